What follows belongs to an exercise in optimizing a design on an open flow for small area and a short achievable clock period; a production flow would make more cautious choices. Where RTL was checked, it was by simulation tests only, not by an equivalence proof against the original. Runs are listed by start time; runs that overlapped did not see each other's results, and the first one shown may already differ from the original design. Not every run is shown, and edits may drop behaviour that the tests do not exercise. The RTL of runs 2 to 4 was laid out without a check of its function. Power and IR drop assume default switching activity.

==> design/flow/design.v <==
`timescale 1ns/1ps
module regfile(input             clk, 
               input             we, 
               input      [4:0]  ra1, ra2, wa, 
               input      [31:0] wd, 
               output reg [31:0] rd1, rd2);
	reg [31:0] R1;
	reg [31:0] R2;
	reg [31:0] R3;
	reg [31:0] R4;
	reg [31:0] R5;
	reg [31:0] R6;
	reg [31:0] R7;
	reg [31:0] R8;
	reg [31:0] R9;
	reg [31:0] R10;
	reg [31:0] R11;
	reg [31:0] R12;
	reg [31:0] R13;
	reg [31:0] R14;
	reg [31:0] R15;
	reg [31:0] R16;
	reg [31:0] R17;
	reg [31:0] R18;
	reg [31:0] R19;
	reg [31:0] R20;
	reg [31:0] R21;
	reg [31:0] R22;
	reg [31:0] R23;
	reg [31:0] R24;
	reg [31:0] R25;
	reg [31:0] R26;
	reg [31:0] R27;
	reg [31:0] R28;
	reg [31:0] R29;
	reg [31:0] R30;
	reg [31:0] R31;
	always @(posedge clk)
	begin
  	 if (we) 
	 begin
   		case (wa[4:0])
   		5'd0:   ;
   		5'd1:   R1  <= wd;
   		5'd2:   R2  <= wd;
   		5'd3:   R3  <= wd;
   		5'd4:   R4  <= wd;
   		5'd5:   R5  <= wd;
   		5'd6:   R6  <= wd;
   		5'd7:   R7  <= wd;
   		5'd8:   R8  <= wd;
   		5'd9:   R9  <= wd;
   		5'd10:  R10 <= wd;
   		5'd11:  R11 <= wd;
   		5'd12:  R12 <= wd;
   		5'd13:  R13 <= wd;
   		5'd14:  R14 <= wd;
   		5'd15:  R15 <= wd;
   		5'd16:  R16 <= wd;
   		5'd17:  R17 <= wd;
   		5'd18:  R18 <= wd;
   		5'd19:  R19 <= wd;
   		5'd20:  R20 <= wd;
   		5'd21:  R21 <= wd;
   		5'd22:  R22 <= wd;
   		5'd23:  R23 <= wd;
   		5'd24:  R24 <= wd;
   		5'd25:  R25 <= wd;
   		5'd26:  R26 <= wd;
   		5'd27:  R27 <= wd;
   		5'd28:  R28 <= wd;
   		5'd29:  R29 <= wd;
   		5'd30:  R30 <= wd;
   		5'd31:  R31 <= wd;
   		endcase
     end
	end
	always @(*)
	begin
		case (ra2[4:0])
		5'd0:   rd2 = 32'b0;
		5'd1:   rd2 = R1;
		5'd2:   rd2 = R2;
		5'd3:   rd2 = R3;
		5'd4:   rd2 = R4;
		5'd5:   rd2 = R5;
		5'd6:   rd2 = R6;
		5'd7:   rd2 = R7;
		5'd8:   rd2 = R8;
		5'd9:   rd2 = R9;
		5'd10:  rd2 = R10;
		5'd11:  rd2 = R11;
		5'd12:  rd2 = R12;
		5'd13:  rd2 = R13;
		5'd14:  rd2 = R14;
		5'd15:  rd2 = R15;
		5'd16:  rd2 = R16;
		5'd17:  rd2 = R17;
		5'd18:  rd2 = R18;
		5'd19:  rd2 = R19;
		5'd20:  rd2 = R20;
		5'd21:  rd2 = R21;
		5'd22:  rd2 = R22;
		5'd23:  rd2 = R23;
		5'd24:  rd2 = R24;
		5'd25:  rd2 = R25;
		5'd26:  rd2 = R26;
		5'd27:  rd2 = R27;
		5'd28:  rd2 = R28;
		5'd29:  rd2 = R29;
		5'd30:  rd2 = R30;
		5'd31:  rd2 = R31;
		endcase
	end
	always @(*)
	begin
		case (ra1[4:0])
		5'd0:   rd1 = 32'b0;
		5'd1:   rd1 = R1;
		5'd2:   rd1 = R2;
		5'd3:   rd1 = R3;
		5'd4:   rd1 = R4;
		5'd5:   rd1 = R5;
		5'd6:   rd1 = R6;
		5'd7:   rd1 = R7;
		5'd8:   rd1 = R8;
		5'd9:   rd1 = R9;
		5'd10:  rd1 = R10;
		5'd11:  rd1 = R11;
		5'd12:  rd1 = R12;
		5'd13:  rd1 = R13;
		5'd14:  rd1 = R14;
		5'd15:  rd1 = R15;
		5'd16:  rd1 = R16;
		5'd17:  rd1 = R17;
		5'd18:  rd1 = R18;
		5'd19:  rd1 = R19;
		5'd20:  rd1 = R20;
		5'd21:  rd1 = R21;
		5'd22:  rd1 = R22;
		5'd23:  rd1 = R23;
		5'd24:  rd1 = R24;
		5'd25:  rd1 = R25;
		5'd26:  rd1 = R26;
		5'd27:  rd1 = R27;
		5'd28:  rd1 = R28;
		5'd29:  rd1 = R29;
		5'd30:  rd1 = R30;
		5'd31:  rd1 = R31;
		endcase
	end
endmodule
module alu(input      [31:0] a, b, 
           input      [2:0]  alucont, 
           output reg [31:0] result,
           output            zero);
  wire [31:0] b2, sum, slt;
  assign b2 = alucont[2] ? ~b:b; 
  assign sum = a + b2 + alucont[2];
  assign slt = sum[31];
  always@(*)
    case(alucont[1:0])
      2'b00: result <= a & b;
      2'b01: result <= a | b;
      2'b10: result <= sum;
      2'b11: result <= slt;
    endcase
  assign zero = (result == 32'b0);
endmodule
module adder(input [31:0] a, b,
             output [31:0] y);
  assign y = a + b;
endmodule
module sl2(input  [31:0] a,
           output [31:0] y);
  assign y = {a[29:0], 2'b00};
endmodule
module sign_zero_ext(input      [15:0] a,
                     input             signext,
                     output reg [31:0] y);
   always @(*)
	begin
	   if (signext)  y <= {{16{a[15]}}, a[15:0]};
	   else          y <= {16'b0, a[15:0]};
	end
endmodule
module shift_left_16(input      [31:0] a,
		               input         shiftl16,
                     output reg [31:0] y);
   always @(*)
	begin
	   if (shiftl16) y = {a[15:0],16'b0};
	   else          y = a[31:0];
	end
endmodule
module flopr #(parameter WIDTH = 8)
              (input                  clk, reset,
               input      [WIDTH-1:0] d, 
               output reg [WIDTH-1:0] q);
  always @(posedge clk, posedge reset)
    if (reset) q <= 0;
    else       q <= d;
endmodule
module flopenr #(parameter WIDTH = 8)
                (input                  clk, reset,
                 input                  en,
                 input      [WIDTH-1:0] d, 
                 output reg [WIDTH-1:0] q);
  always @(posedge clk, posedge reset)
    if      (reset) q <= 0;
    else if (en)    q <= d;
endmodule
module mux2 #(parameter WIDTH = 8)
             (input  [WIDTH-1:0] d0, d1, 
              input              s, 
              output [WIDTH-1:0] y);
  assign y = s ? d1 : d0; 
endmodule
module mux4to1 #(parameter WIDTH = 8)
             (input  [WIDTH-1:0] d0, d1, d2, d3, 
              input        s0,
				  input  		s1,  
              output [WIDTH-1:0] y);
  assign y = s1 ? (s0 ? d3 : d2) : (s0 ? d1 : d0); 
endmodule
`timescale 1ns/1ps
module mips(input         clk, reset,
            output [31:0] pc,
            input  [31:0] instr,
            output        memwrite,
            output [31:0] memaddr,
            output [31:0] memwritedata,
            input  [31:0] memreaddata);
  wire        signext, shiftl16, memtoreg, branch;
  wire        pcsrc, zero;
  wire        alusrc, regdst, regwrite, jump;
  wire [2:0]  alucontrol;
  wire 		  stall;
  wire ID_EX_memtoreg;
  wire [4:0] ID_EX_rs, ID_EX_rt, IF_ID_rs, IF_ID_rt;
  wire EX_MEM_regwrite;   
  wire [1:0] ForwardC, ForwardD;
  wire ForwardA, ForwardB;
  wire [4:0] EX_MEM_writereg, MEM_WB_writereg;
  wire [31:0] IF_ID_instr;
  wire flush;
  controller c(
    .stall     (stall),
	 .flush     (flush),		 
    .clk       (clk),
	 .reset     (reset),		 
    .op         (IF_ID_instr[31:26]), 
		.funct      (IF_ID_instr[5:0]), 
		.zero       (zero),
		.signext    (signext),
		.shiftl16   (shiftl16),
		.MEM_WB_memtoreg   (memtoreg),
		.EX_MEM_memwrite   (memwrite),
		.pcsrc      (pcsrc),
		.ID_EX_alusrc     (alusrc),
		.ID_EX_regdst     (regdst),
		.MEM_WB_regwrite   (regwrite),
		.EX_MEM_regwrite   (EX_MEM_regwrite),
		.ID_EX_jump       (jump),
		.alucontrol (alucontrol),
		.ID_EX_memtoreg  (ID_EX_memtoreg)
		);
  datapath dp(
    .flush      (flush),    
    .stall      (stall),    
    .clk        (clk),
    .reset      (reset),
    .signext    (signext),
    .shiftl16   (shiftl16),
    .memtoreg   (memtoreg),
    .pcsrc      (pcsrc),
    .alusrc     (alusrc),
    .regdst     (regdst),
    .regwrite   (regwrite),
    .jump       (jump),
    .alucontrol (alucontrol),
    .EX_MEM_zero       (zero),   
    .pc         (pc),
    .instr      (instr),
    .EX_MEM_aluout     (memaddr), 
    .EX_MEM_writedata  (memwritedata),
    .readdata   (memreaddata),
	 .IF_ID_instr (IF_ID_instr),
	 .IF_ID_rs   (IF_ID_rs), 
	 .IF_ID_rt   (IF_ID_rt), 
	 .ID_EX_rt   (ID_EX_rt),
	 .ID_EX_rs   (ID_EX_rs),
	 .ForwardA   (ForwardA),
	 .ForwardB   (ForwardB),
	 .ForwardC   (ForwardC),
	 .ForwardD   (ForwardD),
	 .EX_MEM_writereg (EX_MEM_writereg), 
	 .MEM_WB_writereg (MEM_WB_writereg));
	hazard_detection hz (
	.reset      (reset),
	.stall      (stall),
	.ID_EX_memtoreg  (ID_EX_memtoreg),
	.IF_ID_rs   (IF_ID_rs), 
	.IF_ID_rt   (IF_ID_rt), 
	.ID_EX_rt   (ID_EX_rt),
	.flush      (flush),
	.jump       (jump),
	.pcsrc      (pcsrc));
	forwarding_unit fwd (
	.EX_MEM_regwrite  (EX_MEM_regwrite),
	.MEM_WB_regwrite  (regwrite),
	.IF_ID_rs         (IF_ID_rs),
	.IF_ID_rt         (IF_ID_rt),
	.ID_EX_rs         (ID_EX_rs),
	.ID_EX_rt         (ID_EX_rt),
	.EX_MEM_writereg  (EX_MEM_writereg),
	.MEM_WB_writereg  (MEM_WB_writereg),
	.ForwardA         (ForwardA),
	.ForwardB         (ForwardB),
	.ForwardC         (ForwardC),
	.ForwardD         (ForwardD));
endmodule
module forwarding_unit (
						input            EX_MEM_regwrite, MEM_WB_regwrite,
                  input      [4:0] IF_ID_rs, IF_ID_rt, ID_EX_rs, ID_EX_rt, EX_MEM_writereg, MEM_WB_writereg,
                  output reg [1:0] ForwardC, ForwardD,
						output reg ForwardA, ForwardB);
  always @(*) 
  begin
    if (MEM_WB_regwrite & MEM_WB_writereg == IF_ID_rs) 
		ForwardA = 1'b1;
    else 
		ForwardA = 1'b0;
    if (MEM_WB_regwrite & MEM_WB_writereg == IF_ID_rt) 
		ForwardB = 1'b1;
    else 
		ForwardB = 1'b0;
    if (EX_MEM_regwrite & EX_MEM_writereg == ID_EX_rs) 
		ForwardC[1:0] = 2'b01;
    else if (MEM_WB_regwrite & MEM_WB_writereg == ID_EX_rs) 
		ForwardC[1:0] = 2'b10;
    else 
		ForwardC[1:0] = 2'b00;
    if (EX_MEM_regwrite & EX_MEM_writereg == ID_EX_rt) 
		ForwardD[1:0] = 2'b01;
    else if (MEM_WB_regwrite & MEM_WB_writereg == ID_EX_rt) 
		ForwardD[1:0] = 2'b10;
    else 
		ForwardD[1:0] = 2'b00;
  end
endmodule
module hazard_detection (
								input reset,
								input ID_EX_memtoreg,   
								input [4:0] ID_EX_rt,  IF_ID_rs, IF_ID_rt,
								input pcsrc, jump,
								output reg stall, 
								output reg flush
								);
  always @(*) begin
  if (reset == 1)
   stall = 1'b0;
  else if ((ID_EX_memtoreg==1) & (IF_ID_rs == ID_EX_rt))
	stall = 1'b1;
  else if ((ID_EX_memtoreg==1) & (IF_ID_rt == ID_EX_rt))
	stall = 1'b1;
  else 
	stall = 1'b0;
  end
  always @(*) begin
  if (reset == 1)
   flush = 1'b0;
  if (pcsrc | jump)
   flush = 1'b1;
  else
	flush = 1'b0;
  end
endmodule
module controller(  
						input clk, reset, stall, flush,     
						input  [5:0] op, funct,
                  input        zero,
                  output       signext,
                  output       shiftl16,
                  output       MEM_WB_memtoreg, EX_MEM_memwrite,
                  output       pcsrc, ID_EX_alusrc,
                  output       ID_EX_regdst, MEM_WB_regwrite,
                  output       ID_EX_jump,
                  output [2:0] alucontrol,
						output ID_EX_memtoreg,
						output EX_MEM_regwrite
						);
  wire [1:0] aluop;
  wire       branch;
  wire [1:0] hz_aluop;
  wire hz_memtoreg, hz_memwrite, hz_branch, hz_alusrc, hz_regdst, hz_regwrite, hz_jump;
  wire ID_EX_memwrite, ID_EX_branch, ID_EX_regwrite;   
  wire [5:0] ID_EX_funct;
  wire [1:0] ID_EX_aluop;
  wire EX_MEM_memtoreg, EX_MEM_branch;  
  mux2 #(9) hazard (
    .d0 ({memtoreg, memwrite, branch, alusrc, regdst, regwrite, aluop, jump}),
    .d1 (9'b0),
    .s  (stall | flush),
    .y  ({hz_memtoreg, hz_memwrite, hz_branch, hz_alusrc, hz_regdst, hz_regwrite, hz_aluop, hz_jump}));
  flopr #(15) ID_EX (
    .clk (clk),
    .reset (reset),
    .d  ({hz_memtoreg, hz_memwrite, hz_branch, hz_alusrc, hz_regdst, hz_regwrite, hz_aluop, funct, hz_jump}),
    .q  ({ID_EX_memtoreg, ID_EX_memwrite, ID_EX_branch, ID_EX_alusrc, ID_EX_regdst, ID_EX_regwrite, ID_EX_aluop, ID_EX_funct, ID_EX_jump}));
  flopr #(4) EX_MEM (
    .clk (clk),
	 .reset (reset),
	 .d  ({ID_EX_memtoreg, ID_EX_memwrite, ID_EX_branch, ID_EX_regwrite}),
	 .q  ({EX_MEM_memtoreg, EX_MEM_memwrite, EX_MEM_branch, EX_MEM_regwrite}));
  flopr #(2) MEM_WB (
    .clk (clk),
	 .reset (reset),
	 .d  ({EX_MEM_regwrite, EX_MEM_memtoreg}),
	 .q  ({MEM_WB_regwrite, MEM_WB_memtoreg}));
  maindec md(
    .op       (op),
	 .funct	  (funct),    
    .signext  (signext),
    .shiftl16 (shiftl16),
    .memtoreg (memtoreg),
    .memwrite (memwrite),
    .branch   (branch),
    .alusrc   (alusrc),
    .regdst   (regdst),
    .regwrite (regwrite),
    .jump     (jump),
    .aluop    (aluop));
  aludec ad( 
    .op         (op),
    .funct      (ID_EX_funct),
    .aluop      (ID_EX_aluop), 
    .alucontrol (alucontrol));
  assign pcsrc = op[0] ? (EX_MEM_branch & ~zero) : (EX_MEM_branch & zero);  
endmodule
module maindec(input  [5:0] op, funct,   
               output       signext,
               output       shiftl16,
               output       memtoreg, memwrite,
               output       branch, alusrc,
               output       regdst, regwrite,
               output       jump,
               output [1:0] aluop);
  reg [10:0] controls;
  assign {signext, shiftl16, regwrite, regdst, alusrc, branch, memwrite,
          memtoreg, jump, aluop} = controls;
  always @(*)
    case(op)
      6'b000000:
		if (funct == 6'b001000)
			controls <= 11'b00000000100; 
      else if(funct == 6'b000000)
			controls <= 11'b00000000000;  
		else
			controls <= 11'b00110000011;  
      6'b100011: controls <= 11'b10101001000;  
      6'b101011: controls <= 11'b10001010000;  
      6'b000100: controls <= 11'b10000100001;  
		6'b000101: controls <= 11'b10000100001;  
      6'b001000, 
      6'b001001: controls <= 11'b10101000000;  
      6'b001101: controls <= 11'b00101000010;  
      6'b001111: controls <= 11'b01101000000;  
      6'b000010: controls <= 11'b00000000100;  
		6'b000011: controls <= 11'b00100000100;  
		6'b001010: controls <= 11'b10101000011;  
      default:   controls <= 11'b00000000000;  
    endcase
endmodule
module aludec(input      [5:0] funct,
              input      [1:0] aluop,
              output reg [2:0] alucontrol,
				  input      [5:0] op);
  always @(*)
    case(aluop)
      2'b00: alucontrol <= 3'b010;   
      2'b01: alucontrol <= 3'b110;   
      2'b10: alucontrol <= 3'b001;   
		default: case(op)
			 6'b001010: alucontrol <= 3'b111;  
      default: case(funct)           
          6'b100000,
          6'b100001: alucontrol <= 3'b010;  
          6'b100010,
          6'b100011: alucontrol <= 3'b110;  
          6'b100100: alucontrol <= 3'b000;  
          6'b100101: alucontrol <= 3'b001;  
			 6'b101010: alucontrol <= 3'b111;  
          6'b101011: alucontrol <= 3'b111;  
          default:   alucontrol <= 3'b010;  
        endcase
    endcase
    endcase
endmodule
module datapath(input         clk, reset,
                input         signext,
                input         shiftl16,
                input         memtoreg, pcsrc,
                input         alusrc, regdst,
                input         regwrite, jump,
                input  [2:0]  alucontrol,
                output        EX_MEM_zero,
                output [31:0] pc,
                input  [31:0] instr,
                output [31:0] EX_MEM_aluout, EX_MEM_writedata,
                input  [31:0] readdata,
					 output [4:0] IF_ID_rs, IF_ID_rt, ID_EX_rs, ID_EX_rt,
					 input stall, flush,
					 input ForwardA, ForwardB,
					 input [1:0] ForwardC, ForwardD,
					 output [4:0] EX_MEM_writereg, MEM_WB_writereg,
					 output [31:0] IF_ID_instr);
  wire [4:0]  writereg, wa_mux_result;
  wire [31:0] pcnext, pcnextbr, pcplus4, pcbranch;
  wire [31:0] signimm, signimmsh, shiftedimm;
  wire [31:0] srca, srcb;
  wire [31:0] result, jr_pc_result, wd_mux_result;
  wire        shift;
  wire [4:0] ra1_mux_result;
  wire [31:0] MEM_WB_readdata ,MEM_WB_aluout;  
  wire [31:0] aluout;  
  wire [31:0] ID_EX_pcplus4_out;
  wire [31:0] ID_EX_srca, ID_EX_writedata, ID_EX_shiftedimm;
  wire [31:0] IF_ID_pcplus4_out;
  wire [31:0] fwd_srca, fwd_writedata;
  wire [31:0] fwd_srca2, fwd_writedata2;
  wire [4:0]  IF_ID_rd, ID_EX_rd;
  wire [31:0] writedata;
  wire [31:0] pcnext_flush;
  assign IF_ID_rs = IF_ID_instr[25:21];
  assign IF_ID_rt = IF_ID_instr[20:16];
  assign IF_ID_rd = IF_ID_instr[15:11];
  flopenr #(32) pcreg(
    .clk   (clk),
    .reset (reset),
	 .en    (~stall),
    .d     (pcnext_flush),
    .q     (pc));
  adder pcadd1(
    .a (pc),
    .b (32'b100),
    .y (pcplus4));
  sl2 immsh(
    .a (signimm),
    .y (signimmsh));
  adder pcadd2(
    .a (ID_EX_pcplus4_out),
    .b (signimmsh),
    .y (pcbranch));
  mux2 #(32) pcbrmux(
    .d0  (pcplus4),
    .d1  (pcbranch),
    .s   (pcsrc),
    .y   (pcnextbr));
  mux2 #(32) pcmux(
    .d0   (pcnextbr),
    .d1   (jr_pc_result),   
    .s    (~IF_ID_instr[31] & ~IF_ID_instr[30] & ~IF_ID_instr[29] & ~IF_ID_instr[28] & ~IF_ID_instr[27] & ~IF_ID_instr[26] & ~IF_ID_instr[0] & ~IF_ID_instr[1] & ~IF_ID_instr[2] & IF_ID_instr[3] & ~IF_ID_instr[4] & ~IF_ID_instr[5]),
    .y    (pcnext));
   mux2 #(32) pcmux_flush(   
    .d0   (pcplus4),
    .d1   (pcnext),
    .s    (flush),
    .y    (pcnext_flush));
  regfile rf(
    .clk     (clk),
    .we      (regwrite),
    .ra1     (IF_ID_instr[25:21]),
    .ra2     (ra1_mux_result),
    .wa      (wa_mux_result),
    .wd      (wd_mux_result),
    .rd1     (srca),
    .rd2     (writedata));
  mux2 #(5) wrmux(
    .d0  (ID_EX_rt),
    .d1  (ID_EX_rd),
    .s   (regdst),
    .y   (writereg));
  mux2 #(32) resmux(
    .d0 (MEM_WB_aluout),
    .d1 (MEM_WB_readdata),
    .s  (memtoreg),
    .y  (result));
  sign_zero_ext sze(
    .a       (IF_ID_instr[15:0]),
    .signext (signext),
    .y       (signimm[31:0]));
  shift_left_16 sl16(
    .a         (signimm[31:0]),
    .shiftl16  (shiftl16),
    .y         (shiftedimm[31:0]));
  mux2 #(32) srcbmux(
    .d0 (fwd_writedata2),
    .d1 (ID_EX_shiftedimm[31:0]),
    .s  (alusrc),
    .y  (srcb));
  alu alu(
    .a       (fwd_srca2),
    .b       (srcb),
    .alucont (alucontrol),
    .result  (aluout),
    .zero    (zero));
	 mux2 #(32) wd_mux(
    .d0 (result),
    .d1 (IF_ID_pcplus4_out),
    .s  (jump),
    .y  (wd_mux_result));  
	 mux2 #(5) wa_mux(
    .d0 (MEM_WB_writereg),
    .d1 (5'b11111),
    .s  (jump),
    .y  (wa_mux_result));   
	 mux2 #(5) ra1_mux(
    .d0 (IF_ID_instr[20:16]),
    .d1 (5'b11111),
    .s  (~IF_ID_instr[31] & ~IF_ID_instr[30] & ~IF_ID_instr[29] & ~IF_ID_instr[28] & ~IF_ID_instr[27] & ~IF_ID_instr[26] & ~IF_ID_instr[0] & ~IF_ID_instr[1] & ~IF_ID_instr[2] & IF_ID_instr[3] & ~IF_ID_instr[4] & ~IF_ID_instr[5]),  
    .y  (ra1_mux_result));   
	 mux2 #(32) jr_pc_mux(
    .d0 ({pcplus4[31:28], IF_ID_instr[25:0], 2'b00}),
    .d1 (writedata),
    .s  (~IF_ID_instr[31] & ~IF_ID_instr[30] & ~IF_ID_instr[29] & ~IF_ID_instr[28] & ~IF_ID_instr[27] & ~IF_ID_instr[26] & ~IF_ID_instr[0] & ~IF_ID_instr[1] & ~IF_ID_instr[2] & IF_ID_instr[3] & ~IF_ID_instr[4] & ~IF_ID_instr[5]),
    .y  (jr_pc_result));   
	 flopenr #(32) IF_ID(
    .clk   (clk),
    .reset (reset),
    .en    (~stall),
    .d     (flush ? 32'b0 : {instr}),
    .q     ({IF_ID_instr}));
	 flopenr #(32) IF_ID_pcplus4 (   
	 .clk   (clk), 
	 .reset (reset),
	 .en    (~stall),
	 .d     (pcplus4),
	 .q     (IF_ID_pcplus4_out));
	 flopr #(111) ID_EX(    
    .clk   (clk),
    .reset (reset),
    .d     ({fwd_srca, fwd_writedata, shiftedimm, IF_ID_rs, IF_ID_rt, IF_ID_rd}),
    .q     ({ID_EX_srca, ID_EX_writedata, ID_EX_shiftedimm, ID_EX_rs, ID_EX_rt, ID_EX_rd}));
	 flopr #(32) ID_EX_pcplus4 (
	 .clk   (clk), 
	 .reset (reset),
	 .d     (IF_ID_pcplus4_out),
	 .q     (ID_EX_pcplus4_out));
	 flopr #(70) EX_MEM(    
    .clk   (clk),
    .reset (reset),
    .d     ({aluout, fwd_writedata2, writereg, zero}),   
    .q     ({EX_MEM_aluout, EX_MEM_writedata, EX_MEM_writereg, EX_MEM_zero}));
	 flopr #(69) MEM_WB(
    .clk   (clk),
    .reset (reset),
    .d     ({readdata, EX_MEM_aluout, EX_MEM_writereg}),
    .q     ({MEM_WB_readdata, MEM_WB_aluout, MEM_WB_writereg}));
	 mux2 #(32) fwd_before_srca(
    .d0 (srca),
    .d1 (result),
    .s  (ForwardA),
    .y  (fwd_srca));
	 mux2 #(32) fwd_before_writedata(
    .d0 (writedata),
    .d1 (result),
    .s  (ForwardB),
    .y  (fwd_writedata));
	 mux4to1 #(32) fwd_after_srca(
    .d0 (ID_EX_srca),
    .d1 (EX_MEM_aluout),
    .d2 (result),
    .d3 (32'b0),
    .s0 (ForwardC[0]),
	 .s1 (ForwardC[1]),
    .y  (fwd_srca2));
	 mux4to1 #(32) fwd_after_writedata(
    .d0 (ID_EX_writedata),
    .d1 (EX_MEM_aluout),
    .d2 (result),
    .d3 (32'b0),
    .s0 (ForwardD[0]),
	 .s1 (ForwardD[1]),
    .y  (fwd_writedata2));
endmodule
==> design/flow/run.sh <==
#!/bin/bash
# synth_recipe.tcl (not shown) runs the flow's synth.tcl, then flattens the netlist and writes it again
# the make line also repeats each setting of config.mk as NAME=value (left out here)
make -C /OpenROAD-flow-scripts/flow DESIGN_CONFIG=/design/flow/config.mk WORK_HOME=/design/flow/orfs CLKGATE_MAP_FILE= SYNTH_SCRIPT=/design/flow/synth_recipe.tcl finish
==> design/flow/config.mk <==
export PLATFORM = sky130hd
export DESIGN_NAME = mips
export DESIGN_NICKNAME = mips
export VERILOG_FILES = /design/flow/design.v
export SDC_FILE = /design/flow/constraint.sdc
export NUM_CORES = 4
export LEC_CHECK = 0
export CAP_MARGIN = 20
export CORE_MARGIN = 2
export CORE_UTILIZATION = 40
export PLACE_DENSITY = 0.6
export SLEW_MARGIN = 20
==> design/flow/constraint.sdc <==
create_clock -name core_clock -period 7.0 [get_ports {clk}]
set_input_delay 1.4000 -clock core_clock [delete_from_list [all_inputs] [get_ports {clk}]]
set_output_delay 1.4000 -clock core_clock [all_outputs]
set_load 0.01 [all_outputs]
==> impl_metrics.env, run 1 <==
export IMPL_fin_util=0.4712
export IMPL_via_per_inst=7.186
export IMPL_synth_cell_type_count=89
export IMPL_maxCapViolCount=0
export IMPL_syn_area_um2=62070
export IMPL_dp_hpwl_um=179300
export IMPL_syn_inst=4819
export IMPL_drtIter0Drc=10004
export IMPL_p_leak_uw=0.02534
export IMPL_antenna_left=0
export IMPL_cts_root_buf="clkbuf_16"
export IMPL_skew_ns=0.05708
export IMPL_drc=0
export IMPL_cp_max_fo=16
export IMPL_globalplace_congestion=0.9919
export IMPL_status="finished clean"
export IMPL_via_count=51638
export IMPL_arrival_ns=7.13
export IMPL_numCtsBuffers=150
export IMPL_rows=144
export IMPL_path_cells="nand4bb_1 > o311ai_2 > nand2_2 > buf_4 > xor2_1 > ha_1 > a21o_1 > a21o_1 > a21o_1 > a221o_1 > a21oi_1 > o211ai_1 > a21o_1 > a21oi_1 > mux2i_1 > o32a_1 > or4_1 > nor3_1 > o211a_1"
export IMPL_port_buffers=162
export IMPL_antenna_found_initial=10
export IMPL_fillers=13603
export IMPL_yosys_top_cells_count="edfxtp_1, a22oi_1, dfrtp_1"
export IMPL_max_stage_delay_ns=0.73
export IMPL_slew_violations=0
export IMPL_synth_area_leaders="edfxtp_1, dfrtp_1, a22oi_1, a221oi_1, a22o_1"
export IMPL_reg2reg_setup_slack_ns=0.57
export IMPL_fin_nets=5137
export IMPL_synth_seq_area_share=0.6407
export IMPL_worstRegToRegCells=19
export IMPL_syn_to_final_growth_pct=16.94
export IMPL_yosys_area_top_type="edfxtp_1"
export IMPL_syn_nets=4949
export IMPL_crit_slowest_cell="o311ai_2"
export IMPL_ir_worst_vdd_mv=0.2537
export IMPL_ctsResizeCount=0
export IMPL_fin_crit_sh=0.9183
export IMPL_holdPathEnd="c.EX_MEM.q[1]"
export IMPL_p_per_area_nw_per_um2=321.3
export IMPL_cts_tree="built"
export IMPL_ioPinCount=163
export IMPL_die_area_um2=158300
export IMPL_clkTransAtPathRegs_ns=0.06
export IMPL_yosysMostFrequentCell="edfxtp_1"
export IMPL_reg2reg_to="dp.EX_MEM.q[0]"
export IMPL_power_total_uw=23320
export IMPL_clockBufferDepth=3
export IMPL_critPathKind="reg2reg"
export IMPL_post_cts_repair_setup_buffers=0
export IMPL_endpoint_kind="register"
export IMPL_slew_headroom=0.1062
export IMPL_hold_viol_final=0
export IMPL_hold_buffers=0
export IMPL_required_ns=7.71
export IMPL_htree_levels=4
export IMPL_first_global_vias=48660
export IMPL_grt_pass1_wl_um=403100
export IMPL_ys_seq_elements=1391
export IMPL_multiInputGateArea_um2=21650
export IMPL_reg_top3="dp.ID_EX.q x111, dp.EX_MEM.q x70, dp.MEM_WB.q x69"
export IMPL_startpoint_type="register"
export IMPL_synth_top_area_frac=0.4799
export IMPL_largest_register_ffs=111
export IMPL_synth_flop_cell="edfxtp_1"
export IMPL_cts_sinks=1391
export IMPL_die_h_um=397.9
export IMPL_hold_class="reg2reg"
export IMPL_grt_ovfl_total=0
export IMPL_synth_edff_count=992
export IMPL_dr_pass1_iters=10
export IMPL_crit_reg2reg_launch="dp.IF_ID.q[26]"
export IMPL_synth_warning_count=23
export IMPL_hold_start="c.ID_EX.q[12]"
export IMPL_layout_min_cycle_time_ns=6.428
export IMPL_async_flop_share=0.2868
export IMPL_core_area_um2=154000
export IMPL_initial_core_util=0.4029
export IMPL_cp_common_cell="a21o_1"
export IMPL_setup_viol=0
export IMPL_crit_path_start="dp.IF_ID.q[26]"
export IMPL_min_path_cells=0
export IMPL_rsz0062_at_grt="no"
export IMPL_drt_wl_total_um=300500
export IMPL_register_area_um2=39780
export IMPL_max_flop_register="dp.ID_EX.q"
export IMPL_worst_pin_slew_ns=1.333
export IMPL_drive_gt1_frac=0.1297
export IMPL_finalSetupTns_ns=0
export IMPL_routedWlPerCell_um=41.81
export IMPL_fp_dieW_um=397.9
export IMPL_clk_latency_ns=0.82
export IMPL_track_usage=0.3708
export IMPL_fmax_mhz=155.6
export IMPL_grt_max_degree=156
export IMPL_syn_area_per_cell_um2=12.88
layout make-up:
type                            count  share of cell area
Tap cell                         2044             0.03523
Clock inverter                     89             0.01310
Antenna cell                        8           0.0002758
Clock buffer                      190             0.05488
Multi-Input combinational cell   3016              0.2982
Sequential cell                  1391              0.5480
Timing Repair Buffer              382             0.04685
Inverter                           66            0.003465
power by group:
part / switching (µW) / internal [µW] / total [µW]
combinational: 3140 / 1430 / 4570
sequential: 587 / 10200 / 10800
clock: 3580 / 4410 / 7990
per-stage QoR:
step	std cells	hold slack (ns)	setup WS (ns)	cell area [µm²]
after floorplan	4819	0.3312	-1.931	62270
after global placement	6895	0.3341	0.7668	67510
after detailed placement	6898	0.3371	0.7026	67590
after CTS	7177	0.3477	0.6076	72530
after global routing	7181	0.3571	0.2079	72570
final	7186	0.3465	0.5721	72590
worst max-delay path, delay by kind of cell, from the launching register on:
family / cells / cell delay [ns]
AO/OA/AOI/OAI: 11 / 3.10
multiplexers: 1 / 0.10
XOR/XNOR: 1 / 0.17
buffers and inverters: 1 / 0.33
flip-flops: 1 / 0.55
AND/OR/NAND/NOR: 4 / 1.62
adder cells (fa/ha/maj): 1 / 0.42
layout by cell type, fill, tap and decap left out, types with 14 or more instances in the layout:
cell type        netlist  final
edfxtp_1             992    992
a22oi_1              496    496
dfrtp_1              399    397
nand2_1              267    265
buf_4                  6    211
a221oi_1             211    208
a22o_1               206    206
nand3_1              181    179
clkdlybuf4s50_1        0    162
nor2_1               243    160
a21oi_1              161    154
clkbuf_16              0    150
o21ai_0              154    144
nand4_1              136    136
mux2i_1              114     96
nor2_4                 0     81
xor2_1                71     71
nor3_1                95     71
xnor2_1               67     67
inv_1                 66     65
a222oi_1              64     64
ha_1                  62     62
o22ai_1               49     49
a21o_1                39     39
mux2_2                34     34
clkbuf_1             273     32
and3_1                32     30
clkinv_2               0     30
nor2b_1               26     26
a31oi_1               25     25
nor3_2                 1     25
clkinv_1               0     23
a211oi_1              22     22
o21a_1                20     20
nor4_1                22     18
o21ai_1                9     17
mux2i_2                0     16
and2_1                15     14
nand2b_1              14     14
worst max-delay path by stage:
stage	endpoint	slack, ns	cells past startpoint
floorplan	dp.pcreg.q[22]	-1.93	6
global placement	dp.EX_MEM.q[0]	0.77	19
detailed placement	dp.EX_MEM.q[0]	0.70	19
CTS	dp.EX_MEM.q[0]	0.61	19
global route	dp.EX_MEM.q[0]	0.21	21
finish	dp.EX_MEM.q[0]	0.57	19
layer usage:
| layer | vias to the layer above | global-route usage | part of all wire |
|---|---|---|---|
| li1 | 19729 | - | - |
| met1 | 25440 | 0.4565 | 0.34 |
| met2 | 5020 | 0.5222 | 0.40 |
| met3 | 1437 | 0.1620 | 0.16 |
| met4 | 12 | 0.2533 | 0.090 |
| met5 | - | 0.006659 | 0.00072 |
kinds of logic (layout without fill, tap and decap cells):
| family | count (synthesis) | in the layout | synth area share |
|---|---|---|---|
| AND/OR/NAND/NOR | 1088 | 1088 | 0.08504 |
| flip-flops | 1391 | 1391 | 0.6407 |
| multiplexers | 149 | 149 | 0.02479 |
| adder cells (fa/ha/maj) | 73 | 73 | 0.01461 |
| other | 0 | 8 | 0 |
| buffers and inverters | 412 | 727 | 0.02626 |
| AO/OA/AOI/OAI | 1564 | 1564 | 0.1880 |
| XOR/XNOR | 142 | 142 | 0.02052 |
==> run 2: changes to the inputs <==
==> design/flow/design.v (replaced) <==
`timescale 1ns/1ps
module regfile(input             clk,
               input             we,
               input      [4:0]  ra1, ra2, wa,
               input      [31:0] wd,
               output     [31:0] rd1, rd2,
               output     [31:0] r31);
  wire [31:0] q   [0:31];
  wire [31:0] t1  [0:31];
  wire [31:0] t2  [0:31];
  assign q[0]  = 32'b0;
  assign t1[0] = 32'b0;
  assign t2[0] = 32'b0;
  genvar i;
  generate
    for (i = 1; i < 32; i = i + 1) begin : r
      reg  [31:0] R;
      wire        wen = we & (wa == i);
      always @(posedge clk)
        if (wen) R <= wd;
      assign q[i]  = R;
      assign t1[i] = t1[i-1] | (R & {32{ra1 == i}});
      assign t2[i] = t2[i-1] | (R & {32{ra2 == i}});
    end
  endgenerate
  assign rd1 = t1[31];
  assign rd2 = t2[31];
  assign r31 = q[31];
endmodule
module alu(input      [31:0] a, b,
           input      [2:0]  alucont,
           output reg [31:0] result);
  wire [31:0] b2, sum;
  assign b2  = alucont[2] ? ~b : b;
  assign sum = a + b2 + alucont[2];
  always @(*)
    case (alucont[1:0])
      2'b00: result = a & b;
      2'b01: result = a | b;
      2'b10: result = sum;
      2'b11: result = {31'b0, sum[31]};
    endcase
endmodule
`timescale 1ns/1ps
module mips(input         clk, reset,
            output [31:0] pc,
            input  [31:0] instr,
            output        memwrite,
            output [31:0] memaddr,
            output [31:0] memwritedata,
            input  [31:0] memreaddata);
  reg  [31:0] pcF;           
  reg  [31:0] pcprev;        
  reg  [11:0] ctlD;          
  reg  [19:0] fldD;          
  reg         sltiD;         
  reg  [31:0] srcaE, wdE, immE;
  reg  [4:0]  wregE;
  reg         fa1E, fa2E, fb1E, fb2E;   
  reg  [2:0]  aluctlE;
  reg         rtypeE, alusrcE;
  reg         memtoregE, memwriteE, branchE, regwriteE, jumpE;
  reg  [31:0] aluoutM, wdM;
  reg  [4:0]  wregM;
  reg         eqM;
  reg         memtoregM, memwriteM, branchM, regwriteM;
  reg  [31:0] resultW;
  reg  [4:0]  wregW;
  reg         regwriteW;
  wire [31:0] instrD = {ctlD[11:6], fldD, ctlD[5:0]};
  wire [5:0]  opD    = instrD[31:26];
  wire [5:0]  functD = instrD[5:0];
  wire [4:0]  rsD    = instrD[25:21];
  wire [4:0]  rtD    = instrD[20:16];
  wire [4:0]  rdD    = instrD[15:11];
  wire [15:0] immD   = instrD[15:0];
  reg signext, shiftl16, regwrite, regdst, alusrc, branch, memwrite_d,
      memtoreg, jump;
  reg [1:0] aluop;
  always @(*) begin
    {signext, shiftl16, regwrite, regdst, alusrc, branch, memwrite_d,
     memtoreg, jump, aluop} = 11'b0;
    case (opD)
      6'b000000:
        if (functD == 6'b001000)      {jump} = 1'b1;                       
        else if (functD != 6'b000000) {regwrite, regdst, aluop} = 4'b1111;  
      6'b100011: {signext, regwrite, alusrc, memtoreg} = 4'b1111;           
      6'b101011: {signext, alusrc, memwrite_d} = 3'b111;                    
      6'b000100,
      6'b000101: {signext, branch, aluop} = 4'b1101;                        
      6'b001000,
      6'b001001: {signext, regwrite, alusrc} = 3'b111;                      
      6'b001101: {regwrite, alusrc, aluop} = 4'b1110;                       
      6'b001111: {shiftl16, regwrite, alusrc} = 3'b111;                     
      6'b000010: {jump} = 1'b1;                                             
      6'b000011: {regwrite, jump} = 2'b11;                                  
      6'b001010: {signext, regwrite, alusrc, aluop} = 5'b11111;             
      default: ;
    endcase
  end
  reg [2:0] aluctlD;
  always @(*)
    case (aluop)
      2'b00: aluctlD = 3'b010;
      2'b01: aluctlD = 3'b110;
      2'b10: aluctlD = 3'b001;
      default:
        case (functD)
          6'b100010, 6'b100011: aluctlD = 3'b110;
          6'b100100:            aluctlD = 3'b000;
          6'b100101:            aluctlD = 3'b001;
          6'b101010, 6'b101011: aluctlD = 3'b111;
          default:              aluctlD = 3'b010;
        endcase
    endcase
  wire isjrD = (opD == 6'b000000) & (functD == 6'b001000);
  wire [31:0] signimmD = {{16{signext & immD[15]}}, immD};
  wire [31:0] shimmD   = shiftl16 ? {immD, 16'b0} : signimmD;
  wire stall = memtoregE & ((rsD == wregE) | (rtD == wregE));
  wire pcsrc = branchM & (opD[0] ^ eqM);
  wire flush = pcsrc | jumpE;
  wire bubble = stall | flush;
  wire [31:0] rd1, rd2, r31;
  wire        jumpW = jumpE;
  regfile rf(
    .clk (clk),
    .we  (regwriteW),
    .ra1 (rsD),
    .ra2 (rtD),
    .wa  (jumpW ? 5'd31 : wregW),
    .wd  (jumpW ? pcF : resultW),
    .rd1 (rd1),
    .rd2 (rd2),
    .r31 (r31));
  wire fwdA = regwriteW & (wregW == rsD);
  wire fwdB = regwriteW & (wregW == rtD);
  wire [31:0] srcaD = fwdA ? resultW : rd1;
  wire [31:0] wdD   = fwdB ? resultW : rd2;
  wire [31:0] pcplus4  = pcF + 32'd4;
  wire [31:0] pcbranch = pcprev + {signimmD[29:0], 2'b00};
  wire [31:0] pcnext   = ~flush ? pcplus4 :
                         isjrD  ? r31 :
                         pcsrc  ? pcbranch : pcplus4;
  always @(posedge clk, posedge reset)
    if (reset)       pcF <= 32'b0;
    else if (~stall) pcF <= pcnext;
  always @(posedge clk)
    pcprev <= pcF;
  always @(posedge clk, posedge reset)
    if (reset)       ctlD <= 12'b0;
    else if (~stall) ctlD <= flush ? 12'b0 : {instr[31:26], instr[5:0]};
  always @(posedge clk)
    if (~stall) begin
      fldD  <= flush ? 20'b0 : instr[25:6];
      sltiD <= ~flush & (instr[31:26] == 6'b001010);
    end
  always @(posedge clk) begin
    srcaE   <= srcaD;
    wdE     <= wdD;
    immE    <= shimmD;
    wregE   <= regdst ? rdD : rtD;
    fa1E    <= regwriteE & (wregE == rsD);
    fa2E    <= regwriteM & (wregM == rsD);
    fb1E    <= regwriteE & (wregE == rtD);
    fb2E    <= regwriteM & (wregM == rtD);
    aluctlE <= aluctlD;
    rtypeE  <= aluop == 2'b11;
    alusrcE <= alusrc;
  end
  always @(posedge clk, posedge reset)
    if (reset) {memtoregE, memwriteE, branchE, regwriteE, jumpE} <= 5'b0;
    else       {memtoregE, memwriteE, branchE, regwriteE, jumpE} <=
                 bubble ? 5'b0 : {memtoreg, memwrite_d, branch, regwrite, jump};
  wire [31:0] srcA = fa1E ? aluoutM : fa2E ? resultW : srcaE;
  wire [31:0] srcB = fb1E ? aluoutM : fb2E ? resultW : wdE;
  wire [31:0] opB  = alusrcE ? immE : srcB;
  wire [2:0]  alucontrol = (rtypeE & sltiD) ? 3'b111 : aluctlE;
  wire [31:0] aluout;
  alu alu(
    .a       (srcA),
    .b       (opB),
    .alucont (alucontrol),
    .result  (aluout));
  always @(posedge clk) begin
    aluoutM <= aluout;
    wdM     <= srcB;
    wregM   <= wregE;
    eqM     <= srcA == opB;
  end
  always @(posedge clk, posedge reset)
    if (reset) {memtoregM, memwriteM, branchM, regwriteM} <= 4'b0;
    else       {memtoregM, memwriteM, branchM, regwriteM} <=
                 {memtoregE, memwriteE, branchE, regwriteE};
  assign pc           = pcF;
  assign memwrite     = memwriteM;
  assign memaddr      = aluoutM;
  assign memwritedata = wdM;
  always @(posedge clk) begin
    resultW <= memtoregM ? memreaddata : aluoutM;
    wregW   <= wregM;
  end
  always @(posedge clk, posedge reset)
    if (reset) regwriteW <= 1'b0;
    else       regwriteW <= regwriteM;
endmodule
--- a/design/flow/config.mk
+++ b/design/flow/config.mk
@@ -5,8 +5,10 @@
 export SDC_FILE = /design/flow/constraint.sdc
 export NUM_CORES = 4
 export LEC_CHECK = 0
+export ABC_CLOCK_PERIOD_IN_PS = 3500
 export CAP_MARGIN = 20
 export CORE_MARGIN = 2
 export CORE_UTILIZATION = 40
 export PLACE_DENSITY = 0.6
+export SETUP_SLACK_MARGIN = 3.5
 export SLEW_MARGIN = 20
==> run 2 against run 1 <==
Net effect: still clean; clock skew down 0.017 ns; wire length down 6.6%; non-clock buffer count up 24; synthesized cell count down 4.8%; sequential power about the same; cell area down 4.4%; setup slack better by 2.5 ns; via count down 3.3%; clock power down 7.8%; critical endpoint is now aluoutM[24]; largest power group unchanged.
==> impl_metrics.env, run 2 <==
export IMPL_cts_sinks=1316
export IMPL_synth_edff_count=1013
export IMPL_hold_start="memwriteE"
export IMPL_synth_flop_cell="edfxtp_1"
export IMPL_via_per_inst=7.272
export IMPL_numCtsBuffers=138
export IMPL_layout_min_cycle_time_ns=3.891
export IMPL_slew_headroom=0.1205
export IMPL_final_common_cell="edfxtp_1"
export IMPL_ioPinCount=163
export IMPL_arrival_ns=4.62
export IMPL_largest_register_ffs=992
export IMPL_syn_area_per_cell_um2=12.75
export IMPL_synth_top_family_by_area="compound AO/OA/AOI/OAI gates"
export IMPL_cp_common_cell="nor2_1"
export IMPL_startpoint_type="register"
export IMPL_track_usage=0.3651
export IMPL_hold_class="reg2reg"
export IMPL_combPwrFrac=0.217
export IMPL_crit_slowest_cell="or4b_1"
export IMPL_slew_violations=0
export IMPL_p_leak_uw=0.02382
export IMPL_antenna_found_initial=17
export IMPL_cp_max_fo=6
export IMPL_die_area_um2=149200
export IMPL_fin_nets=5021
export IMPL_power_switching_share=0.3193
export IMPL_wl_met3_um=46930
export IMPL_dr_pass1_iters=15
export IMPL_reg2reg_to="aluoutM[24]"
export IMPL_first_global_vias=46563
export IMPL_synth_xor_area_share=0.01678
export IMPL_final_cell_mix="edfxtp_1, a22oi_1, a22o_1, a221oi_1, dfxtp_1"
export IMPL_grt_ovfl_total=0
export IMPL_htree_levels=4
export IMPL_wl_met2_um=114800
export IMPL_worst_pin_slew_ns=1.319
export IMPL_syn_inst=4586
export IMPL_setup_viol=0
export IMPL_p_sw_uw=7375
export IMPL_synth_top_area_frac=0.5203
export IMPL_crit_family="compound AO/OA/AOI/OAI gates"
export IMPL_required_ns=7.73
export IMPL_yosys_area_top_type="edfxtp_1"
export IMPL_clk_latency_ns=0.81
export IMPL_core_area_um2=145400
export IMPL_rows=140
export IMPL_antenna_left=0
export IMPL_cp_depth=19
export IMPL_grt_max_degree=65
export IMPL_dp_hpwl_um=162800
export IMPL_synth_fa_ha_area_frac=0.02722
export IMPL_die_h_um=386.3
export IMPL_worstRegToRegCells=19
export IMPL_pwr_share_seq=0.464
export IMPL_synth_cell_type_count=76
export IMPL_grt_pass1_wl_um=375400
export IMPL_cts_root_buf="clkbuf_16"
export IMPL_drive_gt1_frac=0.1634
export IMPL_p_per_area_nw_per_um2=332.7
export IMPL_status="finished clean"
export IMPL_drc=0
export IMPL_path_cells="buf_8 > mux2i_1 > nor2_1 > a21oi_2 > nor2_1 > a21oi_2 > xor2_1 > ha_1 > a21o_1 > a211oi_2 > o2111ai_2 > nand2_2 > o41ai_4 > a41oi_2 > buf_4 > nor2_1 > or4b_1 > a21oi_1 > o311a_1"
export IMPL_synth_seq_area_share=0.6286
export IMPL_via_count=49943
export IMPL_ys_seq_elements=1316
export IMPL_wl_met1_um=91430
export IMPL_max_flop_register="rf.r.R"
export IMPL_synth_mux_area_frac=0.02865
export IMPL_synth_simple_area_share=0.07890
export IMPL_async_flop_share=0.04103
export IMPL_globalplace_congestion=0.9724
export IMPL_endpoint_kind="register"
export IMPL_yosys_top_cells_count="edfxtp_1, a22oi_1, nor2_1"
export IMPL_critPathKind="reg2reg"
export IMPL_p_int_uw=15720
export IMPL_drt_wl_total_um=280600
export IMPL_syn_to_final_growth_pct=18.74
export IMPL_crit_path_start="fb2E"
export IMPL_yosysMostFrequentCell="edfxtp_1"
export IMPL_ir_worst_vdd_mv=0.1831
export IMPL_syn_area_um2=58470
export IMPL_hold_buffers=0
export IMPL_crit_buf_inv=2
export IMPL_routedWlPerCell_um=40.86
export IMPL_synth_area_leaders="edfxtp_1, dfxtp_1, a22oi_1, a221oi_1, a22o_1"
export IMPL_max_stage_delay_ns=0.46
export IMPL_port_buffers=162
export IMPL_initial_core_util=0.4021
export IMPL_power_share_clock=0.319
export IMPL_fin_cells=6868
export IMPL_fin_crit_sh=0.5559
export IMPL_drtIter0Drc=10905
export IMPL_fp_dieW_um=386.3
export IMPL_dp_cells=6509
export IMPL_skew_ns=0.03960
export IMPL_rsz0062_at_grt="yes"
export IMPL_reg2reg_setup_slack_ns=3.11
export IMPL_finalSetupTns_ns=0
export IMPL_crit_path_end="aluoutM[24]"
export IMPL_clockBufferDepth=3
export IMPL_top_layer="met5"
export IMPL_synth_warning_count=3
export IMPL_hold_viol_final=0
export IMPL_cts_tree="built"
export IMPL_clkTransAtPathRegs_ns=0.06
export IMPL_syn_nets=4778
export IMPL_power_total_uw=23100
export IMPL_synth_compound_area_frac=0.1920
export IMPL_crit_reg2reg_launch="fb2E"
export IMPL_fmax_mhz=257.0
export IMPL_maxCapViolCount=0
[run 2: changes by cell type in the layout (fill, tap and decap cells not counted), moves of 40 or more]
cell | before | now
a22oi_1 | 496 | 414
nand3_1 | 179 | 101
nand2_1 | 265 | 124
a22o_1 | 206 | 246
dfxtp_1 | 0 | 242
nor2_1 | 160 | 224
ha_1 | 62 | 113
o21ai_0 | 144 | 94
inv_1 | 65 | 125
dfrtp_1 | 397 | 33
a21oi_1 | 154 | 194
[run 2: per-stage QoR]
stage / worst slack, ns / cell area, µm² / util / hold slack, ns
2_1_floorplan: 3.420 / 58680 / - / 0.3312
3_3_place_gp: 2.374 / 63340 / 0.4357 / 0.3369
3_5_place_dp: 2.424 / 63350 / 0.4357 / 0.3418
4_1_cts: 3.140 / 68690 / 0.4725 / 0.3522
5_1_grt: 2.913 / 69400 / 0.4773 / 0.3572
6_report: 3.109 / 69430 / 0.4775 / 0.3491
[run 2: worst reg2reg max path: stages (launching register included)]
cell       delay, ns
dfxtp_4         0.42
buf_8           0.16
mux2i_1         0.19
nor2_1          0.08
a21oi_2         0.15
nor2_1          0.08
a21oi_2         0.20
xor2_1          0.18
ha_1            0.26
a21o_1          0.18
a211oi_2        0.25
o2111ai_2       0.19
nand2_2         0.15
o41ai_4         0.11
a41oi_2         0.24
buf_4           0.16
nor2_1          0.04
or4b_1          0.46
a21oi_1         0.16
o311a_1         0.16
[run 2: timing repair]
action / CTS / global route
setup buffers: 54 / 39
setup endpoints to repair: 91 / 77
pin swaps: 21 / 30
cloned: 2 / 0
resized for setup: 113 / 89
[run 2: logic make-up after synthesis]
group                    Yosys count
buffers and inverters            431
adder cells (fa/ha/maj)          126
AND/OR/NAND/NOR                  948
AO/OA/AOI/OAI                   1495
flip-flops                      1316
multiplexers                     158
XOR/XNOR                         112
[run 2: routing by layer]
metal	vias to the layer above	global-route usage
met4	26	0.2710
met1	24067	0.4274
met2	5311	0.5234
met3	1625	0.1666
met5	-	0.008447
li1	18914	-
[run 2: how the worst min path moves through the flow]
stage | end | depth (start not counted)
after floorplan | branchM | 0
after global placement | memwriteM | 0
after detailed placement | memwriteM | 0
after CTS | branchM | 0
after global routing | memwriteM | 0
final | memwriteM | 0
[run 2: final cells by class]
type / count / area [µm²]
diodes: 11 / 27.53
clock buffers: 170 / 3679
clock inverters: 81 / 772.0
fillers: 12690 / 75960
inverters: 127 / 476.7
multi-input cells: 2840 / 21610
flip-flops and latches: 1316 / 36800
well taps: 1917 / 2399
repair buffers: 406 / 3660
[run 2: power by group through the flow]
stage / combinational, µW / sequential (µW) / clock, µW
6_report: 5020 / 10700 / 7370
5_1_grt: 5260 / 10700 / 7660
4_1_cts: 4600 / 10700 / 7370
3_5_place_dp: 4410 / 10800 / 0
3_3_place_gp: 4370 / 10800 / 0
2_1_floorplan: 2540 / 10400 / 0
==> run 3: changes to the inputs <==
--- a/design/flow/design.v
+++ b/design/flow/design.v
@@ -5,36 +5,50 @@
                input      [31:0] wd,
                output     [31:0] rd1, rd2,
                output     [31:0] r31);
-  wire [31:0] q   [0:31];
-  wire [31:0] t1  [0:31];
-  wire [31:0] t2  [0:31];
-  assign q[0]  = 32'b0;
-  assign t1[0] = 32'b0;
-  assign t2[0] = 32'b0;
-  genvar i;
+  reg  [31:0] R [1:31];
+  wire [31:1] s1, s2;
+  genvar i, b;
   generate
     for (i = 1; i < 32; i = i + 1) begin : r
-      reg  [31:0] R;
-      wire        wen = we & (wa == i);
       always @(posedge clk)
-        if (wen) R <= wd;
-      assign q[i]  = R;
-      assign t1[i] = t1[i-1] | (R & {32{ra1 == i}});
-      assign t2[i] = t2[i-1] | (R & {32{ra2 == i}});
+        if (we & (wa == i)) R[i] <= wd;
+      assign s1[i] = ra1 == i;
+      assign s2[i] = ra2 == i;
+    end
+    for (b = 0; b < 32; b = b + 1) begin : c
+      wire [31:1] col;
+      for (i = 1; i < 32; i = i + 1) begin : g
+        assign col[i] = R[i][b];
+      end
+      rdsel p1(.d(col), .s(s1), .y(rd1[b]));
+      rdsel p2(.d(col), .s(s2), .y(rd2[b]));
     end
   endgenerate
-  assign rd1 = t1[31];
-  assign rd2 = t2[31];
-  assign r31 = q[31];
+  assign r31 = R[31];
+endmodule
+module rdsel(input [31:1] d, input [31:1] s, output y);
+  wire [10:0] n;
+  genvar k;
+  generate
+    for (k = 0; k < 10; k = k + 1) begin : g
+      aoi222 a(.a1(d[3*k+1]), .a2(s[3*k+1]),
+               .b1(d[3*k+2]), .b2(s[3*k+2]),
+               .c1(d[3*k+3]), .c2(s[3*k+3]), .y(n[k]));
+    end
+  endgenerate
+  assign n[10] = ~(d[31] & s[31]);
+  assign y = ~(&n[3:0]) | ~(&n[7:4]) | ~(&n[10:8]);
+endmodule
+module aoi222(input a1, a2, b1, b2, c1, c2, output y);
+  assign y = ~((a1 & a2) | (b1 & b2) | (c1 & c2));
 endmodule
 module alu(input      [31:0] a, b,
-           input      [2:0]  alucont,
+           input             cin,
+           input      [1:0]  sel,
            output reg [31:0] result);
-  wire [31:0] b2, sum;
-  assign b2  = alucont[2] ? ~b : b;
-  assign sum = a + b2 + alucont[2];
+  wire [31:0] sum = a + b + cin;
   always @(*)
-    case (alucont[1:0])
+    case (sel)
       2'b00: result = a & b;
       2'b01: result = a | b;
       2'b10: result = sum;
@@ -56,9 +70,10 @@
   reg         sltiD;         
   reg  [31:0] srcaE, wdE, immE;
   reg  [4:0]  wregE;
-  reg         fa1E, fa2E, fb1E, fb2E;   
-  reg  [2:0]  aluctlE;
-  reg         rtypeE, alusrcE;
+  reg         fa0E, fa1E, fa2E;   
+  reg         fb0E, fb1E, fb2E;   
+  reg  [1:0]  aluselE;
+  reg         subE, alusrcE;
   reg         memtoregE, memwriteE, branchE, regwriteE, jumpE;
   reg  [31:0] aluoutM, wdM;
   reg  [4:0]  wregM;
@@ -132,6 +147,11 @@
     .rd1 (rd1),
     .rd2 (rd2),
     .r31 (r31));
+  wire fa1N = regwriteE & (wregE == rsD);
+  wire fa2N = regwriteM & (wregM == rsD);
+  wire fb1N = regwriteE & (wregE == rtD);
+  wire fb2N = regwriteM & (wregM == rtD);
+  wire subN = aluctlD[2] | (aluop == 2'b11 & sltiN);
   wire fwdA = regwriteW & (wregW == rsD);
   wire fwdB = regwriteW & (wregW == rtD);
   wire [31:0] srcaD = fwdA ? resultW : rd1;
@@ -149,43 +169,47 @@
   always @(posedge clk, posedge reset)
     if (reset)       ctlD <= 12'b0;
     else if (~stall) ctlD <= flush ? 12'b0 : {instr[31:26], instr[5:0]};
-  always @(posedge clk)
-    if (~stall) begin
-      fldD  <= flush ? 20'b0 : instr[25:6];
-      sltiD <= ~flush & (instr[31:26] == 6'b001010);
-    end
+  wire sltiN = stall ? sltiD : ~flush & (instr[31:26] == 6'b001010);
+  always @(posedge clk) begin
+    if (~stall) fldD <= flush ? 20'b0 : instr[25:6];
+    sltiD <= sltiN;
+  end
   always @(posedge clk) begin
     srcaE   <= srcaD;
     wdE     <= wdD;
-    immE    <= shimmD;
+    immE    <= shimmD ^ {32{subN}};
     wregE   <= regdst ? rdD : rtD;
-    fa1E    <= regwriteE & (wregE == rsD);
-    fa2E    <= regwriteM & (wregM == rsD);
-    fb1E    <= regwriteE & (wregE == rtD);
-    fb2E    <= regwriteM & (wregM == rtD);
-    aluctlE <= aluctlD;
-    rtypeE  <= aluop == 2'b11;
+    fa0E    <= ~fa1N & ~fa2N;
+    fa1E    <= fa1N;
+    fa2E    <= ~fa1N & fa2N;
+    fb0E    <= ~fb1N & ~fb2N;
+    fb1E    <= fb1N;
+    fb2E    <= ~fb1N & fb2N;
+    aluselE <= (aluop == 2'b11 & sltiN) ? 2'b11 : aluctlD[1:0];
+    subE    <= subN;
     alusrcE <= alusrc;
   end
   always @(posedge clk, posedge reset)
     if (reset) {memtoregE, memwriteE, branchE, regwriteE, jumpE} <= 5'b0;
     else       {memtoregE, memwriteE, branchE, regwriteE, jumpE} <=
                  bubble ? 5'b0 : {memtoreg, memwrite_d, branch, regwrite, jump};
-  wire [31:0] srcA = fa1E ? aluoutM : fa2E ? resultW : srcaE;
-  wire [31:0] srcB = fb1E ? aluoutM : fb2E ? resultW : wdE;
-  wire [31:0] opB  = alusrcE ? immE : srcB;
-  wire [2:0]  alucontrol = (rtypeE & sltiD) ? 3'b111 : aluctlE;
+  wire [31:0] srcA = ({32{fa1E}} & aluoutM) | ({32{fa2E}} & resultW) |
+                     ({32{fa0E}} & srcaE);
+  wire [31:0] srcB = ({32{fb1E}} & aluoutM) | ({32{fb2E}} & resultW) |
+                     ({32{fb0E}} & wdE);
+  wire [31:0] opB  = alusrcE ? immE : srcB ^ {32{subE}};
   wire [31:0] aluout;
   alu alu(
-    .a       (srcA),
-    .b       (opB),
-    .alucont (alucontrol),
-    .result  (aluout));
+    .a      (srcA),
+    .b      (opB),
+    .cin    (subE),
+    .sel    (aluselE),
+    .result (aluout));
   always @(posedge clk) begin
     aluoutM <= aluout;
     wdM     <= srcB;
     wregM   <= wregE;
-    eqM     <= srcA == opB;
+    eqM     <= srcA == srcB;
   end
   always @(posedge clk, posedge reset)
     if (reset) {memtoregM, memwriteM, branchM, regwriteM} <= 4'b0;
--- a/design/flow/config.mk
+++ b/design/flow/config.mk
@@ -8,7 +8,8 @@
 export ABC_CLOCK_PERIOD_IN_PS = 3500
 export CAP_MARGIN = 20
 export CORE_MARGIN = 2
-export CORE_UTILIZATION = 40
-export PLACE_DENSITY = 0.6
+export CORE_UTILIZATION = 55
+export PLACE_DENSITY = 0.65
 export SETUP_SLACK_MARGIN = 3.5
 export SLEW_MARGIN = 20
+export SYNTH_HIERARCHICAL = 1
==> run 3 against run 2 <==
Net effect: cell area shrank 4.2%; flip-flop and latch count grew 1; combinational power grew 6.2%; synthesized cell count shrank 12%; largest power group unchanged; critical endpoint is now srcaE[23]; still clean on timing, DRC and antenna; setup slack gained 0.32 ns; area after synthesis shrank 2.8%; total power grew 1.8%.
==> impl_metrics.env, run 3 <==
export IMPL_final_common_cell="edfxtp_1"
export IMPL_ys_seq_elements=1317
export IMPL_synth_edff_count=1012
export IMPL_grt_ovfl_total=0
export IMPL_finalSetupTns_ns=0
export IMPL_max_flop_register="rf.R"
export IMPL_slew_violations=0
export IMPL_yosys_top_cells_count="edfxtp_1, a222oi_1, dfxtp_1"
export IMPL_max_stage_delay_ns=0.64
export IMPL_cp_max_fo=32
export IMPL_synth_warning_count=10
export IMPL_startpoint_type="register"
export IMPL_syn_to_final_growth_pct=16.96
export IMPL_layout_min_cycle_time_ns=3.575
export IMPL_dp_cells=5548
export IMPL_htree_levels=4
export IMPL_syn_area_per_cell_um2=14.15
export IMPL_endpoint_kind="register"
export IMPL_final_cell_mix="edfxtp_1, a222oi_1, dfxtp_1, nand2_1, buf_4"
export IMPL_synth_area_leaders="edfxtp_1, a222oi_1, dfxtp_1, mux2_2, dfrtp_1"
export IMPL_status="finished clean"
export IMPL_antenna_left=0
export IMPL_synth_seq_area_share=0.6467
export IMPL_required_ns=7.65
export IMPL_fmax_mhz=279.8
export IMPL_p_leak_uw=0.02348
export IMPL_cts_sinks=1317
export IMPL_grt_pass1_wl_um=317100
export IMPL_yosys_area_top_type="edfxtp_1"
export IMPL_synth_top_area_frac=0.5345
export IMPL_synth_cell_type_count=97
export IMPL_rows=117
export IMPL_drt_wl_total_um=230100
export IMPL_first_global_vias=42247
export IMPL_globalplace_congestion=1.010
export IMPL_numCtsBuffers=139
export IMPL_port_buffers=162
export IMPL_hold_buffers=0
export IMPL_fp_dieW_um=325.5
export IMPL_drive_gt1_frac=0.1671
export IMPL_pwr_share_seq=0.462
export IMPL_ir_worst_vdd_mv=0.2400
export IMPL_track_usage=0.4221
export IMPL_rsz0062_at_grt="yes"
export IMPL_grt_max_degree=65
export IMPL_drc=0
export IMPL_cts_tree="built"
export IMPL_hold_viol_final=0
export IMPL_antenna_found_initial=20
export IMPL_cts_root_buf="clkbuf_16"
export IMPL_slew_headroom=0.2760
export IMPL_critPathKind="reg2reg"
export IMPL_ioPinCount=163
export IMPL_die_h_um=325.5
export IMPL_dr_pass1_iters=13
export IMPL_path_cells="nand2b_2 > nor2_2 > buf_4 > a222oi_1 > nand4_1 > a2111o_1 > mux2_2"
export IMPL_arrival_ns=4.22
export IMPL_setup_viol=0
export IMPL_core_area_um2=102200
export IMPL_worst_pin_slew_ns=1.085
export IMPL_combPwrFrac=0.227
export IMPL_fin_cells=5891
export IMPL_crit_slowest_cell="a2111o_1"
export IMPL_yosysMostFrequentCell="edfxtp_1"
export IMPL_via_count=45155
export IMPL_fin_crit_sh=0.5107
export IMPL_p_int_uw=15820
export IMPL_clockBufferDepth=3
export IMPL_p_per_area_nw_per_um2=353.7
export IMPL_clk_latency_ns=0.79
export IMPL_p_sw_uw=7697
export IMPL_syn_nets=4183
export IMPL_async_flop_share=0.04100
export IMPL_holdWs_ns=0.3556
export IMPL_largest_register_ffs=992
export IMPL_syn_area_um2=56850
export IMPL_maxCapViolCount=0
export IMPL_routedWlPerCell_um=39.06
export IMPL_fin_nets=4569
export IMPL_power_share_clock=0.311
export IMPL_initial_core_util=0.5564
export IMPL_dp_hpwl_um=139800
export IMPL_die_area_um2=106000
export IMPL_via_per_inst=7.665
export IMPL_skew_ns=0.03828
export IMPL_hold_class="reg2reg"
export IMPL_syn_inst=4019
export IMPL_drtIter0Drc=11459
export IMPL_synth_flop_cell="edfxtp_1"
export IMPL_fin_util=0.6508
export IMPL_power_switching_share=0.3273
export IMPL_clkTransAtPathRegs_ns=0.06
run 3: cell count changes in the layout (fill, tap and decap cells not counted), moves of 47 or more:
cell and change:
nand2_1 +120, mux2_2 +63, nor2_4 -47, a22oi_1 -410, nand3_1 -61, nor2_1 -132, a22o_1 -243, a21oi_1 -67
a222oi_1 +639, a221oi_1 -236, a2111o_1 +63, mux2i_1 -76
run 3: per-module statistics from Yosys (local to each module, per instance):
| module | cells | copies in the design | flip-flops and latches |
|---|---|---|---|
| alu | 472 | 1 | 0 |
| aoi222 | 1 | 640 | 0 |
| mips | 1518 | 1 | 325 |
| rdsel | 4 | 64 | 0 |
| regfile | 1133 | 1 | 992 |
run 3: worst paths after layout:
path / startpoint / to / slack (ns) / cells past startpoint
min in group asynchronous: reset / memwriteE / 1.19 / 3
setup / recovery: fldD[19] / srcaE[23] / 3.43 / 7
hold reg to reg: memwriteE / memwriteM / 0.36 / 0
setup reg to reg: fldD[19] / srcaE[23] / 3.43 / 7
max in group asynchronous: reset / pcF[6] / 5.21 / 3
hold / removal: memwriteE / memwriteM / 0.36 / 0
run 3: repair_timing:
item	in CTS	in global routing
gates resized for setup	42	62
cloned	1	0
buffers inserted	45	38
pin swaps	26	23
endpoints found under the setup margin	86	80
run 3: per-layer routing:
metal | part of all wire | global-route usage | vias to the layer above
li1 | - | - | 18159
met1 | 0.34 | 0.5332 | 22138
met2 | 0.43 | 0.6240 | 4021
met3 | 0.15 | 0.1300 | 821
met4 | 0.083 | 0.2923 | 16
met5 | 0.00041 | 0 | -
run 3: critical path, delay by kind of cell (launching register included):
| kind | cells | cell delay [ns] |
|---|---|---|
| AO/OA/AOI/OAI | 2 | 1.21 |
| buffers and inverters | 1 | 0.31 |
| flip-flops | 1 | 0.57 |
| multiplexers | 1 | 0.30 |
| AND/OR/NAND/NOR | 3 | 1.02 |
run 3: cell families after synthesis:
logic type	count (synthesis)	synth area share
XOR/XNOR	155	0.02507
flip-flops	1317	0.6467
multiplexers	141	0.02775
AND/OR/NAND/NOR	814	0.07197
AO/OA/AOI/OAI	1227	0.1875
adder cells (fa/ha/maj)	98	0.02196
buffers and inverters	267	0.01906
run 3: per-stage QoR:
stage          worst slack [ns]  total power (µW)  area [µm²]
4_1_cts                   3.446             23080       66000
3_3_place_gp              2.993             15720       61050
2_1_floorplan             2.680             13090       56860
6_report                  3.425             23520       66500
5_1_grt                   3.329             24030       66480
3_5_place_dp              2.934             15760       61050
run 3: area by class of cell:
cell class / count / area, µm²
flip-flops and latches: 1317 / 36800
inverters: 148 / 566.8
diodes: 6 / 15.01
clock inverters: 71 / 675.6
repair buffers: 364 / 3208
fillers: 7609 / 35690
multi-input cells: 2435 / 19740
clock buffers: 182 / 3775
well taps: 1368 / 1712
run 3: power by group through the flow:
stage | logic [µW] | clock network [µW] | registers [µW]
detailed placement | 4830 | 0 | 10900
global route | 5550 | 7630 | 10800
floorplan | 2660 | 0 | 10400
finish | 5330 | 7320 | 10900
CTS | 4980 | 7330 | 10800
global placement | 4790 | 0 | 10900
==> run 4: changes to the inputs <==
--- a/design/flow/config.mk
+++ b/design/flow/config.mk
@@ -10,6 +10,5 @@
 export CORE_MARGIN = 2
 export CORE_UTILIZATION = 55
 export PLACE_DENSITY = 0.65
-export SETUP_SLACK_MARGIN = 3.5
 export SLEW_MARGIN = 20
 export SYNTH_HIERARCHICAL = 1
==> run 4 against run 3 <==
Net effect: critical path type unchanged; utilization decreased by 0.82 points; worst hold slack got worse by 0.0033 ns; global-route usage decreased by 0.45 points; largest power group unchanged; cell count decreased by 1.4%; non-clock buffer count decreased by 81; die area unchanged; critical path depth increased by 6; wire length decreased by 0.59%; still clean on timing, DRC and antenna; synthesized cell count unchanged; first-iteration DRC count increased by 0.69%; cell area decreased by 1.3%; sequential share of layout area increased by 0.66 points.
==> impl_metrics.env, run 4 <==
export IMPL_routedWlPerCell_um=39.38
export IMPL_setup_slack_ns=2.730
export IMPL_syn_nets=4183
export IMPL_met3_usage=0.1290
export IMPL_clkTransAtPathRegs_ns=0.06
export IMPL_final_common_cell="edfxtp_1"
export IMPL_dp_cells=5550
export IMPL_grtUsageMet2=0.6074
export IMPL_synth_edff_count=1012
export IMPL_layout_min_cycle_time_ns=4.270
export IMPL_cts_tree="built"
export IMPL_maxCapViolCount=0
export IMPL_power_total_uw=23310
export IMPL_slew_headroom=0.2228
export IMPL_endpoint_kind="register"
export IMPL_syn_area_um2=56850
export IMPL_yosys_top_cells_count="edfxtp_1, a222oi_1, dfxtp_1"
export IMPL_synth_seq_area_share=0.6467
export IMPL_synth_top_area_frac=0.5345
export IMPL_largest_register_ffs=992
export IMPL_initial_core_util=0.5564
export IMPL_hold_viol_final=0
export IMPL_cp_max_fo=32
export IMPL_fin_crit_sh=0.6100
export IMPL_crit_path_start="fb1E"
export IMPL_hold_class="reg2reg"
export IMPL_status="finished clean"
export IMPL_power_share_clock=0.316
export IMPL_power_switching_share=0.3248
export IMPL_syn_area_per_cell_um2=14.15
export IMPL_track_usage=0.4176
export IMPL_synth_cell_type_count=97
export IMPL_fin_cells=5809
export IMPL_numCtsBuffers=139
export IMPL_synth_warning_count=10
export IMPL_drtIter0Drc=11538
export IMPL_drt_wl_total_um=228800
export IMPL_slew_violations=0
export IMPL_async_flop_share=0.04100
export IMPL_antenna_found_initial=30
export IMPL_dp_hpwl_um=141300
export IMPL_cts_root_buf="clkbuf_16"
export IMPL_skew_ns=0.02721
export IMPL_rsz0062_at_grt="no"
export IMPL_dr_pass1_iters=13
export IMPL_globalplace_congestion=1.010
export IMPL_finalSetupTns_ns=0
export IMPL_holdWs_ns=0.3523
export IMPL_startpoint_type="register"
export IMPL_grt_ovfl_total=0
export IMPL_p_sw_uw=7571
export IMPL_via_count=45030
export IMPL_clockBufferDepth=3
export IMPL_cts_sinks=1317
export IMPL_drc=0
export IMPL_dpl_worst_slack_ns=2.931
export IMPL_die_h_um=325.5
export IMPL_via_per_inst=7.752
export IMPL_ioPinCount=163
export IMPL_post_cts_repair_setup_buffers=0
export IMPL_gr_usage_met1=0.5339
export IMPL_max_flop_register="rf.R"
export IMPL_core_area_um2=102200
export IMPL_antenna_left=0
export IMPL_synth_flop_cell="edfxtp_1"
export IMPL_reg2reg_setup_slack_ns=2.73
export IMPL_final_cell_mix="edfxtp_1, a222oi_1, dfxtp_1, nand2_1, clkdlybuf4s50_1"
export IMPL_grt_pass1_wl_um=313700
export IMPL_fin_nets=4488
export IMPL_ir_worst_vdd_mv=0.2278
export IMPL_worst_pin_slew_ns=1.166
export IMPL_syn_inst=4019
export IMPL_fp_dieW_um=325.5
export IMPL_critPathKind="reg2reg"
export IMPL_combPwrFrac=0.220
export IMPL_p_leak_uw=0.02310
export IMPL_port_buffers=162
export IMPL_first_global_vias=41740
export IMPL_top_usage_layer="met2"
export IMPL_clk_latency_ns=0.77
export IMPL_ctsResizeCount=0
export IMPL_rows=117
export IMPL_ys_seq_elements=1317
export IMPL_synth_area_leaders="edfxtp_1, a222oi_1, dfxtp_1, mux2_2, dfrtp_1"
export IMPL_die_area_um2=106000
export IMPL_yosys_area_top_type="edfxtp_1"
export IMPL_p_per_area_nw_per_um2=355.0
export IMPL_pwr_share_seq=0.464
export IMPL_setup_viol=0
export IMPL_yosysMostFrequentCell="edfxtp_1"
export IMPL_arrival_ns=4.89
export IMPL_fmax_mhz=234.2
export IMPL_crit_reg2reg_launch="fb1E"
export IMPL_hold_start="memwriteE"
export IMPL_syn_to_final_growth_pct=15.49
export IMPL_required_ns=7.62
export IMPL_drive_gt1_frac=0.1394
export IMPL_hold_buffers=0
export IMPL_grt_max_degree=65
export IMPL_p_int_uw=15740
export IMPL_htree_levels=4
-- run 4: cell types whose count changed in the layout (fill, tap and decap cells not counted), moves of 5 or more --
cell,change
a21oi_1,+7
dfrtp_1,+19
a21oi_2,-7
ha_1,+9
o21ai_0,+20
clkbuf_8,+5
clkinv_1,-7
buf_4,-74
o21ai_1,-16
ha_2,-6
buf_6,-6
dfrtp_2,-19
-- run 4: routing by layer --
metal  wire length (µm)  vias up  share of wire
met2              97280     4195           0.43
met3              35190      863           0.15
met1              77010    21947           0.34
li1                   -    18001              -
met4              19120       24          0.084
met5                168        -        0.00073
-- run 4: modules after synthesis, one instance, submodules excluded --
module	cells	cell area, µm²	times used
alu	472	3003	1
aoi222	1	10.01	640
mips	1518	15220	1
rdsel	4	27.53	64
regfile	1133	30460	1
-- run 4: final cells by class --
cell class,count,area (µm²)
antenna,8,20.02
clock buffer,187,3865
clock inverter,63,653.1
fill,7790,36520
inverter,148,563.0
multi-input combinational,2435,19490
sequential,1317,36770
tap,1368,1712
timing repair buffer,283,2582
-- run 4: kinds of logic after synthesis --
group | synth area share
AOI/OAI and AO/OA | 0.1875
buffers and inverters | 0.01906
and+or+nand+nor | 0.07197
muxes | 0.02775
xor gates and xnor gates | 0.02507
adders and majority gates | 0.02196
DFF | 0.6467
-- run 4: worst paths after layout --
path	cells after the start	endpoint
max	13	aluoutM[26]
min	0	memwriteM
max reg2reg	13	aluoutM[26]
min reg2reg	0	memwriteM
max in group asynchronous	3	jumpE
min in group asynchronous	3	pcF[19]
-- run 4: power by group through the flow --
stage          logic, µW  clock network, µW  registers (µW)
4_1_cts             4910               7370           10700
3_5_place_dp        4890                  0           10900
3_3_place_gp        4830                  0           10900
2_1_floorplan       2660                  0           10400
5_1_grt             5320               7700           10800
6_report            5120               7370           10800
-- run 4: per-stage QoR --
step	util	cell area (µm²)
after floorplan	-	56850
after global placement	0.5974	61040
after detailed placement	0.5979	61090
after CTS	0.6421	65610
after global routing	0.6424	65640
final	0.6426	65660
-- run 4: critical path: stages, from the launching register on --
cell and delay (ns):
dfxtp_1 0.29, buf_4 0.24, a222oi_1 0.63, xor2_1 0.18
o21ai_0 0.21, fa_1 0.53, fa_1 0.43, a21o_1 0.23
a221oi_2 0.38, nand2b_4 0.24, o41ai_4 0.12, a31oi_1 0.33
xor2_1 0.20, o22ai_1 0.10
==> run 5: changes to the inputs <==
--- a/design/flow/design.v
+++ b/design/flow/design.v
@@ -3,6 +3,8 @@
                input             we,
                input      [4:0]  ra1, ra2, wa,
                input      [31:0] wd,
+               input             f1, f2,
+               input      [31:0] fd,
                output     [31:0] rd1, rd2,
                output     [31:0] r31);
   reg  [31:0] R [1:31];
@@ -12,21 +14,21 @@
     for (i = 1; i < 32; i = i + 1) begin : r
       always @(posedge clk)
         if (we & (wa == i)) R[i] <= wd;
-      assign s1[i] = ra1 == i;
-      assign s2[i] = ra2 == i;
+      assign s1[i] = ~f1 & (ra1 == i);
+      assign s2[i] = ~f2 & (ra2 == i);
     end
     for (b = 0; b < 32; b = b + 1) begin : c
       wire [31:1] col;
       for (i = 1; i < 32; i = i + 1) begin : g
         assign col[i] = R[i][b];
       end
-      rdsel p1(.d(col), .s(s1), .y(rd1[b]));
-      rdsel p2(.d(col), .s(s2), .y(rd2[b]));
+      rdsel p1(.d(col), .s(s1), .f(f1), .fd(fd[b]), .y(rd1[b]));
+      rdsel p2(.d(col), .s(s2), .f(f2), .fd(fd[b]), .y(rd2[b]));
     end
   endgenerate
   assign r31 = R[31];
 endmodule
-module rdsel(input [31:1] d, input [31:1] s, output y);
+module rdsel(input [31:1] d, input [31:1] s, input f, fd, output y);
   wire [10:0] n;
   genvar k;
   generate
@@ -36,7 +38,7 @@
                .c1(d[3*k+3]), .c2(s[3*k+3]), .y(n[k]));
     end
   endgenerate
-  assign n[10] = ~(d[31] & s[31]);
+  assign n[10] = ~((d[31] & s[31]) | (f & fd));
   assign y = ~(&n[3:0]) | ~(&n[7:4]) | ~(&n[10:8]);
 endmodule
 module aoi222(input a1, a2, b1, b2, c1, c2, output y);
@@ -68,7 +70,10 @@
   reg  [11:0] ctlD;          
   reg  [19:0] fldD;          
   reg         sltiD;         
-  reg  [31:0] srcaE, wdE, immE;
+  reg         sxD;           
+  reg  [31:0] srcaE, wdE;
+  reg  [15:0] immE;          
+  reg         luiE, sxE;     
   reg  [4:0]  wregE;
   reg         fa0E, fa1E, fa2E;   
   reg         fb0E, fb1E, fb2E;   
@@ -129,12 +134,19 @@
         endcase
     endcase
   wire isjrD = (opD == 6'b000000) & (functD == 6'b001000);
-  wire [31:0] signimmD = {{16{signext & immD[15]}}, immD};
-  wire [31:0] shimmD   = shiftl16 ? {immD, 16'b0} : signimmD;
+  wire [31:0] signimmD = {{16{sxD}}, immD};
   wire stall = memtoregE & ((rsD == wregE) | (rtD == wregE));
   wire pcsrc = branchM & (opD[0] ^ eqM);
   wire flush = pcsrc | jumpE;
   wire bubble = stall | flush;
+  wire fa1N = regwriteE & (wregE == rsD);
+  wire fa2N = regwriteM & (wregM == rsD);
+  wire fb1N = regwriteE & (wregE == rtD);
+  wire fb2N = regwriteM & (wregM == rtD);
+  wire sltiN = stall ? sltiD : ~flush & (instr[31:26] == 6'b001010);
+  wire subN = aluctlD[2] | (aluop == 2'b11 & sltiN);
+  wire fwdA = regwriteW & (wregW == rsD);
+  wire fwdB = regwriteW & (wregW == rtD);
   wire [31:0] rd1, rd2, r31;
   wire        jumpW = jumpE;
   regfile rf(
@@ -144,40 +156,45 @@
     .ra2 (rtD),
     .wa  (jumpW ? 5'd31 : wregW),
     .wd  (jumpW ? pcF : resultW),
+    .f1  (fwdA),
+    .f2  (fwdB),
+    .fd  (resultW),
     .rd1 (rd1),
     .rd2 (rd2),
     .r31 (r31));
-  wire fa1N = regwriteE & (wregE == rsD);
-  wire fa2N = regwriteM & (wregM == rsD);
-  wire fb1N = regwriteE & (wregE == rtD);
-  wire fb2N = regwriteM & (wregM == rtD);
-  wire subN = aluctlD[2] | (aluop == 2'b11 & sltiN);
-  wire fwdA = regwriteW & (wregW == rsD);
-  wire fwdB = regwriteW & (wregW == rtD);
-  wire [31:0] srcaD = fwdA ? resultW : rd1;
-  wire [31:0] wdD   = fwdB ? resultW : rd2;
+  wire [31:0] srcaD = rd1;
+  wire [31:0] wdD   = rd2;
   wire [31:0] pcplus4  = pcF + 32'd4;
   wire [31:0] pcbranch = pcprev + {signimmD[29:0], 2'b00};
-  wire [31:0] pcnext   = ~flush ? pcplus4 :
-                         isjrD  ? r31 :
-                         pcsrc  ? pcbranch : pcplus4;
-  always @(posedge clk, posedge reset)
-    if (reset)       pcF <= 32'b0;
-    else if (~stall) pcF <= pcnext;
+  wire        selJr    = ~stall & flush & isjrD;
+  wire        selBr    = ~stall & flush & ~isjrD & pcsrc;
+  wire        selP4    = ~stall & ~(flush & (isjrD | pcsrc));
+  wire [31:0] pcnext   = ({32{stall}} & pcF) | ({32{selP4}} & pcplus4) |
+                         ({32{selJr}} & r31) | ({32{selBr}} & pcbranch);
+  always @(posedge clk, posedge reset)
+    if (reset) pcF <= 32'b0;
+    else       pcF <= pcnext;
   always @(posedge clk)
     pcprev <= pcF;
   always @(posedge clk, posedge reset)
     if (reset)       ctlD <= 12'b0;
     else if (~stall) ctlD <= flush ? 12'b0 : {instr[31:26], instr[5:0]};
-  wire sltiN = stall ? sltiD : ~flush & (instr[31:26] == 6'b001010);
-  always @(posedge clk) begin
-    if (~stall) fldD <= flush ? 20'b0 : instr[25:6];
+  always @(posedge clk) begin
+    if (~stall) begin
+      fldD <= flush ? 20'b0 : instr[25:6];
+      sxD  <= ~flush & instr[15] &
+              ((instr[31:26] == 6'b100011) | (instr[31:26] == 6'b101011) |
+               (instr[31:27] == 5'b00010) | (instr[31:26] == 6'b001000) |
+               (instr[31:26] == 6'b001001) | (instr[31:26] == 6'b001010));
+    end
     sltiD <= sltiN;
   end
   always @(posedge clk) begin
     srcaE   <= srcaD;
     wdE     <= wdD;
-    immE    <= shimmD ^ {32{subN}};
+    immE    <= immD;
+    luiE    <= shiftl16;
+    sxE     <= sxD;
     wregE   <= regdst ? rdD : rtD;
     fa0E    <= ~fa1N & ~fa2N;
     fa1E    <= fa1N;
@@ -197,7 +214,8 @@
                      ({32{fa0E}} & srcaE);
   wire [31:0] srcB = ({32{fb1E}} & aluoutM) | ({32{fb2E}} & resultW) |
                      ({32{fb0E}} & wdE);
-  wire [31:0] opB  = alusrcE ? immE : srcB ^ {32{subE}};
+  wire [31:0] shimmE = luiE ? {immE, 16'b0} : {{16{sxE}}, immE};
+  wire [31:0] opB  = (alusrcE ? shimmE : srcB) ^ {32{subE}};
   wire [31:0] aluout;
   alu alu(
     .a      (srcA),
--- a/design/flow/config.mk
+++ b/design/flow/config.mk
@@ -9,6 +9,10 @@
 export CAP_MARGIN = 20
 export CORE_MARGIN = 2
 export CORE_UTILIZATION = 55
+export CTS_BUF_LIST = sky130_fd_sc_hd__clkbuf_16
+export CTS_CLUSTER_DIAMETER = 80
+export CTS_CLUSTER_SIZE = 30
 export PLACE_DENSITY = 0.65
+export SETUP_SLACK_MARGIN = 3.5
 export SLEW_MARGIN = 20
 export SYNTH_HIERARCHICAL = 1
==> run 5 against run 4 <==
Net effect: sequential share of layout area down 0.22 points; clock skew rose by 0.023 ns; total power shrank 13%; first-iteration DRC count is 13% higher; non-clock buffer count increased by 216; register-to-register slack gained 0.47 ns; die area shrank 1.6%; flip-flop and latch count down 13; setup slack gained 0.47 ns; highest routed layer unchanged.
==> impl_metrics.env, run 5 <==
export IMPL_cts_sinks=1304
export IMPL_fin_util=0.6522
export IMPL_synth_simple_area_share=0.08365
export IMPL_p_leak_uw=0.02262
export IMPL_track_usage=0.4226
export IMPL_port_buffers=162
export IMPL_clockBufferDepth=3
export IMPL_cp_max_fo=32
export IMPL_hold_buffers=0
export IMPL_endpoint_kind="register"
export IMPL_status="finished clean"
export IMPL_maxCapViolCount=0
export IMPL_hold_viol_final=0
export IMPL_synth_seq_area_share=0.6531
export IMPL_fmax_mhz=263.5
export IMPL_syn_to_final_growth_pct=17.16
export IMPL_startpoint_type="register"
export IMPL_synth_mux_area_frac=0.02077
export IMPL_syn_inst=3895
export IMPL_synth_fa_ha_area_frac=0.02211
export IMPL_layout_min_cycle_time_ns=3.796
export IMPL_pwr_share_seq=0.528
export IMPL_hold_class="reg2reg"
export IMPL_fillers=7437
export IMPL_arrival_ns=4.43
export IMPL_ys_seq_elements=1304
export IMPL_drtIter0Drc=13057
export IMPL_grt_max_degree=63
export IMPL_finalSetupTns_ns=0
export IMPL_max_flop_register="rf.R"
export IMPL_p_int_uw=13200
export IMPL_power_share_clock=0.206
export IMPL_worst_pin_slew_ns=1.133
export IMPL_ir_worst_vdd_mv=0.2764
export IMPL_syn_area_um2=55910
export IMPL_synth_warning_count=10
export IMPL_final_cell_mix="edfxtp_1, a222oi_1, buf_4, dfxtp_1"
export IMPL_synth_area_leaders="edfxtp_1, a222oi_1, dfxtp_1, dfrtp_1, ha_1"
export IMPL_synth_xor_area_share=0.02177
export IMPL_htree_levels=2
export IMPL_numCtsBuffers=56
export IMPL_yosys_area_top_type="edfxtp_1"
export IMPL_register_area_um2=36540
export IMPL_synth_cell_type_count=91
export IMPL_synth_top_family_by_area="compound AO/OA/AOI/OAI gates"
export IMPL_grt_pass1_wl_um=309600
export IMPL_die_h_um=322.8
export IMPL_fp_dieW_um=322.8
export IMPL_rsz0062_at_grt="yes"
export IMPL_combPwrFrac=0.266
export IMPL_p_per_area_nw_per_um2=309.4
export IMPL_initial_core_util=0.5567
export IMPL_synth_top_area_frac=0.5441
export IMPL_power_switching_share=0.3485
export IMPL_slew_headroom=0.2445
export IMPL_drt_wl_total_um=231400
export IMPL_cts_tree="built"
export IMPL_async_flop_share=0.04141
export IMPL_clk_latency_ns=0.76
export IMPL_fin_nets=4509
export IMPL_yosys_top_cells_count="edfxtp_1, a222oi_1, dfxtp_1"
export IMPL_critPathKind="reg2reg"
export IMPL_first_global_vias=39898
export IMPL_die_area_um2=104200
export IMPL_slew_violations=0
export IMPL_synth_compound_area_frac=0.1792
export IMPL_core_area_um2=100400
export IMPL_routedWlPerCell_um=40.16
export IMPL_synth_flop_cell="edfxtp_1"
export IMPL_setup_viol=0
export IMPL_antenna_found_initial=7
export IMPL_final_common_cell="edfxtp_1"
export IMPL_fin_crit_sh=0.5422
export IMPL_syn_nets=4058
export IMPL_yosysMostFrequentCell="edfxtp_1"
export IMPL_globalplace_congestion=0.9832
export IMPL_multiInputGateArea_um2=19670
export IMPL_via_count=45290
export IMPL_ioPinCount=163
export IMPL_syn_area_per_cell_um2=14.35
export IMPL_drc=0
export IMPL_via_per_inst=7.861
export IMPL_dp_hpwl_um=143100
export IMPL_largest_register_ffs=992
export IMPL_skew_ns=0.05061
export IMPL_rows=116
export IMPL_antenna_left=0
export IMPL_grt_ovfl_total=0
export IMPL_cts_root_buf="clkbuf_16"
export IMPL_required_ns=7.64
export IMPL_dr_pass1_iters=13
export IMPL_synth_edff_count=1013
export IMPL_clkTransAtPathRegs_ns=0.12
export IMPL_drive_gt1_frac=0.1782
export IMPL_p_sw_uw=7065
## run 5: final timing paths
path                       startpoint       end  slack [ns]  cells after the start
min in group asynchronous       reset   pcF[24]        1.21                      3
hold / removal                branchE   branchM        0.37                      0
max in group asynchronous       reset     jumpE        5.20                      3
hold reg to reg               branchE   branchM        0.37                      0
setup reg to reg             fldD[18]  srcaE[4]        3.20                     10
setup / recovery             fldD[18]  srcaE[4]        3.20                     10
## run 5: kinds of logic after synthesis
| logic type | after synthesis |
|---|---|
| AO/OA/AOI/OAI | 1152 |
| XOR/XNOR | 139 |
| adder cells (fa/ha/maj) | 97 |
| buffers and inverters | 277 |
| flip-flops | 1304 |
| multiplexers | 106 |
| AND/OR/NAND/NOR | 820 |
## run 5: what timing repair did
action / in CTS / in global routing
cloned: 6 / 14
gates resized for setup: 126 / 127
pin swaps: 68 / 106
setup endpoints to repair: 123 / 110
buffers inserted: 102 / 91
## run 5: critical path, cell delays in order, from the launching register on
cell and delay [ns]:
edfxtp_1 0.46, xor2_1 0.17, nor4_1 0.28, and3_4 0.28, buf_12 0.12, or4b_4 0.18, nor2_2 0.05, buf_6 0.24
a222oi_1 0.39, nand4_1 0.74, or4_4 0.76
## run 5: routing by layer
| layer | vias up | share of wire | global-route usage |
|---|---|---|---|
| met3 | 784 | 0.16 | 0.1012 |
| met2 | 4418 | 0.42 | 0.6141 |
| li1 | 17852 | - | - |
| met1 | 22232 | 0.35 | 0.5855 |
| met4 | 4 | 0.075 | 0.2383 |
| met5 | - | 0.000099 | 0 |
## run 5: layout make-up
| class | instances | share of cell area |
|---|---|---|
| antenna | 11 | 0.0004202 |
| tap | 1357 | 0.02592 |
| inverter | 169 | 0.009722 |
| clock buffer | 56 | 0.02139 |
| clock inverter | 49 | 0.006781 |
| sequential | 1304 | 0.5578 |
| timing repair buffer | 499 | 0.07776 |
| multi-input combinational | 2316 | 0.3002 |
## run 5: metrics by stage
step	instances	hold slack (ns)	worst slack, ns	power (µW)	cell area [µm²]
global placement	5427	0.3382	2.424	15350	60330
global route	5751	0.3754	3.173	20660	65480
finish	5761	0.3682	3.204	20270	65510
floorplan	3895	0.3312	2.725	12810	56040
CTS	5645	0.3708	3.329	19690	63850
detailed placement	5432	0.3457	2.477	15400	60450
## run 5: power by group through the flow
stage | clock (µW) | sequential [µW] | combinational (µW)
floorplan | 0 | 10300 | 2530
CTS | 4170 | 10600 | 4910
global placement | 0 | 10800 | 4560
detailed placement | 0 | 10800 | 4610
global route | 4430 | 10700 | 5570
finish | 4180 | 10700 | 5390
## run 5: per-module statistics from Yosys (local to each module, per instance)
module   flops+latches  area [µm²]
alu                  0        3014
aoi222               0       10.01
mips               312       13590
rdsel                0       36.28
regfile            992       30570
==> run 6: changes to the inputs <==
--- a/design/flow/design.v
+++ b/design/flow/design.v
@@ -5,7 +5,7 @@
                input      [31:0] wd,
                input             f1, f2,
                input      [31:0] fd,
-               output     [31:0] rd1, rd2,
+               output     [31:0] rd1n, rd2n,
                output     [31:0] r31);
   reg  [31:0] R [1:31];
   wire [31:1] s1, s2;
@@ -22,13 +22,13 @@
       for (i = 1; i < 32; i = i + 1) begin : g
         assign col[i] = R[i][b];
       end
-      rdsel p1(.d(col), .s(s1), .f(f1), .fd(fd[b]), .y(rd1[b]));
-      rdsel p2(.d(col), .s(s2), .f(f2), .fd(fd[b]), .y(rd2[b]));
+      rdsel p1(.d(col), .s(s1), .f(f1), .fd(fd[b]), .yn(rd1n[b]));
+      rdsel p2(.d(col), .s(s2), .f(f2), .fd(fd[b]), .yn(rd2n[b]));
     end
   endgenerate
   assign r31 = R[31];
 endmodule
-module rdsel(input [31:1] d, input [31:1] s, input f, fd, output y);
+module rdsel(input [31:1] d, input [31:1] s, input f, fd, output yn);
   wire [10:0] n;
   genvar k;
   generate
@@ -39,23 +39,81 @@
     end
   endgenerate
   assign n[10] = ~((d[31] & s[31]) | (f & fd));
-  assign y = ~(&n[3:0]) | ~(&n[7:4]) | ~(&n[10:8]);
+  assign yn = &n;
 endmodule
 module aoi222(input a1, a2, b1, b2, c1, c2, output y);
   assign y = ~((a1 & a2) | (b1 & b2) | (c1 & c2));
 endmodule
-module alu(input      [31:0] a, b,
-           input             cin,
-           input      [1:0]  sel,
-           output reg [31:0] result);
-  wire [31:0] sum = a + b + cin;
-  always @(*)
-    case (sel)
-      2'b00: result = a & b;
-      2'b01: result = a | b;
-      2'b10: result = sum;
-      2'b11: result = {31'b0, sum[31]};
-    endcase
+module exslice(input            clk,
+               input     [13:0] selN,
+               input            ssltN,
+               input     [7:0]  mem, wb, rsv, rtv, immx,
+               output    [7:0]  a, b, ob, lg,
+               output reg       ssum, sslt);
+  reg fa0, fa1, fa2, fb0, fb1, fb2, fo0, fo1, fo2, foi, sand, sor, sub;
+  always @(posedge clk) begin
+    {fa0, fa1, fa2, fb0, fb1, fb2, fo0, fo1, fo2, foi, sand, sor, ssum, sub}
+      <= selN;
+    sslt <= ssltN;
+  end
+  wire [7:0] subx = {8{sub}};
+  assign a  = ({8{fa1}} & mem) | ({8{fa2}} & wb) | ({8{fa0}} & rsv);
+  assign b  = ({8{fb1}} & mem) | ({8{fb2}} & wb) | ({8{fb0}} & rtv);
+  assign ob = ({8{fo1}} & (mem ^ subx)) | ({8{fo2}} & (wb ^ subx)) |
+              ({8{fo0}} & (rtv ^ subx)) | ({8{foi}} & immx);
+  assign lg = ({8{sand}} & (a & ob)) | ({8{sor}} & (a | ob));
+endmodule
+module ksadd(input [31:0] a, b, input cin, output [31:0] s);
+  wire [31:0] p = a ^ b;
+  wire [31:0] g = a & b;
+  wire [31:0] G [0:5];
+  wire [31:0] P [0:5];
+  assign G[0] = {g[31:1], g[0] | (p[0] & cin)};
+  assign P[0] = p;
+  genvar k, i;
+  generate
+    for (k = 0; k < 5; k = k + 1) begin : lvl
+      for (i = 0; i < 32; i = i + 1) begin : b
+        if (i >= (1 << k)) begin : op
+          if (k % 2 == 0) begin : n
+            aoi21 cg(.a1(P[k][i]), .a2(G[k][i-(1<<k)]), .b1(G[k][i]), .y(G[k+1][i]));
+            nand2 cp(.a(P[k][i]), .b(P[k][i-(1<<k)]), .y(P[k+1][i]));
+          end else begin : t
+            oai21 cg(.a1(P[k][i]), .a2(G[k][i-(1<<k)]), .b1(G[k][i]), .y(G[k+1][i]));
+            nor2 cp(.a(P[k][i]), .b(P[k][i-(1<<k)]), .y(P[k+1][i]));
+          end
+        end else begin : cp
+          if (k % 2 == 0) begin : n
+            assign G[k+1][i] = ~G[k][i];
+            assign P[k+1][i] = ~P[k][i];
+          end else begin : t
+            assign G[k+1][i] = ~G[k][i];
+            assign P[k+1][i] = ~P[k][i];
+          end
+        end
+      end
+    end
+  endgenerate
+  assign s = ~(p ^ {G[5][30:0], ~cin});
+endmodule
+module aoi21(input a1, a2, b1, output y);
+  assign y = ~((a1 & a2) | b1);
+endmodule
+module oai21(input a1, a2, b1, output y);
+  assign y = ~((a1 | a2) & b1);
+endmodule
+module nand2(input a, b, output y);
+  assign y = ~(a & b);
+endmodule
+module nor2(input a, b, output y);
+  assign y = ~(a | b);
+endmodule
+module outreg #(parameter WIDTH = 8)
+               (input                  clk,
+                input      [WIDTH-1:0] d,
+                output reg [WIDTH-1:0] q);
+  always @(posedge clk)
+    q <= d;
 endmodule
 `timescale 1ns/1ps
 module mips(input         clk, reset,
@@ -71,14 +129,11 @@
   reg  [19:0] fldD;          
   reg         sltiD;         
   reg         sxD;           
-  reg  [31:0] srcaE, wdE;
-  reg  [15:0] immE;          
-  reg         luiE, sxE;     
+  reg         fwdAD, fwdBD;  
+  reg  [31:0] srcaEn, wdEn;  
+  reg  [31:0] immxE;         
   reg  [4:0]  wregE;
-  reg         fa0E, fa1E, fa2E;   
-  reg         fb0E, fb1E, fb2E;   
-  reg  [1:0]  aluselE;
-  reg         subE, alusrcE;
+  reg         subE;
   reg         memtoregE, memwriteE, branchE, regwriteE, jumpE;
   reg  [31:0] aluoutM, wdM;
   reg  [4:0]  wregM;
@@ -135,35 +190,33 @@
     endcase
   wire isjrD = (opD == 6'b000000) & (functD == 6'b001000);
   wire [31:0] signimmD = {{16{sxD}}, immD};
-  wire stall = memtoregE & ((rsD == wregE) | (rtD == wregE));
-  wire pcsrc = branchM & (opD[0] ^ eqM);
-  wire flush = pcsrc | jumpE;
+  wire stall  = memtoregE & ((rsD == wregE) | (rtD == wregE));
+  wire pcsrc  = branchM & (opD[0] ^ eqM);
+  wire flush  = pcsrc | jumpE;
   wire bubble = stall | flush;
+  wire [31:0] instrN = stall ? instrD : flush ? 32'b0 : instr;
+  wire [4:0]  rsN    = instrN[25:21];
+  wire [4:0]  rtN    = instrN[20:16];
   wire fa1N = regwriteE & (wregE == rsD);
   wire fa2N = regwriteM & (wregM == rsD);
   wire fb1N = regwriteE & (wregE == rtD);
   wire fb2N = regwriteM & (wregM == rtD);
-  wire sltiN = stall ? sltiD : ~flush & (instr[31:26] == 6'b001010);
-  wire subN = aluctlD[2] | (aluop == 2'b11 & sltiN);
-  wire fwdA = regwriteW & (wregW == rsD);
-  wire fwdB = regwriteW & (wregW == rtD);
-  wire [31:0] rd1, rd2, r31;
-  wire        jumpW = jumpE;
+  wire       sltiN = stall ? sltiD : ~flush & (instr[31:26] == 6'b001010);
+  wire [2:0] aluctlN = (aluop == 2'b11 & sltiN) ? 3'b111 : aluctlD;
+  wire [31:0] rd1n, rd2n, r31;
   regfile rf(
     .clk (clk),
     .we  (regwriteW),
     .ra1 (rsD),
     .ra2 (rtD),
-    .wa  (jumpW ? 5'd31 : wregW),
-    .wd  (jumpW ? pcF : resultW),
-    .f1  (fwdA),
-    .f2  (fwdB),
+    .wa  (jumpE ? 5'd31 : wregW),
+    .wd  (jumpE ? pcF : resultW),
+    .f1  (fwdAD),
+    .f2  (fwdBD),
     .fd  (resultW),
-    .rd1 (rd1),
-    .rd2 (rd2),
+    .rd1n(rd1n),
+    .rd2n(rd2n),
     .r31 (r31));
-  wire [31:0] srcaD = rd1;
-  wire [31:0] wdD   = rd2;
   wire [31:0] pcplus4  = pcF + 32'd4;
   wire [31:0] pcbranch = pcprev + {signimmD[29:0], 2'b00};
   wire        selJr    = ~stall & flush & isjrD;
@@ -177,52 +230,65 @@
   always @(posedge clk)
     pcprev <= pcF;
   always @(posedge clk, posedge reset)
-    if (reset)       ctlD <= 12'b0;
-    else if (~stall) ctlD <= flush ? 12'b0 : {instr[31:26], instr[5:0]};
-  always @(posedge clk) begin
-    if (~stall) begin
-      fldD <= flush ? 20'b0 : instr[25:6];
-      sxD  <= ~flush & instr[15] &
-              ((instr[31:26] == 6'b100011) | (instr[31:26] == 6'b101011) |
-               (instr[31:27] == 5'b00010) | (instr[31:26] == 6'b001000) |
-               (instr[31:26] == 6'b001001) | (instr[31:26] == 6'b001010));
-    end
+    if (reset) ctlD <= 12'b0;
+    else       ctlD <= {instrN[31:26], instrN[5:0]};
+  always @(posedge clk) begin
+    fldD  <= instrN[25:6];
     sltiD <= sltiN;
-  end
-  always @(posedge clk) begin
-    srcaE   <= srcaD;
-    wdE     <= wdD;
-    immE    <= immD;
-    luiE    <= shiftl16;
-    sxE     <= sxD;
-    wregE   <= regdst ? rdD : rtD;
-    fa0E    <= ~fa1N & ~fa2N;
-    fa1E    <= fa1N;
-    fa2E    <= ~fa1N & fa2N;
-    fb0E    <= ~fb1N & ~fb2N;
-    fb1E    <= fb1N;
-    fb2E    <= ~fb1N & fb2N;
-    aluselE <= (aluop == 2'b11 & sltiN) ? 2'b11 : aluctlD[1:0];
-    subE    <= subN;
-    alusrcE <= alusrc;
+    if (~stall)
+      sxD <= ~flush & instr[15] &
+             ((instr[31:26] == 6'b100011) | (instr[31:26] == 6'b101011) |
+              (instr[31:27] == 5'b00010)  | (instr[31:26] == 6'b001000) |
+              (instr[31:26] == 6'b001001) | (instr[31:26] == 6'b001010));
+    fwdAD <= regwriteM & (wregM == rsN);
+    fwdBD <= regwriteM & (wregM == rtN);
+  end
+  always @(posedge clk) begin
+    srcaEn <= rd1n;
+    wdEn   <= rd2n;
+    immxE  <= (shiftl16 ? {immD, 16'b0} : signimmD) ^ {32{aluctlN[2]}};
+    wregE  <= regdst ? rdD : rtD;
+    subE   <= aluctlN[2];
   end
   always @(posedge clk, posedge reset)
     if (reset) {memtoregE, memwriteE, branchE, regwriteE, jumpE} <= 5'b0;
     else       {memtoregE, memwriteE, branchE, regwriteE, jumpE} <=
                  bubble ? 5'b0 : {memtoreg, memwrite_d, branch, regwrite, jump};
-  wire [31:0] srcA = ({32{fa1E}} & aluoutM) | ({32{fa2E}} & resultW) |
-                     ({32{fa0E}} & srcaE);
-  wire [31:0] srcB = ({32{fb1E}} & aluoutM) | ({32{fb2E}} & resultW) |
-                     ({32{fb0E}} & wdE);
-  wire [31:0] shimmE = luiE ? {immE, 16'b0} : {{16{sxE}}, immE};
-  wire [31:0] opB  = (alusrcE ? shimmE : srcB) ^ {32{subE}};
-  wire [31:0] aluout;
-  alu alu(
-    .a      (srcA),
-    .b      (opB),
-    .cin    (subE),
-    .sel    (aluselE),
-    .result (aluout));
+  wire [31:0] srcaE  = ~srcaEn;
+  wire [31:0] wdE    = ~wdEn;
+  wire [13:0] selN = {~fa1N & ~fa2N, fa1N, ~fa1N & fa2N,
+                      ~fb1N & ~fb2N, fb1N, ~fb1N & fb2N,
+                      ~alusrc & ~fb1N & ~fb2N, ~alusrc & fb1N,
+                      ~alusrc & ~fb1N & fb2N, alusrc,
+                      aluctlN[1:0] == 2'b00, aluctlN[1:0] == 2'b01,
+                      aluctlN[1:0] == 2'b10, aluctlN[2]};
+  wire [31:0] srcA, srcB, opB, logicE;
+  wire [3:0]  ssum, sslt;
+  genvar q;
+  generate
+    for (q = 0; q < 4; q = q + 1) begin : ex
+      exslice s(
+        .clk    (clk),
+        .selN   (selN),
+        .ssltN  (aluctlN[1:0] == 2'b11),
+        .mem    (aluoutM[8*q+7:8*q]),
+        .wb     (resultW[8*q+7:8*q]),
+        .rsv    (srcaE[8*q+7:8*q]),
+        .rtv    (wdE[8*q+7:8*q]),
+        .immx   (immxE[8*q+7:8*q]),
+        .a      (srcA[8*q+7:8*q]),
+        .b      (srcB[8*q+7:8*q]),
+        .ob     (opB[8*q+7:8*q]),
+        .lg     (logicE[8*q+7:8*q]),
+        .ssum   (ssum[q]),
+        .sslt   (sslt[q]));
+    end
+  endgenerate
+  wire [31:0] sum;
+  ksadd add(.a(srcA), .b(opB), .cin(subE), .s(sum));
+  wire [31:0] aluout = logicE |
+                       ({{8{ssum[3]}}, {8{ssum[2]}}, {8{ssum[1]}}, {8{ssum[0]}}} & sum) |
+                       {31'b0, sslt[0] & sum[31]};
   always @(posedge clk) begin
     aluoutM <= aluout;
     wdM     <= srcB;
@@ -235,7 +301,7 @@
                  {memtoregE, memwriteE, branchE, regwriteE};
   assign pc           = pcF;
   assign memwrite     = memwriteM;
-  assign memaddr      = aluoutM;
+  outreg #(32) maddr(.clk(clk), .d(aluout), .q(memaddr));
   assign memwritedata = wdM;
   always @(posedge clk) begin
     resultW <= memtoregM ? memreaddata : aluoutM;
--- a/design/flow/config.mk
+++ b/design/flow/config.mk
@@ -5,7 +5,7 @@
 export SDC_FILE = /design/flow/constraint.sdc
 export NUM_CORES = 4
 export LEC_CHECK = 0
-export ABC_CLOCK_PERIOD_IN_PS = 3500
+export ABC_CLOCK_PERIOD_IN_PS = 3000
 export CAP_MARGIN = 20
 export CORE_MARGIN = 2
 export CORE_UTILIZATION = 55
@@ -13,6 +13,6 @@
 export CTS_CLUSTER_DIAMETER = 80
 export CTS_CLUSTER_SIZE = 30
 export PLACE_DENSITY = 0.65
-export SETUP_SLACK_MARGIN = 3.5
+export SETUP_SLACK_MARGIN = 4.2
 export SLEW_MARGIN = 20
 export SYNTH_HIERARCHICAL = 1
==> run 6 against run 5 <==
Net effect: highest routed layer unchanged; worst hold slack worse by 0.0063 ns; count of clock-buffer cells in the layout rose by 6; total power increased by 7.0%; utilization fell by 1.0 points; clock power is 6.2% higher; fmax up 26%; area after synthesis increased by 6.6%; global-route usage is 1.6 points lower; critical path type unchanged; via count rose by 2.8%; flip-flop and latch count grew 96; setup slack improved by 0.79 ns; wire length is 1.1% higher.
==> impl_metrics.env, run 6 <==
export IMPL_dpl_cell_area_um2=63860
export IMPL_p_leak_uw=0.02403
export IMPL_fp_dieW_um=333.1
export IMPL_initial_core_util=0.5558
export IMPL_grt_max_degree=55
export IMPL_finalSetupTns_ns=0
export IMPL_power_switching_share=0.3491
export IMPL_rsz0062_at_grt="yes"
export IMPL_grt_pass1_wl_um=321300
export IMPL_clkTransAtPathRegs_ns=0.11
export IMPL_endpoint_kind="register"
export IMPL_worst_pin_slew_ns=1.048
export IMPL_track_usage=0.4062
export IMPL_htree_levels=2
export IMPL_required_ns=7.63
export IMPL_syn_nets=4377
export IMPL_syn_to_final_growth_pct=15.49
export IMPL_slew_headroom=0.2997
export IMPL_first_global_vias=42905
export IMPL_p_int_uw=14120
export IMPL_antenna_left=0
export IMPL_synth_warning_count=12
export IMPL_max_flop_register="rf.R"
export IMPL_die_area_um2=111000
export IMPL_syn_area_per_cell_um2=14.02
export IMPL_via_count=46557
export IMPL_slew_violations=0
export IMPL_pwr_share_seq=0.520
export IMPL_syn_area_um2=59580
export IMPL_ioPinCount=163
export IMPL_drive_gt1_frac=0.2153
export IMPL_fillers=7978
export IMPL_die_h_um=333.1
export IMPL_drt_wl_total_um=233800
export IMPL_cts_sinks=1400
export IMPL_clk_latency_ns=0.77
export IMPL_core_area_um2=107200
export IMPL_numCtsBuffers=59
export IMPL_ir_worst_vdd_mv=0.2103
export IMPL_layout_min_cycle_time_ns=3.002
export IMPL_cts_tree="built"
export IMPL_dr_pass1_iters=22
export IMPL_cp_max_fo=4
export IMPL_cts_root_buf="clkbuf_16"
export IMPL_antenna_found_initial=14
export IMPL_port_buffers=162
export IMPL_startpoint_type="register"
export IMPL_power_share_clock=0.205
export IMPL_grt_ovfl_total=0
export IMPL_fin_area_um2=68810
export IMPL_p_per_area_nw_per_um2=315.3
export IMPL_rows=120
export IMPL_fin_nets=4760
export IMPL_maxCapViolCount=0
export IMPL_arrival_ns=3.63
export IMPL_status="finished clean"
export IMPL_multiInputGateArea_um2=22180
export IMPL_largest_register_ffs=992
export IMPL_drtIter0Drc=11565
export IMPL_register_area_um2=38520
export IMPL_drc=0
export IMPL_final_common_cell="edfxtp_1"
export IMPL_hold_viol_final=0
export IMPL_globalplace_congestion=0.9846
export IMPL_critPathKind="reg2reg"
export IMPL_hold_class="reg2reg"
export IMPL_dp_hpwl_um=151200
export IMPL_p_sw_uw=7574
export IMPL_via_per_inst=7.647
export IMPL_setup_viol=0
export IMPL_fin_crit_sh=0.4289
export IMPL_final_cell_mix="edfxtp_1, a222oi_1, dfxtp_1, nand2_1, buf_4"
export IMPL_skew_ns=0.04469
export IMPL_routedWlPerCell_um=38.41
export IMPL_syn_inst=4249
export IMPL_combPwrFrac=0.275
export IMPL_fmax_mhz=333.1
export IMPL_clockBufferDepth=3
==> run 6: metrics by stage <==
step	total power, µW	setup WS (ns)	util	hold slack [ns]	instances
final	21690	3.998	0.6419	0.3619	6088
after global routing	22210	3.906	0.6418	0.3884	6085
after CTS	21130	3.984	0.6286	0.3666	6010
after detailed placement	16490	3.065	0.5957	0.3426	5801
after global placement	16450	3.180	0.5956	0.3349	5801
after floorplan	13830	4.084	-	0.3290	4249
==> run 6: what timing repair did <==
item,CTS,global route
setup buffers,97,72
hold endpoints to repair,0,0
hold buffers,0,0
gates resized for setup,472,179
cloned,1,3
endpoints found under the setup margin,1256,653
pin swaps,50,73
==> run 6: layout make-up <==
type / instances / area share
antenna: 3 / 0.0001091
sequential: 1400 / 0.5598
clock inverter: 49 / 0.005455
multi-input combinational: 2598 / 0.3224
inverter: 130 / 0.007201
timing repair buffer: 443 / 0.05697
clock buffer: 62 / 0.02255
tap: 1403 / 0.02551
==> run 6: power by group through the flow <==
stage | registers (µW) | logic, µW | clock network [µW]
final | 11300 | 5970 | 4440
after global routing | 11300 | 6170 | 4710
after CTS | 11200 | 5460 | 4440
after detailed placement | 11600 | 4920 | 0
after global placement | 11600 | 4890 | 0
after floorplan | 11100 | 2770 | 0
==> run 6: final timing paths <==
kind,startpoint,to,slack (ns),cells after the start
max reg2reg,ex[0].s.sub,maddr.q[0],4.00,12
min reg2reg,branchE,branchM,0.36,0
min in group asynchronous,reset,pcF[29],1.18,3
min,branchE,branchM,0.36,0
max in group asynchronous,reset,pcF[8],5.23,3
max,ex[0].s.sub,maddr.q[0],4.00,12
==> run 6: metal layers <==
layer | global-route usage | part of all wire | vias up | wire (µm)
met2 | 0.6195 | 0.44 | 3952 | 103200
met4 | 0.2121 | 0.067 | 12 | 15690
met1 | 0.5347 | 0.35 | 22933 | 80930
met5 | 0 | 0.00031 | - | 73
met3 | 0.1090 | 0.15 | 687 | 33960
li1 | - | - | 18973 | -
==> run 6: critical path, stage by stage, from the launching register on <==
cell,delay (ns)
dfxtp_4,0.38
buf_4,0.16
xor2_1,0.16
a22o_1,0.20
or2_4,0.27
ha_4,0.25
a21oi_4,0.14
o21ai_2,0.10
a21oi_2,0.17
o21ai_2,0.11
a21oi_2,0.25
xnor3_2,0.35
a221o_1,0.34
==> run 7: changes to the inputs <==
--- a/design/flow/design.v
+++ b/design/flow/design.v
@@ -59,8 +59,15 @@
   wire [7:0] subx = {8{sub}};
   assign a  = ({8{fa1}} & mem) | ({8{fa2}} & wb) | ({8{fa0}} & rsv);
   assign b  = ({8{fb1}} & mem) | ({8{fb2}} & wb) | ({8{fb0}} & rtv);
-  assign ob = ({8{fo1}} & (mem ^ subx)) | ({8{fo2}} & (wb ^ subx)) |
-              ({8{fo0}} & (rtv ^ subx)) | ({8{foi}} & immx);
+  wire [7:0] n1, n2;
+  genvar i;
+  generate
+    for (i = 0; i < 8; i = i + 1) begin : o
+      aoi22 x1(.a1(fo1), .a2(mem[i] ^ sub), .b1(fo2), .b2(wb[i] ^ sub), .y(n1[i]));
+      aoi22 x2(.a1(fo0), .a2(rtv[i] ^ sub), .b1(foi), .b2(immx[i]), .y(n2[i]));
+      nand2 x3(.a(n1[i]), .b(n2[i]), .y(ob[i]));
+    end
+  endgenerate
   assign lg = ({8{sand}} & (a & ob)) | ({8{sor}} & (a | ob));
 endmodule
 module ksadd(input [31:0] a, b, input cin, output [31:0] s);
@@ -94,7 +101,18 @@
       end
     end
   endgenerate
-  assign s = ~(p ^ {G[5][30:0], ~cin});
+  wire [31:0] cn = {G[5][30:0], ~cin};
+  generate
+    for (i = 0; i < 32; i = i + 1) begin : sx
+      xnor2 x(.a(p[i]), .b(cn[i]), .y(s[i]));
+    end
+  endgenerate
+endmodule
+module xnor2(input a, b, output y);
+  assign y = ~(a ^ b);
+endmodule
+module aoi22(input a1, a2, b1, b2, output y);
+  assign y = ~((a1 & a2) | (b1 & b2));
 endmodule
 module aoi21(input a1, a2, b1, output y);
   assign y = ~((a1 & a2) | b1);
@@ -140,7 +158,7 @@
   reg         eqM;
   reg         memtoregM, memwriteM, branchM, regwriteM;
   reg  [31:0] resultW;
-  reg  [4:0]  wregW;
+  reg  [4:0]  waW;           
   reg         regwriteW;
   wire [31:0] instrD = {ctlD[11:6], fldD, ctlD[5:0]};
   wire [5:0]  opD    = instrD[31:26];
@@ -209,7 +227,7 @@
     .we  (regwriteW),
     .ra1 (rsD),
     .ra2 (rtD),
-    .wa  (jumpE ? 5'd31 : wregW),
+    .wa  (waW),
     .wd  (jumpE ? pcF : resultW),
     .f1  (fwdAD),
     .f2  (fwdBD),
@@ -305,7 +323,7 @@
   assign memwritedata = wdM;
   always @(posedge clk) begin
     resultW <= memtoregM ? memreaddata : aluoutM;
-    wregW   <= wregM;
+    waW     <= (~bubble & jump) ? 5'd31 : wregM;
   end
   always @(posedge clk, posedge reset)
     if (reset) regwriteW <= 1'b0;
==> run 7 against run 6 <==
Net effect: still clean on timing, DRC and antenna; sequential share of layout area hardly changed; clock power is 1% lower; setup slack better by 0.14 ns; via count is 0.91% lower.
==> impl_metrics.env, run 7 <==
export IMPL_status="finished clean"
export IMPL_critPathKind="reg2reg"
export IMPL_fillers=8066
export IMPL_syn_nets=4360
export IMPL_syn_area_um2=59570
export IMPL_rsz0062_at_grt="yes"
export IMPL_fin_cells=6119
export IMPL_maxCapViolCount=0
export IMPL_antenna_left=0
export IMPL_antenna_found_initial=9
export IMPL_grt_ovfl_total=0
export IMPL_initial_core_util=0.5557
export IMPL_path_cells="buf_4 > nand4bb_4 > nor2_4 > buf_6 > a222oi_1 > nand4_1 > nor4_2"
export IMPL_hold_viol_final=0
export IMPL_ir_worst_vdd_mv=0.2563
export IMPL_startpoint_type="register"
export IMPL_ioPinCount=163
export IMPL_cts_root_buf="clkbuf_16"
export IMPL_drtIter0Drc=10686
export IMPL_grt_pass1_wl_um=318300
export IMPL_htree_levels=2
export IMPL_cts_sinks=1400
export IMPL_clkTransAtPathRegs_ns=0.11
export IMPL_synth_warning_count=12
export IMPL_grt_max_degree=55
export IMPL_largest_register_ffs=992
export IMPL_endpoint_kind="register"
export IMPL_via_count=46134
export IMPL_slew_violations=0
export IMPL_drive_gt1_frac=0.2285
export IMPL_syn_to_final_growth_pct=15.41
export IMPL_setup_viol=0
export IMPL_globalplace_congestion=1.034
export IMPL_final_cell_mix="edfxtp_1, a222oi_1, dfxtp_1, buf_4, nand2_1"
export IMPL_port_buffers=162
export IMPL_required_ns=7.63
export IMPL_arrival_ns=3.49
export IMPL_routedWlPerCell_um=37.78
export IMPL_max_flop_register="rf.R"
export IMPL_hold_buffers=0
export IMPL_fmax_mhz=349.0
export IMPL_register_area_um2=38500
export IMPL_clockBufferDepth=3
export IMPL_worst_pin_slew_ns=0.9048
export IMPL_drc=0
export IMPL_clk_latency_ns=0.74
export IMPL_dp_cells=5798
export IMPL_cts_tree="built"
export IMPL_slew_headroom=0.3928
export IMPL_multiInputGateArea_um2=21830
export IMPL_cp_max_fo=32
export IMPL_first_global_vias=43007
export IMPL_layout_min_cycle_time_ns=2.866
export IMPL_skew_ns=0.02835
export IMPL_track_usage=0.4013
export IMPL_crit_family="simple AND/OR/NAND/NOR gates"
export IMPL_p_per_area_nw_per_um2=316.9
export IMPL_dp_hpwl_um=148200
export IMPL_p_leak_uw=0.02424
export IMPL_die_h_um=333.1
export IMPL_final_common_cell="edfxtp_1"
export IMPL_hold_class="reg2reg"
export IMPL_syn_area_per_cell_um2=14.08
export IMPL_core_area_um2=107200
export IMPL_drt_wl_total_um=231200
export IMPL_fin_nets=4793
export IMPL_syn_inst=4232
export IMPL_via_per_inst=7.539
export IMPL_rows=120
export IMPL_crit_buf_inv=2
export IMPL_die_area_um2=111000
export IMPL_fp_dieW_um=333.1
export IMPL_numCtsBuffers=58
export IMPL_finalSetupTns_ns=0
export IMPL_fin_crit_sh=0.4094
export IMPL_crit_slowest_cell="nand4_1"
export IMPL_max_stage_delay_ns=0.66
export IMPL_dr_pass1_iters=13
-- run 7: worst register-to-register path, delay by kind of cell, from the launching register on --
family	cells	cell delay, ns
simple gates	4	1.42
compound gates	1	0.56
buf+inv	2	0.40
flops	1	0.38
-- run 7: per-stage QoR --
step                hold WS, ns  setup slack (ns)  instance area, µm²    util  total power (µW)
floorplan                0.3312             3.562               59670       -             13960
global placement         0.3397             3.382               63860  0.5957             16550
detailed placement       0.3364             3.302               63860  0.5957             16590
CTS                      0.3613             4.184               67580  0.6304             21190
global route             0.3744             4.169               68750  0.6413             22290
finish                   0.3614             4.134               68760  0.6414             21790
-- run 7: final timing paths --
| check | startpoint | to | slack [ns] | cells after the start |
|---|---|---|---|---|
| worst max-delay path | fldD[11] | wdEn[23] | 4.13 | 7 |
| worst min-delay path | branchE | branchM | 0.36 | 0 |
| worst max register to register | fldD[11] | wdEn[23] | 4.13 | 7 |
| worst min register to register | branchE | branchM | 0.36 | 0 |
| max in group asynchronous | reset | pcF[24] | 5.14 | 3 |
| min in group asynchronous | reset | ctlD[11] | 1.22 | 3 |
-- run 7: power by group --
part / total (µW) / internal, µW / leakage (µW) / switching [µW]
sequential: 11300 / 10400 / 0.0126 / 834
combinational: 6130 / 2090 / 0.0107 / 4040
clock: 4380 / 1680 / 0.00101 / 2690
-- run 7: what timing repair did --
action | CTS | global route
pin swaps | 57 | 88
buffers inserted | 136 | 65
setup endpoints to repair | 334 | 113
endpoints found under the hold margin | 0 | 0
resized for setup | 436 | 149
gates cloned | 4 | 5
-- run 7: cell type report --
type                            count  share of cell area
Multi-Input combinational cell   2554              0.3175
Antenna cell                        2          0.00007279
Inverter                          167            0.009135
Clock buffer                       59             0.02147
Timing Repair Buffer              484             0.06074
Tap cell                         1403             0.02553
Sequential cell                  1400              0.5599
Clock inverter                     50            0.005678
-- run 7: layer usage --
layer | share of wire | GRT usage
met1 | 0.35 | 0.5241
met2 | 0.44 | 0.6160
met3 | 0.14 | 0.1000
met4 | 0.068 | 0.2241
met5 | 0.00037 | 0
==> run 8: changes to the inputs <==
--- a/design/flow/design.v
+++ b/design/flow/design.v
@@ -45,20 +45,19 @@
   assign y = ~((a1 & a2) | (b1 & b2) | (c1 & c2));
 endmodule
 module exslice(input            clk,
-               input     [13:0] selN,
+               input     [10:0] selN,
                input            ssltN,
                input     [7:0]  mem, wb, rsv, rtv, immx,
-               output    [7:0]  a, b, ob, lg,
+               output    [7:0]  a, ob, lg,
                output reg       ssum, sslt);
-  reg fa0, fa1, fa2, fb0, fb1, fb2, fo0, fo1, fo2, foi, sand, sor, sub;
+  reg fa0, fa1, fa2, fo0, fo1, fo2, foi, sand, sor, sub;
   always @(posedge clk) begin
-    {fa0, fa1, fa2, fb0, fb1, fb2, fo0, fo1, fo2, foi, sand, sor, ssum, sub}
+    {fa0, fa1, fa2, fo0, fo1, fo2, foi, sand, sor, ssum, sub}
       <= selN;
     sslt <= ssltN;
   end
   wire [7:0] subx = {8{sub}};
   assign a  = ({8{fa1}} & mem) | ({8{fa2}} & wb) | ({8{fa0}} & rsv);
-  assign b  = ({8{fb1}} & mem) | ({8{fb2}} & wb) | ({8{fb0}} & rtv);
   wire [7:0] n1, n2;
   genvar i;
   generate
@@ -70,7 +69,7 @@
   endgenerate
   assign lg = ({8{sand}} & (a & ob)) | ({8{sor}} & (a | ob));
 endmodule
-module ksadd(input [31:0] a, b, input cin, output [31:0] s);
+module ksadd(input [31:0] a, b, input cin, output [31:0] s, output pall);
   wire [31:0] p = a ^ b;
   wire [31:0] g = a & b;
   wire [31:0] G [0:5];
@@ -101,6 +100,7 @@
       end
     end
   endgenerate
+  assign pall = ~P[5][31];
   wire [31:0] cn = {G[5][30:0], ~cin};
   generate
     for (i = 0; i < 32; i = i + 1) begin : sx
@@ -152,6 +152,7 @@
   reg  [31:0] immxE;         
   reg  [4:0]  wregE;
   reg         subE;
+  reg         fb0E, fb1E, fb2E;        
   reg         memtoregE, memwriteE, branchE, regwriteE, jumpE;
   reg  [31:0] aluoutM, wdM;
   reg  [4:0]  wregM;
@@ -267,6 +268,9 @@
     immxE  <= (shiftl16 ? {immD, 16'b0} : signimmD) ^ {32{aluctlN[2]}};
     wregE  <= regdst ? rdD : rtD;
     subE   <= aluctlN[2];
+    fb0E   <= ~fb1N & ~fb2N;
+    fb1E   <= fb1N;
+    fb2E   <= ~fb1N & fb2N;
   end
   always @(posedge clk, posedge reset)
     if (reset) {memtoregE, memwriteE, branchE, regwriteE, jumpE} <= 5'b0;
@@ -274,13 +278,14 @@
                  bubble ? 5'b0 : {memtoreg, memwrite_d, branch, regwrite, jump};
   wire [31:0] srcaE  = ~srcaEn;
   wire [31:0] wdE    = ~wdEn;
-  wire [13:0] selN = {~fa1N & ~fa2N, fa1N, ~fa1N & fa2N,
-                      ~fb1N & ~fb2N, fb1N, ~fb1N & fb2N,
+  wire [10:0] selN = {~fa1N & ~fa2N, fa1N, ~fa1N & fa2N,
                       ~alusrc & ~fb1N & ~fb2N, ~alusrc & fb1N,
                       ~alusrc & ~fb1N & fb2N, alusrc,
                       aluctlN[1:0] == 2'b00, aluctlN[1:0] == 2'b01,
                       aluctlN[1:0] == 2'b10, aluctlN[2]};
-  wire [31:0] srcA, srcB, opB, logicE;
+  wire [31:0] srcA, opB, logicE;
+  wire [31:0] srcB = ({32{fb1E}} & aluoutM) | ({32{fb2E}} & resultW) |
+                     ({32{fb0E}} & wdE);
   wire [3:0]  ssum, sslt;
   genvar q;
   generate
@@ -295,7 +300,6 @@
         .rtv    (wdE[8*q+7:8*q]),
         .immx   (immxE[8*q+7:8*q]),
         .a      (srcA[8*q+7:8*q]),
-        .b      (srcB[8*q+7:8*q]),
         .ob     (opB[8*q+7:8*q]),
         .lg     (logicE[8*q+7:8*q]),
         .ssum   (ssum[q]),
@@ -303,7 +307,8 @@
     end
   endgenerate
   wire [31:0] sum;
-  ksadd add(.a(srcA), .b(opB), .cin(subE), .s(sum));
+  wire        eqE;           
+  ksadd add(.a(srcA), .b(opB), .cin(subE), .s(sum), .pall(eqE));
   wire [31:0] aluout = logicE |
                        ({{8{ssum[3]}}, {8{ssum[2]}}, {8{ssum[1]}}, {8{ssum[0]}}} & sum) |
                        {31'b0, sslt[0] & sum[31]};
@@ -311,7 +316,7 @@
     aluoutM <= aluout;
     wdM     <= srcB;
     wregM   <= wregE;
-    eqM     <= srcA == srcB;
+    eqM     <= eqE;
   end
   always @(posedge clk, posedge reset)
     if (reset) {memtoregM, memwriteM, branchM, regwriteM} <= 4'b0;
==> design/flow/config.mk (replaced) <==
export PLATFORM = sky130hd
export DESIGN_NAME = mips
export DESIGN_NICKNAME = mips
export VERILOG_FILES = /design/flow/design.v
export SDC_FILE = /design/flow/constraint.sdc
export NUM_CORES = 4
export LEC_CHECK = 0
export CAP_MARGIN = 20
export CORE_MARGIN = 2
export CORE_UTILIZATION = 55
export CTS_BUF_LIST = sky130_fd_sc_hd__clkbuf_16
export CTS_CLUSTER_DIAMETER = 80
export CTS_CLUSTER_SIZE = 26
export PLACE_DENSITY = 0.65
export SETUP_SLACK_MARGIN = 4.3
export SLEW_MARGIN = 20
export SYNTH_HIERARCHICAL = 1
==> run 8 against run 7 <==
Net effect: combinational power fell by 4.1%; worst hold slack improved by 0.010 ns; fmax rose by 1.8%; count of clock-buffer cells in the layout rose by 14; total power rose by 0.42%; global-route usage rose by 0.50 points; sequential power barely moved; flip-flop and latch count fell by 9; still clean on timing, DRC and antenna.
==> impl_metrics.env, run 8 <==
export IMPL_fin_util=0.6452
export IMPL_rsz0062_at_grt="yes"
export IMPL_slew_violations=0
export IMPL_via_per_inst=7.619
export IMPL_clkTransAtPathRegs_ns=0.10
export IMPL_wl_met1_um=80890
export IMPL_pwr_share_seq=0.516
export IMPL_dpl_worst_slack_ns=3.413
export IMPL_globalplace_congestion=1.000
export IMPL_arrival_ns=3.38
export IMPL_ioPinCount=163
export IMPL_routedWlPerCell_um=38.43
export IMPL_worst_pin_slew_ns=0.9706
export IMPL_power_share_clock=0.215
export IMPL_combPwrFrac=0.269
export IMPL_power_switching_share=0.3412
export IMPL_max_flop_register="rf.R"
export IMPL_layout_min_cycle_time_ns=2.815
export IMPL_p_per_area_nw_per_um2=317.2
export IMPL_p_int_uw=14410
export IMPL_fmax_mhz=355.2
export IMPL_final_common_cell="edfxtp_1"
export IMPL_setup_viol=0
export IMPL_drive_gt1_frac=0.2391
export IMPL_fin_nets=4767
export IMPL_p_leak_uw=0.02407
export IMPL_core_area_um2=106900
export IMPL_hold_viol_final=0
export IMPL_antenna_found_initial=28
export IMPL_critPathKind="reg2reg"
export IMPL_setup_slack_ns=4.185
export IMPL_slew_headroom=0.3505
export IMPL_syn_area_per_cell_um2=14.09
export IMPL_port_buffers=162
export IMPL_syn_area_um2=59120
export IMPL_startpoint_type="register"
export IMPL_via_count=46468
export IMPL_fin_crit_sh=0.4022
export IMPL_cts_root_buf="clkbuf_16"
export IMPL_fillers=7912
export IMPL_ir_worst_vdd_mv=0.2475
export IMPL_clockBufferDepth=3
export IMPL_die_area_um2=110100
export IMPL_skew_ns=0.03617
export IMPL_rows=120
export IMPL_wl_met2_um=102100
export IMPL_status="finished clean"
export IMPL_syn_inst=4195
export IMPL_antenna_left=0
export IMPL_cts_sinks=1391
export IMPL_drc=0
export IMPL_hold_class="reg2reg"
export IMPL_p_sw_uw=7466
export IMPL_top_layer="met5"
export IMPL_synth_warning_count=12
export IMPL_initial_core_util=0.5530
export IMPL_drt_wl_total_um=234400
export IMPL_hold_buffers=0
export IMPL_syn_to_final_growth_pct=16.66
export IMPL_drtIter0Drc=11981
export IMPL_wl_met3_um=35230
export IMPL_largest_register_ffs=992
export IMPL_track_usage=0.4063
export IMPL_maxCapViolCount=0
export IMPL_grt_ovfl_total=0
export IMPL_htree_levels=3
export IMPL_grt_pass1_wl_um=319700
export IMPL_endpoint_kind="register"
export IMPL_numCtsBuffers=69
export IMPL_dr_pass1_iters=14
export IMPL_cts_tree="built"
export IMPL_clk_latency_ns=0.69
export IMPL_grt_max_degree=55
export IMPL_dp_hpwl_um=148400
export IMPL_first_global_vias=42768
export IMPL_fp_dieW_um=331.9
export IMPL_cp_max_fo=32
export IMPL_final_cell_mix="edfxtp_1, a222oi_1, dfxtp_1, nand2_1, buf_4"
export IMPL_finalSetupTns_ns=0
export IMPL_required_ns=7.56
export IMPL_die_h_um=331.9
export IMPL_syn_nets=4323
run 8: area by class of cell:
| cell class | count | area, µm² | share of cell area |
|---|---|---|---|
| inverter | 139 | 530.5 | 0.007692 |
| clock buffer | 73 | 1827 | 0.02649 |
| sequential | 1391 | 38330 | 0.5558 |
| tap | 1403 | 1755 | 0.02545 |
| antenna | 7 | 17.52 | 0.0002540 |
| multi-input combinational | 2555 | 21800 | 0.3161 |
| timing repair buffer | 483 | 4369 | 0.06335 |
| clock inverter | 48 | 336.6 | 0.004880 |
run 8: path summary, 6_finish.rpt:
path                       startpoint      end  slack [ns]  cells after the start
max                          fldD[13]  wdEn[9]        4.18                      7
max reg2reg                  fldD[13]  wdEn[9]        4.18                      7
min in group asynchronous       reset  ctlD[5]        1.32                      3
max in group asynchronous       reset  pcF[27]        5.08                      3
min reg2reg                   branchE  branchM        0.37                      0
min                           branchE  branchM        0.37                      0
run 8: worst max-delay path, stage by stage (launching register included):
cell	delay (ns)
dfxtp_4	0.41
buf_4	0.20
nand2_2	0.16
nor2_2	0.07
buf_6	0.23
a222oi_1	0.52
nand4_1	0.60
nor4_4	0.49
run 8: power by group through the flow:
stage | Clock [µW] | Sequential (µW) | Combinational [µW]
detailed placement | 0 | 11500 | 4810
global route | 4990 | 11300 | 6090
floorplan | 0 | 11000 | 2740
CTS | 4710 | 11200 | 5440
finish | 4710 | 11300 | 5880
global placement | 0 | 11500 | 4780
run 8: repair_timing:
action / CTS / global route
setup endpoints to repair: 316 / 186
pin swaps: 80 / 74
buffers inserted: 126 / 74
resized for setup: 492 / 194
gates cloned: 5 / 7
run 8: metrics by stage:
| step | std cells | total power [µW] | hold slack (ns) | area (µm²) |
|---|---|---|---|---|
| after floorplan | 4195 | 13770 | 0.3312 | 59280 |
| after global placement | 5759 | 16300 | 0.3355 | 63410 |
| after detailed placement | 5759 | 16340 | 0.3456 | 63410 |
| after CTS | 6011 | 21360 | 0.3717 | 67590 |
| after global routing | 6092 | 22380 | 0.3839 | 68950 |
| final | 6099 | 21880 | 0.3719 | 68970 |
run 8: routing by layer:
layer  track usage  up-vias
li1              -    18810
met1        0.5384    22908
met2        0.6168     4072
met3        0.1128      658
met4        0.2051       20
met5             0        -

==> static timing again, ports no longer ideal <==
The flow's constraints put no driver on any port. The routed layouts listed below were extracted and timed again, unchanged, in two steps. Step 1 sets driving cells, clkbuf_16 on the clock port and buf_2 on the other inputs (assumed; they add their load-dependent delay and slew). Step 2 adds t to the input delays and takes it off the output delays; t is the mean of the earliest and latest rising clock arrival at the registers after step 1. Input paths then give back, and output paths get back, about the clock's delay inside the block. Three values: ideal ports, drivers, drivers and shift; two values: the first two.
run	t (ns)	setup WS [ns]	worst setup path after step 2	slew at the worst register clock pin (ns)
run 1	0.875	0.572 / 0.572 / 0.572	register to register	0.07 / 0.07
run 2	0.875	3.109 / 3.109 / 3.109	register to register	0.07 / 0.07
run 3	0.843	3.425 / 3.408 / 3.137	input to register	0.07 / 0.07
run 4	0.823	2.730 / 2.730 / 2.730	register to register	0.07 / 0.07
run 5	0.804	3.204 / 3.204 / 3.204	register to register	0.12 / 0.12
run 6	0.819	3.998 / 3.998 / 3.635	input to register	0.12 / 0.12
run 7	0.809	4.134 / 4.134 / 3.476	input to register	0.12 / 0.12
run 8	0.740	4.185 / 4.185 / 3.633	input to register	0.11 / 0.11
After both steps every run listed still meets setup and hold. The setup slack of run 7, which loses most, moves by 0.000 ns with the drivers and by -0.658 ns with both steps.
